Background: an optimization exercise with open tools, aiming at small area and a short achievable clock period. Do not read the settings as production practice.
In this exercise RTL edits were held to simulation tests only and were not proved equivalent to the original.
The runs stand in the order in which they began. Some may have run side by side, so a run need not build on the results above it, and the first need not be the original design.
Not every run is shown, and edits may drop behaviour that the tests do not exercise.
No activity file was given, so power comes from the tool's default toggle rates.

===== config.mk =====
export PLATFORM = sky130hd
export DESIGN_NAME = cache
export DESIGN_NICKNAME = cache
export VERILOG_FILES = /design/flow/design.v
export SDC_FILE = /design/flow/constraint.sdc
export NUM_CORES = 4
export LEC_CHECK = 0
export CAP_MARGIN = 20
export CORE_MARGIN = 2
export CORE_UTILIZATION = 45
export SLEW_MARGIN = 20

===== constraint.sdc =====
create_clock -name core_clock -period 8.0 [get_ports {clk}]
set_input_delay 1.6000 -clock core_clock [delete_from_list [all_inputs] [get_ports {clk}]]
set_output_delay 1.6000 -clock core_clock [all_outputs]
set_load 0.01 [all_outputs]

===== run.sh =====
#!/bin/bash
# synth_recipe.tcl (not shown) runs the flow's synth.tcl, then flattens the netlist and writes it again
# the make line also repeats each setting of config.mk as NAME=value (left out here)
make -C /OpenROAD-flow-scripts/flow DESIGN_CONFIG=/design/flow/config.mk WORK_HOME=/design/flow/orfs CLKGATE_MAP_FILE= SYNTH_SCRIPT=/design/flow/synth_recipe.tcl finish

===== design.v =====
`timescale 1ns/1ps
module cache (
    input  logic        clk,
    input  logic        rst_n,
    input  logic        read_en,
    input  logic        write_en,
    input  logic [31:0] address,
    input  logic [31:0] write_data,
    output logic [31:0] read_data,
    output logic        hit
);
    localparam NSETS       = 16;
    localparam OFFSET_BITS = 2;
    localparam INDEX_BITS  = 4;
    localparam TAG_BITS    = 32 - OFFSET_BITS - INDEX_BITS;
    localparam NWAYS       = 2;
    logic [TAG_BITS-1:0]    tag;
    logic [INDEX_BITS-1:0]  index;
    logic [OFFSET_BITS-1:0] offset;
    always_comb begin
        tag    = address[31:OFFSET_BITS+INDEX_BITS];
        index  = address[OFFSET_BITS+INDEX_BITS-1:OFFSET_BITS];
        offset = address[OFFSET_BITS-1:0];
    end
    logic [TAG_BITS-1:0]  cache_tag   [0:NWAYS-1][0:NSETS-1];
    logic [31:0]         cache_data  [0:NWAYS-1][0:NSETS-1];
    logic                valid       [0:NWAYS-1][0:NSETS-1];
    logic                lru         [0:NSETS-1];
    logic chosen_way;
    logic w0_hit, w1_hit;
    logic [31:0] data_out;
    always_comb begin
        w0_hit = valid[0][index] && (cache_tag[0][index] == tag);
        w1_hit = valid[1][index] && (cache_tag[1][index] == tag);
        hit = w0_hit || w1_hit;
        data_out = w0_hit ? cache_data[0][index] : (w1_hit ? cache_data[1][index] : 32'b0);
    end
    always_comb begin
        if (!valid[0][index]) chosen_way = 0;
        else if (!valid[1][index]) chosen_way = 1;
        else chosen_way = lru[index];  
    end
    always_ff @(posedge clk or negedge rst_n) begin
        if (!rst_n) begin
            integer i, w;
            for (i = 0; i < NSETS; i++) begin
                lru[i] <= 0;
                for (w = 0; w < NWAYS; w++) begin
                    valid[w][i] <= 0;
                    cache_tag[w][i] <= 0;
                    cache_data[w][i] <= 0;
                end
            end
            read_data <= 0;
        end else if (read_en || write_en) begin
            if (hit) begin
                if (w0_hit) begin
                    lru[index] <= 1'b1;  
                    if (write_en) cache_data[0][index] <= write_data;
                end else begin
                    lru[index] <= 1'b0;  
                    if (write_en) cache_data[1][index] <= write_data;
                end
            end else begin
                valid[chosen_way][index] <= 1;
                cache_tag[chosen_way][index] <= tag;
                if (read_en) begin
                    cache_data[chosen_way][index] <= address;  
                end
                if (write_en) cache_data[chosen_way][index] <= write_data;
                lru[index] <= (chosen_way == 0) ? 1'b1 : 1'b0;
            end
            read_data <= data_out;
        end
    end
endmodule

==> results of run 1 <==
## layout make-up
| class | instances | area share |
|---|---|---|
| timing repair buffer | 603 | 0.05035 |
| clock buffer | 309 | 0.05512 |
| clock inverter | 76 | 0.008730 |
| inverter | 91 | 0.003083 |
| sequential | 1936 | 0.4373 |
| antenna | 12 | 0.0002710 |
| tap | 2854 | 0.03223 |
| multi-input combinational | 5358 | 0.4129 |
## worst register-to-register path: stages (launching register included)
cell and delay (ps):
dfrtp_1 380, mux2i_1 600, o22ai_1 410, a221oi_1 390, buf_4 210, o2111ai_1 120
xor2_1 250, nor4_1 90, nand3_1 390, buf_4 230, nor2_4 60, o21ai_1 850
nand3_1 1060, a22oi_1 460
## path summary, 6_finish.rpt
check / start / to / cells past startpoint
worst max register to register: cache_tag[26][11]$_DFFE_PN0P_ / cache_data[30][31]$_DFFE_PN0P_ / 13
max in group asynchronous: rst_n / cache_tag[0][18]$_DFFE_PN0P_ / 3
worst min register to register: valid[26]$_DFFE_PN0P_ / valid[26]$_DFFE_PN0P_ / 2
min in group asynchronous: rst_n / cache_data[5][9]$_DFFE_PN0P_ / 1
worst min-delay path: valid[26]$_DFFE_PN0P_ / valid[26]$_DFFE_PN0P_ / 2
worst max-delay path: address[3] / hit / 11
## state kept, by name (all words and copies together), names as in the netlist
register and count:
cache_data 1024, cache_tag 832, lru 16, read_data 32
valid 32
## metal layers
layer  share of wire  track usage  vias up
li1                -            -    32510
met1            0.35       0.5078    44001
met2            0.42       0.6025     7734
met3            0.13       0.1477     2487
met4           0.093       0.3160       40
met5         0.00077     0.002379        -
## report_power, final
part,switching [mW],internal (mW)
logic,3.65,3.82
clock network,4.41,5.78
registers,2.28,13.5
## cells in the final DEF, fill, tap and decap left out, types with 97 or more instances in the layout
master	count
dfrtp_1	1936
mux2_2	1057
a22o_1	525
a2bb2oi_1	483
buf_4	429
a22oi_1	335
o32ai_1	268
nand2_1	253
mux2i_1	231
clkbuf_16	210
nor3_1	202
o22a_1	191
a221oi_1	175
nand3_1	154
o2bb2ai_1	153
nor2_1	148
o32a_1	136
a21oi_1	111
o21ai_0	97
## metrics by stage
step	instance area, um^2	util	hold slack (ps)
detailed placement	103700	0.4779	432.8
finish	110800	0.5107	446.0
global route	110800	0.5106	481.3
global placement	103700	0.4778	425.0
CTS	110800	0.5105	447.9
floorplan	98210	-	414.3
## logic make-up (layout without fill, tap and decap cells)
| group | count (synthesis) | after routing | synth area share |
|---|---|---|---|
| AO/OA/AOI/OAI | 2820 | 2820 | 0.2391 |
| flip-flops | 1936 | 1936 | 0.4933 |
| multiplexers | 1311 | 1311 | 0.1480 |
| buffers and inverters | 1231 | 1079 | 0.05257 |
| AND/OR/NAND/NOR | 1201 | 1201 | 0.06470 |
| XOR/XNOR | 26 | 26 | 0.002319 |
| other | 0 | 12 | 0 |
==> impl_metrics.yaml, run 1 <==
detailed_routing:
  drcViolationCount: 0
  drtAntennaViolNets: 0
  vias: 86772
  vias_per_cell: 7.721
  avgRoutedWirePerCell_um: 42.28
  routed_wl_um: 475200
  first_pass_iters: 13
  drtIter0Drc: 13697
global_route:
  grt_antenna_before_repair: 31
  grt_max_degree: 182
  grtUsageTotal: 0.4164
  grt_pass1_wl_um: 665200
  grt-ovfl-total: 0
  grt_pass1_vias: 85019
floorplanning:
  start_util: 0.4527
  die_w_um: 471.2
  dieArea_um2: 222000
  ios: 101
  fp.dieH_um: 471.2
  core_um2: 217000
  rows: 171
pwr:
  p_leak_nw: 45.19
  power.density_nw_per_um2: 302.2
  vdd_drop_max_uv: 226.6
  p_total_mw: 33.48
clocking:
  cts_htree_levels: 4
  clk-insertion-delay-late_ps: 910
  post_cts_resized: 0
  clock_path_buffers: 3
  cts_tree: "built"
  cts_hold_buf: 0
  cts_made_buffers: 209
  path_clk_slew_ps: 60
  cts_setup_buffers: 0
  clock-sinks: 1936
  clockRootBuffer: "clkbuf_16"
critical_path:
  r2r_setup_slack_ps: 2400
  crit_arrival_ps: 6270
  slowest_stage: "nor2b_4"
  path_cells: "clkbuf_8 -> nor2b_4 -> buf_4 -> a221oi_1 -> or3_1 -> a21oi_1 -> xnor2_1 -> and4_1 -> nand3_1 -> nand2_4 -> clkdlybuf4s50_1"
  path_buf_inv: 3
  cp_max_fo: 48
  setup.worst_path.start_class: "input port"
  path_delay_family: "simple AND/OR/NAND/NOR gates"
  cp-end-kind: "output pin"
  crit_required_ps: 6400
  slowest_delay_ps: 900
  path_class: "in -> out"
logic_synthesis:
  ys.flop_type: "dfrtp_1"
  synth_edf_count: 0
  synthTopCellsByCount: "dfrtp_1, mux2_2, clkbuf_1, a22o_1, a2bb2oi_1"
  synth_top_area_frac: 0.4933
  synth-seq-area-share: 0.4933
  yosys_register_bits: 1936
  ys_top_cells_by_area: "dfrtp_1, mux2_2, a22o_1"
  yosysMostFrequentCell: "dfrtp_1"
  syn_area_um2: 98210
  postSynthCellCount: 8525
  ys_warn_count: 5
  synth_top_area_cell: "dfrtp_1"
  syn_nets: 8593
  synth_cell_types: 95
  syn_area_per_cell_um2: 11.52
  ys_async_sr_fraction: 1.000
finish:
  multi_input_comb_area_um2: 45750
  syn2layout_area_growth_pct: 12.82
  fin_cells: 11239
  seq_area_um2: 48450
  num-fill-cells: 18922
  drive_above_1_share: 0.2586
  final_nets: 8267
run:
  cap_viol_max_count: 0
sta:
  final-hold-violation-count: 0
  setup_tns_ps: 0
  drv_slew: 0
  fmax_mhz: 127.1
  period_share: 0.9834
  setup_violations: 0
  finalCriticalPeriod_ps: 7867
  setup_slack_ps: 132.6
  relSlewSlack: 0.1184
  tightestPinTransition_ps: 1309
  clock_skew_ps: 45.69
  rsz0062_at_grt: "false"
min_path:
  hp-class: "reg -> reg"
placed_design:
  place_ws_ps: 530.1
  portBuffers: 100
  hpwl_um: 285600
  dp.cells: 10841
  place_congestion: 0.9856
status:
  status: "no timing/DRC/antenna violations"
==> run 2, diff against run 1 <==
==> design.v (replaced) <==
`timescale 1ns/1ps
module cache (
    input  logic        clk,
    input  logic        rst_n,
    input  logic        read_en,
    input  logic        write_en,
    input  logic [31:0] address,
    input  logic [31:0] write_data,
    output logic [31:0] read_data,
    output logic        hit
);
    localparam NSETS = 16;
    logic [25:0] tag;
    logic [3:0]  index;
    logic        access;
    assign tag    = address[31:6];
    assign index  = address[5:2];
    assign access = read_en | write_en;
    logic [25:0] tag0  [0:NSETS-1];
    logic [25:0] tag1  [0:NSETS-1];
    logic [31:0] data0 [0:NSETS-1];
    logic [31:0] data1 [0:NSETS-1];
    logic [NSETS-1:0] v1;
    logic [NSETS-1:0] lru;
    logic [NSETS-1:0] sel;
    always_comb begin
        for (int s = 0; s < NSETS; s++) sel[s] = (index == s);
    end
    logic [NSETS-1:0] m0, m1, h0, h1;
    always_comb begin
        for (int s = 0; s < NSETS; s++) begin
            m0[s] = (v1[s] | lru[s]) & (tag0[s] == tag);
            m1[s] = v1[s] & (tag1[s] == tag);
            h0[s] = sel[s] & m0[s];
            h1[s] = sel[s] & m1[s];
        end
    end
    logic w0_hit, w1_hit;
    assign w0_hit = |h0;
    assign w1_hit = |h1;
    assign hit    = w0_hit | w1_hit;
    logic [31:0] data_out;
    always_comb begin
        data_out = '0;
        for (int s = 0; s < NSETS; s++) begin
            data_out = data_out | ({32{h0[s]}} & data0[s]) | ({32{h1[s]}} & data1[s]);
        end
    end
    logic [31:0] fill;
    assign fill = write_en ? write_data : address;
    always_ff @(posedge clk or negedge rst_n) begin
        if (!rst_n) begin
            v1        <= '0;
            lru       <= '0;
            read_data <= '0;
        end else if (access) begin
            read_data <= data_out;
            for (int s = 0; s < NSETS; s++) begin
                if (sel[s]) begin
                    if (hit) begin
                        lru[s] <= w0_hit;
                    end else begin
                        lru[s] <= ~lru[s];
                        if (lru[s]) v1[s] <= 1'b1;
                    end
                end
            end
        end
    end
    always_ff @(posedge clk) begin
        for (int s = 0; s < NSETS; s++) begin
            if (access && sel[s]) begin
                if (!hit && !lru[s]) tag0[s] <= tag;
                if (!hit &&  lru[s]) tag1[s] <= tag;
                if ((m0[s] && write_en) || (!hit && !lru[s])) data0[s] <= fill;
                if ((m1[s] && write_en) || (!hit &&  lru[s])) data1[s] <= fill;
            end
        end
    end
endmodule
==> impl_metrics.yaml, run 2 <==
floorplanning:
  fp.dieH_um: 426.4
  core_um2: 177800
  start_util: 0.4514
  die_w_um: 426.4
  dieArea_um2: 181800
  ios: 101
  rows: 155
clocking:
  cts_hold_buf: 0
  path_clk_slew_ps: 60
  clock_path_buffers: 3
  cts_setup_buffers: 0
  clockRootBuffer: "clkbuf_16"
  cts_tree: "built"
  clk-insertion-delay-late_ps: 880
  cts_htree_levels: 4
  post_cts_resized: 0
  cts_made_buffers: 194
  clock-sinks: 1920
critical_path:
  cp-end-kind: "output pin"
  path_class: "in -> out"
  reg2reg_from: "tag0[3][11]$_DFFE_PP_"
  critPathLaunch: "address[5]"
  crit_required_ps: 6400
  ff2ff_path_depth: 11
  cp-endpoint: "hit"
  setup.worst_path.start_class: "input port"
  rr_endpoint: "data1[2][12]$_DFFE_PP_"
  r2r_setup_slack_ps: 2930
  cp_max_fo: 7
  crit_arrival_ps: 5720
global_route:
  grtUsageTotal: 0.3291
  grt-ovfl-total: 0
  grt_max_degree: 57
  grt_pass1_wl_um: 412100
  grt_antenna_before_repair: 20
  grt_pass1_vias: 50199
logic_synthesis:
  syn_area_um2: 80280
  yosysMostFrequentCell: "edfxtp_1"
  synth_edf_count: 1856
  postSynthCellCount: 5205
  synthTopCellsByCount: "edfxtp_1, xnor2_1, nand4_1, nand2_1, a22oi_1"
  synth_top_area_frac: 0.6943
  synth_cell_types: 72
  ys_async_sr_fraction: 0.03333
  syn_nets: 5273
  yosys_register_bits: 1920
  synth_top_area_cell: "edfxtp_1"
  ys_warn_count: 5
  ys.flop_type: "edfxtp_1"
  synth-seq-area-share: 0.7142
  ys_top_cells_by_area: "edfxtp_1, xnor2_1, nand4_1"
  syn_area_per_cell_um2: 15.42
detailed_routing:
  drtAntennaViolNets: 0
  drtIter0Drc: 9014
  vias: 53259
  drcViolationCount: 0
  avgRoutedWirePerCell_um: 37.53
  routed_wl_um: 301900
  first_pass_iters: 8
  vias_per_cell: 6.621
sta:
  relSlewSlack: 0.1129
  finalCriticalPeriod_ps: 7324
  final-hold-violation-count: 0
  setup_tns_ps: 0
  setup_violations: 0
  tightestPinTransition_ps: 1318
  rsz0062_at_grt: "false"
  clock_skew_ps: 61.30
  fmax_mhz: 136.5
  period_share: 0.9155
  drv_slew: 0
finish:
  final_nets: 5578
  syn2layout_area_growth_pct: 14.83
  drive_above_1_share: 0.1439
  finalInstanceArea_um2: 92180
  mostFrequentLayoutCells: "edfxtp_1, xnor2_1, nand4_1"
  layout_commonest_cell: "edfxtp_1"
  largest_registers: "data0 (512), data1 (512)"
pwr:
  power.density_nw_per_um2: 239.0
  vdd_drop_max_uv: 206.2
  p_leak_nw: 28.26
placed_design:
  postPlaceCellArea_um2: 85730
  hpwl_um: 188400
  place_congestion: 0.9975
  portBuffers: 100
min_path:
  hp-class: "reg -> reg"
status:
  status: "no timing/DRC/antenna violations"
run:
  cap_viol_max_count: 0
==> run 2: cell count changes after synthesis, sizes merged, moves of 192 or more <==
cell / delta
a22o: -484
mux2: -1043
edfxtp: +1856
mux2i: -231
clkbuf: -642
nand4: +355
dfrtp: -1872
o32ai: -192
a2bb2oi: -491
xnor2: +645
==> run 2: worst max-delay path, cell delays in order <==
cell and delay [ps]:
clkdlybuf4s50_1 770, nor4bb_2 1060, nand4_1 190, nor4b_1 740, a2111oi_0 270, buf_4 210, nand2_1 50, or4_1 220
clkdlybuf4s50_1 580
==> run 2: logic make-up after synthesis <==
logic type                share of synthesized area
DFF                                          0.7142
muxes                                      0.004489
buffers and inverters                       0.02441
and+or+nand+nor                              0.1103
AOI/OAI and AO/OA                           0.05581
xor gates and xnor gates                    0.09077
==> run 2: per-stage QoR <==
step                      utilization  setup WS (ps)  instances  power, mW  hold WS (ps)
after floorplan                     -           1385       5205      12.29         487.4
after global placement         0.4820          641.2       7667      12.98         491.3
after detailed placement       0.4820          642.0       7667      13.00         496.4
after CTS                      0.5181          606.7       8032      22.05         509.8
after global routing           0.5182          594.8       8036      22.51         530.3
final                          0.5183          676.4       8044      22.03         506.7
==> run 2: how the worst min path moves through the flow <==
stage / startpoint / end / slack, ps / depth (start not counted)
2_1_floorplan: v1[7]$_DFFE_PN0P_ / v1[7]$_DFFE_PN0P_ / 490 / 1
3_3_place_gp: read_data[29]$_DFFE_PN0N_ / read_data[29]$_DFFE_PN0N_ / 490 / 1
3_5_place_dp: read_data[14]$_DFFE_PN0N_ / read_data[14]$_DFFE_PN0N_ / 500 / 1
4_1_cts: read_data[14]$_DFFE_PN0N_ / read_data[14]$_DFFE_PN0N_ / 510 / 1
5_1_grt: read_data[14]$_DFFE_PN0N_ / read_data[14]$_DFFE_PN0N_ / 530 / 1
6_report: read_data[14]$_DFFE_PN0N_ / read_data[14]$_DFFE_PN0N_ / 510 / 1
==> run 2: routing by layer <==
| layer | vias to the layer above | GRT usage | routed length (um) |
|---|---|---|---|
| li1 | 21217 | - | - |
| met3 | 864 | 0.08543 | 37950 |
| met1 | 27188 | 0.4458 | 113300 |
| met2 | 3976 | 0.5008 | 134000 |
| met5 | - | 0 | 101 |
| met4 | 14 | 0.1454 | 16600 |
==> run 2: power breakdown <==
part,switching [mW],internal [mW],total [mW]
Combinational,1.00,0.386,1.39
Sequential,0.128,11.3,11.4
Clock,3.99,5.22,9.21
Total,5.12,16.9,22.0
==> run 2: area by class of cell <==
| cell class | count | area [um^2] |
|---|---|---|
| Inverter | 15 | 56.30 |
| Antenna cell | 10 | 25.02 |
| Timing Repair Buffer | 428 | 3789 |
| Tap cell | 2355 | 2947 |
| Sequential cell | 1920 | 57340 |
| Clock buffer | 288 | 5530 |
| Clock inverter | 77 | 874.6 |
| Fill cell | 14600 | 85660 |
| Multi-Input combinational cell | 2951 | 21620 |
==> run 3, diff against run 2 <==
--- a/config.mk
+++ b/config.mk
@@ -7,5 +7,9 @@
 export LEC_CHECK = 0
 export CAP_MARGIN = 20
 export CORE_MARGIN = 2
-export CORE_UTILIZATION = 45
+export CORE_UTILIZATION = 55
+export CTS_BUF_LIST = sky130_fd_sc_hd__clkbuf_8
+export CTS_CLUSTER_SIZE = 30
+export SETUP_SLACK_MARGIN = 4.0
 export SLEW_MARGIN = 20
+export TNS_END_PERCENT = 5
==> impl_metrics.yaml, run 3 <==
sta:
  finalCriticalPeriod_ps: 5798
  final-hold-violation-count: 0
  whs_ps: 504.1
  tightestPinTransition_ps: 1354
  rsz0062_at_grt: "true"
  relSlewSlack: 0.08928
  fmax_mhz: 172.5
  setup_violations: 0
  setup_tns_ps: 0
  period_share: 0.7247
  clock_skew_ps: 83.26
  drv_slew: 0
detailed_routing:
  vias: 54330
  drcViolationCount: 0
  avgRoutedWirePerCell_um: 39.02
  drtAntennaViolNets: 0
  routed_wl_um: 304900
  first_pass_iters: 6
  vias_per_cell: 6.955
  drtIter0Drc: 8728
logic_synthesis:
  syn_nets: 5273
  ys.flop_type: "edfxtp_1"
  synth_top_area_frac: 0.6943
  yosysMostFrequentCell: "edfxtp_1"
  synth-seq-area-share: 0.7142
  synth_edf_count: 1856
  ys_async_sr_fraction: 0.03333
  yosys_register_bits: 1920
  ys_warn_count: 5
  synth_top_area_cell: "edfxtp_1"
  postSynthCellCount: 5205
  synthTopCellsByCount: "edfxtp_1, xnor2_1, nand4_1, nand2_1, a22oi_1"
  syn_area_per_cell_um2: 15.42
  syn_area_um2: 80280
  synth_cell_types: 72
  ys_top_cells_by_area: "edfxtp_1, xnor2_1, nand4_1"
clocking:
  cts_tree: "built"
  clockRootBuffer: "clkbuf_8"
  cts_made_buffers: 328
  clock_path_buffers: 4
  clock-sinks: 1920
  cts_htree_levels: 5
  clk-insertion-delay-late_ps: 1060
  cts_hold_buf: 0
  path_clk_slew_ps: 60
global_route:
  grt_pass1_vias: 51272
  grt_max_degree: 56
  grtUsageTotal: 0.4085
  grt_antenna_before_repair: 11
  grt-ovfl-total: 0
  grt_pass1_wl_um: 414100
finish:
  drive_above_1_share: 0.1677
  syn2layout_area_growth_pct: 15.05
  layout_commonest_cell: "edfxtp_1"
  final_nets: 5724
  mostFrequentLayoutCells: "edfxtp_1, xnor2_1, nand4_1"
  largest_registers: "data0 (512), data1 (512)"
min_path:
  holdPathStages: 1
  hp-class: "reg -> reg"
critical_path:
  cp_max_fo: 21
  path_cells: "buf_16 -> buf_6 -> buf_4 -> xnor2_1 -> nand4_1 -> nor4_1 -> nand3_1 -> nand4_1 -> or4_4 -> or4_4 -> buf_2"
  crit_arrival_ps: 4200
  setup.worst_path.start_class: "input port"
  ff2ff_path_depth: 10
  slowest_delay_ps: 620
  path_class: "in -> out"
  slowest_stage: "or4_4"
  cp-end-kind: "output pin"
  path_buf_inv: 4
  crit_required_ps: 6400
  path_delay_family: "simple AND/OR/NAND/NOR gates"
  worst-path-stages: 11
floorplanning:
  start_util: 0.5528
  ios: 101
  fp.dieH_um: 386.0
  rows: 140
  die_w_um: 386.0
  dieArea_um2: 149000
  core_um2: 145200
placed_design:
  portBuffers: 100
  hpwl_um: 183900
  place_congestion: 0.9845
pwr:
  power.density_nw_per_um2: 227.1
  vdd_drop_max_uv: 147.6
  p_total_mw: 20.98
  p_leak_nw: 29.20
run:
  cap_viol_max_count: 0
status:
  status: "no timing/DRC/antenna violations"
[run 3: cell type report]
cell class                      count  area, um^2
Antenna cell                        4       10.01
Clock buffer                      357        4913
Clock inverter                    208       893.4
Fill cell                       10815       52860
Inverter                           15       56.30
Multi-Input combinational cell   2951       22100
Sequential cell                  1920       57340
Tap cell                         1917        2399
Timing Repair Buffer              440        4649
[run 3: report_power, final]
part | internal, mW | total (mW) | switching, mW | leakage (nW)
sequential | 11.3 | 11.4 | 0.114 | 17.5
combinational | 0.430 | 1.44 | 1.01 | 8.20
clock | 4.16 | 8.11 | 3.95 | 3.48
total | 15.9 | 21.0 | 5.08 | 29.2
[run 3: logic make-up after synthesis]
logic type | share of synthesized area
flip-flops | 0.7142
AND/OR/NAND/NOR | 0.1103
XOR/XNOR | 0.09077
AO/OA/AOI/OAI | 0.05581
buffers and inverters | 0.02441
multiplexers | 0.004489
[run 3: per-layer routing]
layer,global-route usage,vias up,wire [um]
li1,-,21518,-
met1,0.5537,27367,112900
met2,0.6027,4430,132400
met3,0.1174,1007,39600
met4,0.2110,8,19930
met5,0,-,62
[run 3: worst paths after layout]
kind / start / to / slack (ps)
min in group asynchronous: rst_n / read_data[3]$_DFFE_PN0N_ / 520
max in group asynchronous: rst_n / v1[4]$_DFFE_PN0P_ / 6050
max reg2reg: tag0[5][13]$_DFFE_PP_ / data0[11][15]$_DFFE_PP_ / 3770
min reg2reg: read_data[8]$_DFFE_PN0N_ / read_data[8]$_DFFE_PN0N_ / 500
min: read_data[8]$_DFFE_PN0N_ / read_data[8]$_DFFE_PN0N_ / 500
max: address[6] / hit / 2200
[run 3: through the flow]
stage / setup slack, ps / cell area [um^2] / utilization / instances
6_report: 2202 / 92350 / 0.6360 / 7812
5_1_grt: 2203 / 92350 / 0.6359 / 7809
4_1_cts: 2195 / 92140 / 0.6345 / 7798
3_5_place_dp: 792.5 / 85000 / 0.5853 / 7201
3_3_place_gp: 929.1 / 84970 / 0.5851 / 7200
2_1_floorplan: 2864 / 81130 / - / 5205
[run 3: what timing repair did]
item	4_1_cts	5_1_grt
pin swaps	8	6
buffers inserted	26	10
resized for setup	207	16
setup endpoints to repair	1921	1892
gates cloned	6	0
==> run 4, diff against run 3 <==
--- a/design.v
+++ b/design.v
@@ -1,4 +1,62 @@
 `timescale 1ns/1ps
+module cache_xnor2 (input logic a, b, output logic y);
+    assign y = ~(a ^ b);
+endmodule
+module cache_nand4 (input logic a, b, c, d, output logic y);
+    assign y = ~(a & b & c & d);
+endmodule
+module cache_nor4 (input logic a, b, c, d, output logic y);
+    assign y = ~(a | b | c | d);
+endmodule
+module cache_nor3 (input logic a, b, c, output logic y);
+    assign y = ~(a | b | c);
+endmodule
+module cache_nand2 (input logic a, b, output logic y);
+    assign y = ~(a & b);
+endmodule
+module cache_line_match (
+    input  logic [25:0] stored,
+    input  logic [25:0] tag,
+    input  logic        valid,
+    input  logic        sel,
+    output logic        y,
+    output logic        y_n
+);
+    logic [27:0] eq;
+    genvar b;
+    generate
+        for (b = 0; b < 26; b++) begin : g_eq
+            cache_xnor2 u_x (.a(stored[b]), .b(tag[b]), .y(eq[b]));
+        end
+    endgenerate
+    assign eq[26] = valid;
+    assign eq[27] = sel;
+    logic [6:0] n;
+    genvar k;
+    generate
+        for (k = 0; k < 7; k++) begin : g_n
+            cache_nand4 u_n (.a(eq[4*k]), .b(eq[4*k+1]), .c(eq[4*k+2]), .d(eq[4*k+3]), .y(n[k]));
+        end
+    endgenerate
+    logic qa, qb;
+    cache_nor4  u_qa (.a(n[0]), .b(n[1]), .c(n[2]), .d(n[3]), .y(qa));
+    cache_nor3  u_qb (.a(n[4]), .b(n[5]), .c(n[6]), .y(qb));
+    cache_nand2 u_y  (.a(qa), .b(qb), .y(y_n));
+    assign y = qa & qb;
+endmodule
+module cache_or32n (input logic [31:0] in_n, output logic y);
+    logic [7:0] t;
+    genvar j;
+    generate
+        for (j = 0; j < 8; j++) begin : g_t
+            cache_nand4 u_t (.a(in_n[4*j]), .b(in_n[4*j+1]), .c(in_n[4*j+2]), .d(in_n[4*j+3]), .y(t[j]));
+        end
+    endgenerate
+    logic u0, u1;
+    cache_nor4  u_u0 (.a(t[0]), .b(t[1]), .c(t[2]), .d(t[3]), .y(u0));
+    cache_nor4  u_u1 (.a(t[4]), .b(t[5]), .c(t[6]), .d(t[7]), .y(u1));
+    cache_nand2 u_y  (.a(u0), .b(u1), .y(y));
+endmodule
 module cache (
     input  logic        clk,
     input  logic        rst_n,
@@ -26,19 +84,20 @@
     always_comb begin
         for (int s = 0; s < NSETS; s++) sel[s] = (index == s);
     end
-    logic [NSETS-1:0] m0, m1, h0, h1;
-    always_comb begin
-        for (int s = 0; s < NSETS; s++) begin
-            m0[s] = (v1[s] | lru[s]) & (tag0[s] == tag);
-            m1[s] = v1[s] & (tag1[s] == tag);
-            h0[s] = sel[s] & m0[s];
-            h1[s] = sel[s] & m1[s];
+    logic [NSETS-1:0] h0, h1, h0_n, h1_n;
+    genvar gs;
+    generate
+        for (gs = 0; gs < NSETS; gs++) begin : g_set
+            cache_line_match u_m0 (.stored(tag0[gs]), .tag(tag), .valid(v1[gs] | lru[gs]),
+                                   .sel(sel[gs]), .y(h0[gs]), .y_n(h0_n[gs]));
+            cache_line_match u_m1 (.stored(tag1[gs]), .tag(tag), .valid(v1[gs]),
+                                   .sel(sel[gs]), .y(h1[gs]), .y_n(h1_n[gs]));
         end
-    end
+    endgenerate
+    cache_or32n u_hit (.in_n({h1_n, h0_n}), .y(hit));
     logic w0_hit, w1_hit;
     assign w0_hit = |h0;
     assign w1_hit = |h1;
-    assign hit    = w0_hit | w1_hit;
     logic [31:0] data_out;
     always_comb begin
         data_out = '0;
@@ -72,8 +131,8 @@
             if (access && sel[s]) begin
                 if (!hit && !lru[s]) tag0[s] <= tag;
                 if (!hit &&  lru[s]) tag1[s] <= tag;
-                if ((m0[s] && write_en) || (!hit && !lru[s])) data0[s] <= fill;
-                if ((m1[s] && write_en) || (!hit &&  lru[s])) data1[s] <= fill;
+                if ((h0[s] && write_en) || (!hit && !lru[s])) data0[s] <= fill;
+                if ((h1[s] && write_en) || (!hit &&  lru[s])) data1[s] <= fill;
             end
         end
     end
--- a/config.mk
+++ b/config.mk
@@ -8,8 +8,8 @@
 export CAP_MARGIN = 20
 export CORE_MARGIN = 2
 export CORE_UTILIZATION = 55
-export CTS_BUF_LIST = sky130_fd_sc_hd__clkbuf_8
-export CTS_CLUSTER_SIZE = 30
 export SETUP_SLACK_MARGIN = 4.0
 export SLEW_MARGIN = 20
+export SYNTH_HIERARCHICAL = 1
+export SYNTH_MINIMUM_KEEP_SIZE = 0
 export TNS_END_PERCENT = 5
==> impl_metrics.yaml, run 4 <==
status:
  status: "no timing/DRC/antenna violations"
finish:
  num-fill-cells: 9312
  final_nets: 4776
  largest_registers: "data0 (512), data1 (512)"
  seq_area_um2: 57340
  drive_above_1_share: 0.1766
  layout_commonest_cell: "edfxtp_1"
  syn2layout_area_growth_pct: 19.01
  fin_cells: 6656
  mostFrequentLayoutCells: "edfxtp_1, xnor2_1, a22oi_1"
  multi_input_comb_area_um2: 17760
  post-route-util: 0.6580
logic_synthesis:
  synth_top_area_frac: 0.7460
  ys_warn_count: 15
  synth_edf_count: 1856
  yosysMostFrequentCell: "edfxtp_1"
  ys_top_cells_by_area: "edfxtp_1, xnor2_1, a22oi_1"
  syn_nets: 4322
  synth_top_area_cell: "edfxtp_1"
  ys.flop_type: "edfxtp_1"
  syn_area_per_cell_um2: 17.56
  synth-seq-area-share: 0.7675
  syn_area_um2: 74710
  ys_async_sr_fraction: 0.03333
  synth_cell_types: 44
  postSynthCellCount: 4254
  synthTopCellsByCount: "edfxtp_1, xnor2_1, a22oi_1, nand4_1, nand2_1"
  yosys_register_bits: 1920
detailed_routing:
  drcViolationCount: 0
  drtAntennaViolNets: 0
  routed_wl_um: 260000
  vias_per_cell: 6.743
  drtIter0Drc: 7206
  first_pass_iters: 6
  avgRoutedWirePerCell_um: 39.06
  vias: 44879
floorplanning:
  ios: 101
  core_um2: 135100
  rows: 135
  dieArea_um2: 138800
  die_w_um: 372.6
  fp.dieH_um: 372.6
  start_util: 0.5528
pwr:
  p_leak_nw: 28.32
  vdd_drop_max_uv: 237.3
  power.density_nw_per_um2: 243.3
placed_design:
  hpwl_um: 120200
  place_congestion: 0.9088
  portBuffers: 100
  dp.cells: 6132
sta:
  tightestPinTransition_ps: 1171
  finalCriticalPeriod_ps: 5109
  fmax_mhz: 195.7
  drv_slew: 0
  rsz0062_at_grt: "true"
  period_share: 0.6386
  setup_tns_ps: 0
  relSlewSlack: 0.2149
  setup_violations: 0
  clock_skew_ps: 44.64
  final-hold-violation-count: 0
critical_path:
  setup.worst_path.start_class: "input port"
  crit_top_cell: "nand4_1"
  crit_arrival_ps: 3510
  cp_max_fo: 38
  crit_required_ps: 6400
  path_class: "in -> out"
  slowest_stage: "nor3_2"
  cp-end-kind: "output pin"
  path_cells: "buf_12 -> buf_4 -> xnor2_1 -> nand4_1 -> nor3_2 -> nand2_4 -> nand4_1 -> nor4_4 -> nand2_2 -> buf_6"
  slowest_delay_ps: 350
clocking:
  path_clk_slew_ps: 50
  clock-sinks: 1920
  cts_made_buffers: 190
  cts_tree: "built"
  cts_htree_levels: 4
  clockRootBuffer: "clkbuf_16"
  clk-insertion-delay-late_ps: 840
  clock_path_buffers: 3
global_route:
  grt-ovfl-total: 0
  grt_antenna_before_repair: 10
  grt_max_degree: 66
  grt_pass1_wl_um: 348000
  grt_pass1_vias: 41260
  grtUsageTotal: 0.3734
min_path:
  hp-class: "reg -> reg"
run:
  cap_viol_max_count: 0
-- run 4: cell types whose count changed in the layout (fill, tap and decap cells not counted), moves of 88 or more --
| cell | change |
|---|---|
| nor3_1 | -198 |
| xor2_1 | -138 |
| a22oi_1 | +204 |
| buf_4 | -107 |
| clkbuf_8 | -342 |
| clkbuf_16 | +195 |
| nand2_1 | -337 |
| inv_1 | -146 |
| xnor2_1 | +153 |
| nor4_1 | -118 |
| nand4_1 | -88 |
-- run 4: power by group --
| part | switching (mW) | internal (mW) | total [mW] |
|---|---|---|---|
| logic | 0.859 | 0.511 | 1.37 |
| clock network | 3.78 | 5.03 | 8.81 |
| registers | 0.140 | 11.3 | 11.5 |
-- run 4: layer usage --
metal	global-route usage	part of all wire
met1	0.5312	0.38
met2	0.5478	0.44
met4	0.1348	0.043
met5	0	0.00080
met3	0.1138	0.14
-- run 4: path summary, 6_finish.rpt --
kind	from	to	slack [ps]	depth (start not counted)
setup / recovery	address[25]	hit	2890	10
hold / removal	v1[6]$_DFFE_PN0P_	v1[6]$_DFFE_PN0P_	480	1
hold reg to reg	v1[6]$_DFFE_PN0P_	v1[6]$_DFFE_PN0P_	480	1
setup reg to reg	lru[4]$_DFFE_PN0P_	data0[13][0]$_DFFE_PP_	3830	13
min in group asynchronous	rst_n	read_data[21]$_DFFE_PN0N_	650	1
max in group asynchronous	rst_n	v1[6]$_DFFE_PN0P_	5930	2
-- run 4: what timing repair did --
item / 4_1_cts / 5_1_grt
buffers inserted: 102 / 12
hold buffers: 0 / 0
gates resized for setup: 287 / 39
setup endpoints to repair: 1921 / 1858
pin swaps: 70 / 19
gates cloned: 44 / 6
endpoints found under the hold margin: 0 / 0
-- run 4: cells by family (layout without fill, tap and decap cells) --
kind of cell / after synthesis / count (layout) / share of synthesized area
AO/OA/AOI/OAI: 577 / 577 / 0.05939
XOR/XNOR: 832 / 832 / 0.09754
buffers and inverters: 147 / 751 / 0.009095
flip-flops: 1920 / 1920 / 0.7675
multiplexers: 32 / 32 / 0.004824
other: 0 / 11 / 0
AND/OR/NAND/NOR: 746 / 752 / 0.06167
-- run 4: modules after synthesis (local to each module, per instance), a selection --
module            flip-flops and latches  cells
cache_nor3                             0      1
cache_nand4                            0      1
cache                               1920   3059
cache_nor4                             0      1
cache_nand2                            0      1
cache_line_match                       0      1
cache_xnor2                            0      1
-- run 4: layout make-up --
cell class | count | share of cell area
well taps | 1781 | 0.02506
repair buffers | 394 | 0.06134
clock inverters | 75 | 0.009035
diodes | 11 | 0.0003096
clock buffers | 273 | 0.05927
inverters | 9 | 0.0004081
flip-flops and latches | 1920 | 0.6449
multi-input cells | 2193 | 0.1997
-- run 4: through the flow --
step	hold WS [ps]	total power, mW	worst slack, ps	instance area (um^2)
final	483.5	21.63	2891	88910
after global routing	505.4	22.13	2871	88880
after CTS	487.7	21.62	3021	88520
after detailed placement	474.9	12.72	1237	78880
after global placement	472.1	12.70	1274	78860
after floorplan	448.7	12.14	3453	75190
-- run 4: worst max-delay path, delay by kind of cell --
kind | cells | cell delay, ps
and+or+nand+nor | 6 | 1090
buffers and inverters | 3 | 640
xor gates and xnor gates | 1 | 140
==> run 5, diff against run 4 <==
--- a/design.v
+++ b/design.v
@@ -2,11 +2,8 @@
 module cache_xnor2 (input logic a, b, output logic y);
     assign y = ~(a ^ b);
 endmodule
-module cache_nand4 (input logic a, b, c, d, output logic y);
-    assign y = ~(a & b & c & d);
-endmodule
-module cache_nor4 (input logic a, b, c, d, output logic y);
-    assign y = ~(a | b | c | d);
+module cache_nand3 (input logic a, b, c, output logic y);
+    assign y = ~(a & b & c);
 endmodule
 module cache_nor3 (input logic a, b, c, output logic y);
     assign y = ~(a | b | c);
@@ -14,48 +11,59 @@
 module cache_nand2 (input logic a, b, output logic y);
     assign y = ~(a & b);
 endmodule
+module cache_nor2 (input logic a, b, output logic y);
+    assign y = ~(a | b);
+endmodule
 module cache_line_match (
     input  logic [25:0] stored,
     input  logic [25:0] tag,
-    input  logic        valid,
-    input  logic        sel,
-    output logic        y,
+    input  logic        en,
     output logic        y_n
 );
-    logic [27:0] eq;
+    logic [26:0] eq;
     genvar b;
     generate
         for (b = 0; b < 26; b++) begin : g_eq
             cache_xnor2 u_x (.a(stored[b]), .b(tag[b]), .y(eq[b]));
         end
     endgenerate
-    assign eq[26] = valid;
-    assign eq[27] = sel;
-    logic [6:0] n;
+    assign eq[26] = en;
+    logic [8:0] n;
     genvar k;
     generate
-        for (k = 0; k < 7; k++) begin : g_n
-            cache_nand4 u_n (.a(eq[4*k]), .b(eq[4*k+1]), .c(eq[4*k+2]), .d(eq[4*k+3]), .y(n[k]));
+        for (k = 0; k < 9; k++) begin : g_n
+            cache_nand3 u_n (.a(eq[3*k]), .b(eq[3*k+1]), .c(eq[3*k+2]), .y(n[k]));
         end
     endgenerate
-    logic qa, qb;
-    cache_nor4  u_qa (.a(n[0]), .b(n[1]), .c(n[2]), .d(n[3]), .y(qa));
-    cache_nor3  u_qb (.a(n[4]), .b(n[5]), .c(n[6]), .y(qb));
-    cache_nand2 u_y  (.a(qa), .b(qb), .y(y_n));
-    assign y = qa & qb;
+    logic [2:0] g;
+    generate
+        for (k = 0; k < 3; k++) begin : g_g
+            cache_nor3 u_g (.a(n[3*k]), .b(n[3*k+1]), .c(n[3*k+2]), .y(g[k]));
+        end
+    endgenerate
+    cache_nand3 u_y (.a(g[0]), .b(g[1]), .c(g[2]), .y(y_n));
 endmodule
 module cache_or32n (input logic [31:0] in_n, output logic y);
-    logic [7:0] t;
+    logic [15:0] l1;
+    logic [7:0]  l2;
+    logic [3:0]  l3;
+    logic [1:0]  l4;
     genvar j;
     generate
-        for (j = 0; j < 8; j++) begin : g_t
-            cache_nand4 u_t (.a(in_n[4*j]), .b(in_n[4*j+1]), .c(in_n[4*j+2]), .d(in_n[4*j+3]), .y(t[j]));
+        for (j = 0; j < 16; j++) begin : g_l1
+            cache_nand2 u (.a(in_n[2*j]), .b(in_n[2*j+1]), .y(l1[j]));
+        end
+        for (j = 0; j < 8; j++) begin : g_l2
+            cache_nor2 u (.a(l1[2*j]), .b(l1[2*j+1]), .y(l2[j]));
+        end
+        for (j = 0; j < 4; j++) begin : g_l3
+            cache_nand2 u (.a(l2[2*j]), .b(l2[2*j+1]), .y(l3[j]));
+        end
+        for (j = 0; j < 2; j++) begin : g_l4
+            cache_nor2 u (.a(l3[2*j]), .b(l3[2*j+1]), .y(l4[j]));
         end
     endgenerate
-    logic u0, u1;
-    cache_nor4  u_u0 (.a(t[0]), .b(t[1]), .c(t[2]), .d(t[3]), .y(u0));
-    cache_nor4  u_u1 (.a(t[4]), .b(t[5]), .c(t[6]), .d(t[7]), .y(u1));
-    cache_nand2 u_y  (.a(u0), .b(u1), .y(y));
+    cache_nand2 u_y (.a(l4[0]), .b(l4[1]), .y(y));
 endmodule
 module cache (
     input  logic        clk,
@@ -88,12 +96,14 @@
     genvar gs;
     generate
         for (gs = 0; gs < NSETS; gs++) begin : g_set
-            cache_line_match u_m0 (.stored(tag0[gs]), .tag(tag), .valid(v1[gs] | lru[gs]),
-                                   .sel(sel[gs]), .y(h0[gs]), .y_n(h0_n[gs]));
-            cache_line_match u_m1 (.stored(tag1[gs]), .tag(tag), .valid(v1[gs]),
-                                   .sel(sel[gs]), .y(h1[gs]), .y_n(h1_n[gs]));
+            cache_line_match u_m0 (.stored(tag0[gs]), .tag(tag), .en(sel[gs] & (v1[gs] | lru[gs])),
+                                   .y_n(h0_n[gs]));
+            cache_line_match u_m1 (.stored(tag1[gs]), .tag(tag), .en(sel[gs] & v1[gs]),
+                                   .y_n(h1_n[gs]));
         end
     endgenerate
+    assign h0 = ~h0_n;
+    assign h1 = ~h1_n;
     cache_or32n u_hit (.in_n({h1_n, h0_n}), .y(hit));
     logic w0_hit, w1_hit;
     assign w0_hit = |h0;
--- a/config.mk
+++ b/config.mk
@@ -7,7 +7,9 @@
 export LEC_CHECK = 0
 export CAP_MARGIN = 20
 export CORE_MARGIN = 2
-export CORE_UTILIZATION = 55
+export CORE_UTILIZATION = 65
+export CTS_CLUSTER_DIAMETER = 60
+export CTS_CLUSTER_SIZE = 30
 export SETUP_SLACK_MARGIN = 4.0
 export SLEW_MARGIN = 20
 export SYNTH_HIERARCHICAL = 1
==> impl_metrics.yaml, run 5 <==
status:
  status: "no timing/DRC/antenna violations"
sta:
  tightestPinTransition_ps: 1138
  setup_slack_ps: 2810
  finalCriticalPeriod_ps: 5190
  whs_ps: 495.2
  relSlewSlack: 0.2413
  final-hold-violation-count: 0
  period_share: 0.6487
  drv_slew: 0
  setup_tns_ps: 0
  setup_violations: 0
  rsz0062_at_grt: "true"
  fmax_mhz: 192.7
  clock_skew_ps: 43.01
logic_synthesis:
  ys.flop_type: "edfxtp_1"
  yosys_register_bits: 1920
  synth_cell_types: 34
  ys_warn_count: 15
  synth_top_area_cell: "edfxtp_1"
  yosysMostFrequentCell: "edfxtp_1"
  synth-seq-area-share: 0.7614
  synth_top_area_frac: 0.7401
  syn_area_um2: 75300
  syn_nets: 4494
  synthTopCellsByCount: "edfxtp_1, xnor2_1, a22oi_1, nand3_1, nor2_1"
  ys_top_cells_by_area: "edfxtp_1, xnor2_1, a22oi_1"
  postSynthCellCount: 4426
  syn_area_per_cell_um2: 17.01
  ys_async_sr_fraction: 0.03333
  synth_edf_count: 1856
floorplanning:
  start_util: 0.6568
  ios: 101
  rows: 124
  core_um2: 114700
  die_w_um: 344.4
  fp.dieH_um: 344.4
  dieArea_um2: 118600
clocking:
  cts_tree: "built"
  cts_htree_levels: 4
  clock_path_buffers: 3
  clockRootBuffer: "clkbuf_16"
  cts_made_buffers: 139
  clk-insertion-delay-late_ps: 790
  cts_hold_buf: 0
  clock-sinks: 1920
  path_clk_slew_ps: 50
pwr:
  p_leak_nw: 29.35
  vdd_drop_max_uv: 253.0
  power.density_nw_per_um2: 222.9
  p_total_mw: 20.36
finish:
  syn2layout_area_growth_pct: 21.31
  final_nets: 5100
  post-route-util: 0.7967
  multi_input_comb_area_um2: 19870
  finalInstanceArea_um2: 91350
  layout_commonest_cell: "edfxtp_1"
  num-fill-cells: 6082
  mostFrequentLayoutCells: "edfxtp_1, xnor2_1, a22oi_1"
  fin_cells: 6656
  largest_registers: "data0 (512), data1 (512)"
  seq_area_um2: 57340
  drive_above_1_share: 0.2353
detailed_routing:
  vias_per_cell: 7.087
  highest_layer: "met5"
  drtAntennaViolNets: 0
  drtIter0Drc: 8024
  wl_met3_um: 40070
  drcViolationCount: 0
  vias: 47173
  wl_met1_um: 87660
  first_pass_iters: 8
  wl_met2_um: 112500
  avgRoutedWirePerCell_um: 38.39
  routed_wl_um: 255500
min_path:
  holdPathStages: 1
  hp-class: "reg -> reg"
run:
  cap_viol_max_count: 0
critical_path:
  slowest_delay_ps: 330
  cp-end-kind: "output pin"
  slowest_stage: "nor3_4"
  path_cells: "buf_16 -> buf_4 -> buf_4 -> xnor2_2 -> nand3_2 -> nor3_4 -> nand3_4 -> nand2_1 -> nor2_1 -> nand2_1 -> nor2_2 -> nand2_2 -> buf_8 -> buf_6"
  ff2ff_path_depth: 16
  crit_arrival_ps: 3590
  crit_required_ps: 6400
  setup.worst_path.start_class: "input port"
  cp_max_fo: 6
  path_class: "in -> out"
global_route:
  grt_antenna_before_repair: 18
  grt_pass1_vias: 43428
  grt_max_degree: 55
  grt-ovfl-total: 0
  grtUsageTotal: 0.4150
  grt_pass1_wl_um: 335700
placed_design:
  place_ws_ps: 1068
  portBuffers: 100
  place_congestion: 0.8936
  hpwl_um: 124200
  dp.cells: 6129
  postPlaceCellArea_um2: 80000
[run 5: worst paths after layout]
| check | slack, ps | start | endpoint |
|---|---|---|---|
| min in group asynchronous | 840 | rst_n | read_data[13]$_DFFE_PN0N_ |
| hold / removal | 500 | v1[15]$_DFFE_PN0P_ | v1[15]$_DFFE_PN0P_ |
| setup / recovery | 2810 | address[19] | hit |
| max in group asynchronous | 6010 | rst_n | v1[8]$_DFFE_PN0P_ |
| setup reg to reg | 3720 | lru[9]$_DFFE_PN0P_ | tag0[8][13]$_DFFE_PP_ |
| hold reg to reg | 500 | v1[15]$_DFFE_PN0P_ | v1[15]$_DFFE_PN0P_ |
[run 5: modules after synthesis, one instance, submodules excluded, excerpt]
module | copies in the design | cells inside
cache_nand2 | 21 | 1
cache_nand3 | 320 | 1
cache | 1 | 3147
cache_nor2 | 10 | 1
cache_xnor2 | 832 | 1
cache_nor3 | 96 | 1
[run 5: cell families after synthesis]
| group | after synthesis | synth area share |
|---|---|---|
| xor+xnor | 832 | 0.09677 |
| flops | 1920 | 0.7614 |
| mux | 32 | 0.004785 |
| simple gates | 895 | 0.07040 |
| buf+inv | 155 | 0.007726 |
| compound gates | 592 | 0.05894 |
[run 5: repair_timing]
item / CTS / global route
pin swaps: 112 / 154
endpoints found under the setup margin: 1921 / 1920
gates cloned: 32 / 26
setup buffers: 116 / 100
resized for setup: 411 / 288
[run 5: critical path: cells and delay by family]
family                 cells  cell delay, ps
XOR/XNOR                   1             190
buffers and inverters      5             690
AND/OR/NAND/NOR            8            1060
[run 5: cell type report]
cell class,instances,share of cell area
sequential,1920,0.6277
multi-input combinational,2353,0.2175
timing repair buffer,586,0.08106
clock buffer,157,0.04008
tap,1512,0.02071
clock inverter,90,0.01138
inverter,32,0.001438
antenna,6,0.0001644
[run 5: power breakdown]
part | internal, mW | switching (mW) | leakage, nW
combinational | 0.568 | 0.930 | 9.55
sequential | 11.3 | 0.140 | 17.5
clock | 3.82 | 3.62 | 2.28
[run 5: routing by layer]
layer | global-route usage | vias up
li1 | - | 18464
met1 | 0.5803 | 23894
met2 | 0.6191 | 4005
met3 | 0.1165 | 800
met4 | 0.1820 | 10
met5 | 0 | -
==> run 6, diff against run 5 <==
==> design.v: back to that of run 4 <==
==> config.mk (replaced) <==
export PLATFORM = sky130hd
export DESIGN_NAME = cache
export DESIGN_NICKNAME = cache
export VERILOG_FILES = /design/flow/design.v
export SDC_FILE = /design/flow/constraint.sdc
export NUM_CORES = 4
export LEC_CHECK = 0
export CAP_MARGIN = 5
export CORE_MARGIN = 2
export CORE_UTILIZATION = 55
export CTS_CLUSTER_DIAMETER = 60
export CTS_CLUSTER_SIZE = 30
export SETUP_SLACK_MARGIN = 4.0
export SLEW_MARGIN = 5
export SYNTH_HIERARCHICAL = 1
export SYNTH_MINIMUM_KEEP_SIZE = 0
export TNS_END_PERCENT = 5
==> impl_metrics.yaml, run 6 <==
finish:
  layout_commonest_cell: "edfxtp_1"
  finalInstanceArea_um2: 87730
  largest_registers: "data0 (512), data1 (512)"
  mostFrequentLayoutCells: "edfxtp_1, xnor2_1, a22oi_1"
  num-fill-cells: 9441
  post-route-util: 0.6493
  final_nets: 4735
  syn2layout_area_growth_pct: 17.44
  drive_above_1_share: 0.1789
pwr:
  p_leak_nw: 27.79
  intPower_mw: 15.60
  p_sw_frac: 0.2313
  vdd_drop_max_uv: 245.7
  combPwrFrac: 0.068
  switchingPower_mw: 4.692
  pwr-share-seq: 0.564
  power.density_nw_per_um2: 231.3
  clockPowerShare: 0.368
clocking:
  cts_tree: "built"
  clockRootBuffer: "clkbuf_16"
  path_clk_slew_ps: 70
  clock_path_buffers: 3
  clock-sinks: 1920
  clk-insertion-delay-late_ps: 810
  cts_made_buffers: 137
  cts_htree_levels: 4
  cts_hold_buf: 0
global_route:
  grt_pass1_vias: 41043
  grt_max_degree: 66
  grt-ovfl-total: 0
  grtUsageTotal: 0.3724
  grt_pass1_wl_um: 346800
  grt_antenna_before_repair: 19
detailed_routing:
  vias_per_cell: 6.820
  routed_wl_um: 260300
  drtIter0Drc: 7266
  avgRoutedWirePerCell_um: 39.63
  vias: 44799
  first_pass_iters: 8
  drcViolationCount: 0
  drtAntennaViolNets: 0
critical_path:
  crit_required_ps: 6400
  r2r_setup_slack_ps: 3770
  crit_arrival_ps: 3460
  cp_max_fo: 6
  path_class: "in -> out"
  cp-end-kind: "output pin"
  setup.worst_path.start_class: "input port"
logic_synthesis:
  postSynthCellCount: 4254
  synth_top_area_cell: "edfxtp_1"
  ys_top_cells_by_area: "edfxtp_1, xnor2_1, a22oi_1"
  synth_edf_count: 1856
  syn_nets: 4322
  synthTopCellsByCount: "edfxtp_1, xnor2_1, a22oi_1, nand4_1, nand2_1"
  ys_warn_count: 15
  syn_area_per_cell_um2: 17.56
  yosysMostFrequentCell: "edfxtp_1"
  synth_top_area_frac: 0.7460
  yosys_register_bits: 1920
  ys_async_sr_fraction: 0.03333
  synth_cell_types: 44
  syn_area_um2: 74710
  ys.flop_type: "edfxtp_1"
  synth-seq-area-share: 0.7675
placed_design:
  place_ws_ps: 1241
  postPlaceCellArea_um2: 78860
  hpwl_um: 120200
  place_congestion: 0.9088
  portBuffers: 100
sta:
  rsz0062_at_grt: "true"
  final-hold-violation-count: 0
  setup_tns_ps: 0
  setup_slack_ps: 2935
  setup_violations: 0
  period_share: 0.6331
  finalCriticalPeriod_ps: 5065
  drv_slew: 0
  clock_skew_ps: 42.00
  tightestPinTransition_ps: 1240
  relSlewSlack: 0.1722
  fmax_mhz: 197.4
floorplanning:
  ios: 101
  fp.dieH_um: 372.6
  core_um2: 135100
  start_util: 0.5528
  rows: 135
  die_w_um: 372.6
  dieArea_um2: 138800
run:
  cap_viol_max_count: 0
status:
  status: "no timing/DRC/antenna violations"
min_path:
  hp-class: "reg -> reg"
run 6: cell count changes after synthesis, moves of 62 or more:
cell / change
nor3_2: -62
nor2_1: -66
and4_1: -92
nand3_1: -287
nand4_1: +294
nor2b_1: -66
run 6: layer usage:
layer | GRT usage | wire, um | vias to the layer above
met1 | 0.5417 | 99970 | 23440
met5 | 0 | 26 | -
met3 | 0.1012 | 34970 | 540
met2 | 0.5385 | 113800 | 3078
li1 | - | - | 17737
met4 | 0.1440 | 11560 | 4
run 6: cell type report:
type                            count  area, um^2  share of cell area
Clock inverter                     87        1007             0.01148
Clock buffer                      158        3707             0.04226
Inverter                            9       36.28           0.0004136
Multi-Input combinational cell   2194       17860              0.2036
Tap cell                         1781        2228             0.02540
Timing Repair Buffer              405        5524             0.06296
Sequential cell                  1920       57340              0.6535
Antenna cell                       15       37.54           0.0004278
run 6: Yosys stat by module, one instance, submodules excluded, a selection:
| module | flops+latches | area, um^2 |
|---|---|---|
| cache | 1920 | 64900 |
| cache_line_match | 0 | 6.256 |
| cache_nand2 | 0 | 3.754 |
| cache_nand4 | 0 | 6.256 |
| cache_nor3 | 0 | 10.01 |
| cache_nor4 | 0 | 12.51 |
| cache_xnor2 | 0 | 8.758 |
run 6: cells by family after synthesis:
logic type / after synthesis / share of synthesized area
buf+inv: 147 / 0.009095
compound gates: 577 / 0.05939
mux: 32 / 0.004824
simple gates: 746 / 0.06167
xor+xnor: 832 / 0.09754
flops: 1920 / 0.7675
run 6: path summary, 6_finish.rpt:
path,startpoint,end,cells after the start
worst max-delay path,address[20],hit,12
worst min-delay path,v1[14]$_DFFE_PN0P_,v1[14]$_DFFE_PN0P_,1
worst max register to register,lru[4]$_DFFE_PN0P_,data0[13][4]$_DFFE_PP_,14
worst min register to register,v1[14]$_DFFE_PN0P_,v1[14]$_DFFE_PN0P_,1
max in group asynchronous,rst_n,lru[10]$_DFFE_PN0P_,2
min in group asynchronous,rst_n,read_data[21]$_DFFE_PN0N_,1
run 6: metrics by stage:
| stage | power (mW) | cells | hold slack (ps) |
|---|---|---|---|
| 2_1_floorplan | 12.14 | 4254 | 448.7 |
| 3_5_place_dp | 12.72 | 6131 | 475.2 |
| 5_1_grt | 20.75 | 6556 | 511.4 |
| 6_report | 20.29 | 6569 | 493.2 |
| 3_3_place_gp | 12.70 | 6131 | 472.1 |
| 4_1_cts | 20.26 | 6521 | 492.2 |
run 6: what timing repair did:
| action | in CTS | in global routing |
|---|---|---|
| setup endpoints to repair | 1921 | 1891 |
| cloned | 45 | 11 |
| buffers inserted | 100 | 22 |
| gates resized for setup | 276 | 58 |
| pin swaps | 73 | 24 |
run 6: worst max-delay path: stages:
cell,delay [ps]
buf_16,150
buf_16,180
buf_4,200
xnor2_1,130
nand4_1,140
nor4_4,50
buf_4,160
nand2_1,70
nand4_1,190
nor4_2,260
nand2_2,120
buf_6,160
run 6: power groups by stage:
stage / Sequential (mW) / Combinational (mW) / Clock [mW]
global placement: 11.6 / 1.05 / 0
global route: 11.5 / 1.43 / 7.87
CTS: 11.4 / 1.33 / 7.51
floorplan: 11.6 / 0.526 / 0
finish: 11.4 / 1.38 / 7.47
detailed placement: 11.7 / 1.07 / 0
==> run 7, diff against run 6 <==
--- a/config.mk
+++ b/config.mk
@@ -10,7 +10,7 @@
 export CORE_UTILIZATION = 55
 export CTS_CLUSTER_DIAMETER = 60
 export CTS_CLUSTER_SIZE = 30
-export SETUP_SLACK_MARGIN = 4.0
+export SETUP_SLACK_MARGIN = 3.0
 export SLEW_MARGIN = 5
 export SYNTH_HIERARCHICAL = 1
 export SYNTH_MINIMUM_KEEP_SIZE = 0
==> impl_metrics.yaml, run 7 <==
floorplanning:
  ios: 101
  die_w_um: 372.6
  dieArea_um2: 138800
  fp.dieH_um: 372.6
  rows: 135
  start_util: 0.5528
  core_um2: 135100
detailed_routing:
  drtIter0Drc: 6794
  vias: 44085
  routed_wl_um: 249300
  drcViolationCount: 0
  first_pass_iters: 6
  drtAntennaViolNets: 0
  vias_per_cell: 6.784
  avgRoutedWirePerCell_um: 38.36
sta:
  final-hold-violation-count: 0
  setup_violations: 0
  period_share: 0.6619
  finalCriticalPeriod_ps: 5295
  clock_skew_ps: 51.25
  drv_slew: 0
  tightestPinTransition_ps: 1191
  relSlewSlack: 0.2060
  setup_tns_ps: 0
  rsz0062_at_grt: "true"
  fmax_mhz: 188.9
logic_synthesis:
  yosys_register_bits: 1920
  postSynthCellCount: 4254
  synth_top_area_cell: "edfxtp_1"
  ys_warn_count: 15
  ys.flop_type: "edfxtp_1"
  synth_edf_count: 1856
  synth_top_area_frac: 0.7460
  synth-seq-area-share: 0.7675
  syn_nets: 4322
  syn_area_per_cell_um2: 17.56
  syn_area_um2: 74710
  yosysMostFrequentCell: "edfxtp_1"
  ys_async_sr_fraction: 0.03333
  synthTopCellsByCount: "edfxtp_1, xnor2_1, a22oi_1, nand4_1, nand2_1"
  synth_cell_types: 44
  ys_top_cells_by_area: "edfxtp_1, xnor2_1, a22oi_1"
critical_path:
  crit_top_cell: "buf_4"
  slowest_delay_ps: 660
  slowest_stage: "buf_4"
  reg2reg_from: "tag1[3][7]$_DFFE_PP_"
  cp-end-kind: "flip-flop"
  setup.worst_path.start_class: "input port"
  path_cells: "buf_8 -> xnor2_1 -> nand4_1 -> nor3_2 -> nand2_1 -> nand4_1 -> nor4_2 -> nand2_2 -> buf_4 -> buf_4 -> nor3_1 -> and3_1 -> buf_4 -> a21o_2 -> buf_4"
  cp_max_fo: 65
  crit_arrival_ps: 5720
  critPathLaunch: "address[30]"
  path_class: "in -> reg"
  crit_required_ps: 8420
finish:
  drive_above_1_share: 0.1608
  largest_registers: "data0 (512), data1 (512)"
  final_nets: 4662
  layout_commonest_cell: "edfxtp_1"
  finalInstanceArea_um2: 87040
  syn2layout_area_growth_pct: 16.51
  mostFrequentLayoutCells: "edfxtp_1, xnor2_1, a22oi_1"
global_route:
  grt_pass1_wl_um: 339400
  grt_pass1_vias: 40816
  grtUsageTotal: 0.3622
  grt_antenna_before_repair: 15
  grt_max_degree: 66
  grt-ovfl-total: 0
clocking:
  clockRootBuffer: "clkbuf_16"
  cts_tree: "built"
  cts_htree_levels: 4
  clock_path_buffers: 3
  path_clk_slew_ps: 80
  clk-insertion-delay-late_ps: 820
  cts_made_buffers: 142
  clock-sinks: 1920
pwr:
  clockPowerShare: 0.382
  p_sw_frac: 0.2320
  vdd_drop_max_uv: 209.2
  p_leak_nw: 27.48
  combPwrFrac: 0.064
  pwr-share-seq: 0.554
  switchingPower_mw: 4.787
  intPower_mw: 15.85
  power.density_nw_per_um2: 237.1
status:
  status: "no timing/DRC/antenna violations"
placed_design:
  hpwl_um: 119800
  portBuffers: 100
  postPlaceCellArea_um2: 78760
  place_congestion: 0.8740
min_path:
  worstHoldStart: "v1[14]$_DFFE_PN0P_"
  hp-class: "reg -> reg"
run:
  cap_viol_max_count: 0
-- run 7: cell count changes in the layout (fill, tap and decap cells not counted), moves of 8 or more --
cell | previous run | this run
buf_4 | 186 | 145
buf_6 | 29 | 6
a21o_2 | 4 | 18
a21o_4 | 20 | 6
nand2_1 | 57 | 71
diode_2 | 15 | 2
xnor2_1 | 808 | 820
buf_12 | 34 | 23
xnor2_2 | 22 | 11
inv_8 | 9 | 18
and3_1 | 1 | 9
and3_4 | 8 | 0
nand2_2 | 15 | 7
-- run 7: modules after synthesis (local to each module, per instance), excerpt --
| module | flip-flops and latches | cells inside |
|---|---|---|
| cache | 1920 | 3059 |
| cache_nor4 | 0 | 1 |
| cache_nor3 | 0 | 1 |
| cache_xnor2 | 0 | 1 |
| cache_line_match | 0 | 1 |
| cache_nand4 | 0 | 1 |
| cache_nand2 | 0 | 1 |
-- run 7: layout make-up --
type | instances | area, um^2
multi-input combinational | 2187 | 17430
antenna | 2 | 5.005
fill | 9445 | 48090
timing repair buffer | 334 | 4876
clock buffer | 164 | 3921
clock inverter | 101 | 1211
sequential | 1920 | 57340
inverter | 9 | 33.78
tap | 1781 | 2228
-- run 7: logic make-up (layout without fill, tap and decap cells) --
group                     after synthesis  count (layout)  synth area share
AOI/OAI and AO/OA                     577             577           0.05939
xor gates and xnor gates              832             832           0.09754
buffers and inverters                 147             608          0.009095
DFF                                  1920            1920            0.7675
muxes                                  32              32          0.004824
other                                   0               2                 0
and+or+nand+nor                       746             746           0.06167
-- run 7: path summary, 6_finish.rpt --
path / slack (ps) / endpoint / cells after the start
worst max-delay path: 2710 / data1[0][9]$_DFFE_PP_ / 15
worst min-delay path: 500 / v1[14]$_DFFE_PN0P_ / 1
worst max register to register: 3520 / data1[0][9]$_DFFE_PP_ / 15
worst min register to register: 500 / v1[14]$_DFFE_PN0P_ / 1
max in group asynchronous: 5990 / lru[1]$_DFFE_PN0P_ / 2
min in group asynchronous: 800 / read_data[5]$_DFFE_PN0N_ / 1
-- run 7: power groups by stage --
stage	Sequential, mW	Combinational (mW)	Clock [mW]
2_1_floorplan	11.6	0.516	0
3_3_place_gp	11.6	1.05	0
3_5_place_dp	11.6	1.06	0
4_1_cts	11.4	1.31	7.93
5_1_grt	11.4	1.38	8.26
6_report	11.4	1.33	7.89
-- run 7: through the flow --
| stage | instances | worst slack, ps | power, mW | utilization | hold slack (ps) |
|---|---|---|---|---|---|
| after global placement | 6133 | 1406 | 12.69 | 0.5829 | 471.7 |
| after floorplan | 4254 | 2828 | 12.13 | - | 448.7 |
| final | 6498 | 2705 | 20.63 | 0.6441 | 495.6 |
| after global routing | 6496 | 2694 | 21.08 | 0.6441 | 510.3 |
| after CTS | 6496 | 2971 | 20.65 | 0.6439 | 493.1 |
| after detailed placement | 6133 | 1368 | 12.71 | 0.5829 | 477.3 |
-- run 7: repair_timing --
item                                    CTS  global route
resized for setup                       258             7
endpoints found under the setup margin  883           527
buffers inserted                         53             0
hold buffers                              0             0
pin swaps                                46             0
gates cloned                             45             0
-- run 7: critical path, delay by kind of cell --
| family | cells | cell delay [ps] |
|---|---|---|
| AO/OA/AOI/OAI | 1 | 150 |
| XOR/XNOR | 1 | 140 |
| buffers and inverters | 5 | 1790 |
| AND/OR/NAND/NOR | 8 | 1880 |
-- run 7: metal layers --
metal  GRT usage  wire (um)
met1      0.5327      98220
met2      0.5342     111000
met3     0.07983      29670
met4      0.1345      10270
met5           0         69
==> run 8, diff against run 7 <==
--- a/design.v
+++ b/design.v
@@ -95,9 +95,8 @@
         end
     endgenerate
     cache_or32n u_hit (.in_n({h1_n, h0_n}), .y(hit));
-    logic w0_hit, w1_hit;
-    assign w0_hit = |h0;
-    assign w1_hit = |h1;
+    logic [NSETS-1:0] hs;
+    assign hs = h0 | h1;
     logic [31:0] data_out;
     always_comb begin
         data_out = '0;
@@ -116,8 +115,8 @@
             read_data <= data_out;
             for (int s = 0; s < NSETS; s++) begin
                 if (sel[s]) begin
-                    if (hit) begin
-                        lru[s] <= w0_hit;
+                    if (hs[s]) begin
+                        lru[s] <= h0[s];
                     end else begin
                         lru[s] <= ~lru[s];
                         if (lru[s]) v1[s] <= 1'b1;
@@ -129,10 +128,10 @@
     always_ff @(posedge clk) begin
         for (int s = 0; s < NSETS; s++) begin
             if (access && sel[s]) begin
-                if (!hit && !lru[s]) tag0[s] <= tag;
-                if (!hit &&  lru[s]) tag1[s] <= tag;
-                if ((h0[s] && write_en) || (!hit && !lru[s])) data0[s] <= fill;
-                if ((h1[s] && write_en) || (!hit &&  lru[s])) data1[s] <= fill;
+                if (!hs[s] && !lru[s]) tag0[s] <= tag;
+                if (!hs[s] &&  lru[s]) tag1[s] <= tag;
+                if ((h0[s] && write_en) || (!hs[s] && !lru[s])) data0[s] <= fill;
+                if ((h1[s] && write_en) || (!hs[s] &&  lru[s])) data1[s] <= fill;
             end
         end
     end
--- a/config.mk
+++ b/config.mk
@@ -10,7 +10,7 @@
 export CORE_UTILIZATION = 55
 export CTS_CLUSTER_DIAMETER = 60
 export CTS_CLUSTER_SIZE = 30
-export SETUP_SLACK_MARGIN = 3.0
+export SETUP_SLACK_MARGIN = 4.0
 export SLEW_MARGIN = 5
 export SYNTH_HIERARCHICAL = 1
 export SYNTH_MINIMUM_KEEP_SIZE = 0
==> impl_metrics.yaml, run 8 <==
status:
  status: "no timing/DRC/antenna violations"
global_route:
  grt_pass1_wl_um: 330800
  grt_pass1_vias: 40781
  grt_antenna_before_repair: 13
  grt_max_degree: 66
  grtUsageTotal: 0.3448
  grt-ovfl-total: 0
placed_design:
  portBuffers: 100
  hpwl_um: 114900
  place_ws_ps: 1589
  place_congestion: 0.7974
  dp.cells: 6155
logic_synthesis:
  ys_warn_count: 15
  ys_top_cells_by_area: "edfxtp_1, xnor2_1, a22oi_1"
  syn_area_um2: 74810
  postSynthCellCount: 4288
  synth_edf_count: 1856
  synthTopCellsByCount: "edfxtp_1, xnor2_1, a22oi_1, nand4_1, nor2_1"
  synth_cell_types: 42
  synth_top_area_cell: "edfxtp_1"
  synth_top_area_frac: 0.7450
  synth-seq-area-share: 0.7664
  ys_async_sr_fraction: 0.03333
  yosysMostFrequentCell: "edfxtp_1"
  syn_area_per_cell_um2: 17.45
  syn_nets: 4356
  yosys_register_bits: 1920
  ys.flop_type: "edfxtp_1"
critical_path:
  reg2reg_from: "tag0[13][8]$_DFFE_PP_"
  path_delay_family: "simple AND/OR/NAND/NOR gates"
  slowest_stage: "nor4_4"
  cp-end-kind: "output pin"
  path_cells: "buf_16 -> buf_12 -> xnor2_2 -> nand4_1 -> nor4_4 -> nand2_2 -> nand4_1 -> nor4_2 -> nand2_1 -> buf_2"
  critPathLaunch: "address[17]"
  crit_top_cell: "nand4_1"
  cp_max_fo: 16
  rr_endpoint: "data0[13][23]$_DFFE_PP_"
  crit_required_ps: 6400
  path_class: "in -> out"
  ff2ff_path_depth: 8
  path_buf_inv: 3
  slowest_delay_ps: 410
  setup.worst_path.start_class: "input port"
  crit_arrival_ps: 3530
  r2r_setup_slack_ps: 4370
floorplanning:
  start_util: 0.5529
  core_um2: 135300
  rows: 135
  die_w_um: 372.8
  fp.dieH_um: 372.8
  ios: 101
  dieArea_um2: 139000
sta:
  tightestPinTransition_ps: 1238
  setup_tns_ps: 0
  period_share: 0.6407
  drv_slew: 0
  finalCriticalPeriod_ps: 5126
  relSlewSlack: 0.1727
  final-hold-violation-count: 0
  setup_slack_ps: 2874
  setup_violations: 0
  fmax_mhz: 195.1
  clock_skew_ps: 47.18
  rsz0062_at_grt: "true"
finish:
  mostFrequentLayoutCells: "edfxtp_1, xnor2_1, a22oi_1"
  drive_above_1_share: 0.1738
  layout_commonest_cell: "edfxtp_1"
  syn2layout_area_growth_pct: 17.20
  num-fill-cells: 9444
  antenna_cells: 0
  largest_registers: "data0 (512), data1 (512)"
  fin_cells: 6540
  final_nets: 4720
min_path:
  min_to: "v1[5]$_DFFE_PN0P_"
  holdPathStages: 1
  worstHoldStart: "v1[5]$_DFFE_PN0P_"
  hp-class: "reg -> reg"
detailed_routing:
  avgRoutedWirePerCell_um: 37.21
  routed_wl_um: 243400
  vias: 43670
  drtAntennaViolNets: 0
  drtIter0Drc: 6072
  drcViolationCount: 0
  vias_per_cell: 6.677
  first_pass_iters: 6
clocking:
  clk-insertion-delay-late_ps: 800
  clockRootBuffer: "clkbuf_16"
  path_clk_slew_ps: 60
  cts_htree_levels: 4
  cts_tree: "built"
  clock-sinks: 1920
  clock_path_buffers: 3
  cts_made_buffers: 140
pwr:
  clockPowerShare: 0.371
  intPower_mw: 15.72
  vdd_drop_max_uv: 177.8
  combPwrFrac: 0.067
  p_leak_nw: 27.56
  pwr-share-seq: 0.562
  power.density_nw_per_um2: 232.5
  switchingPower_mw: 4.665
  p_sw_frac: 0.2288
run:
  cap_viol_max_count: 0
[run 8: cell count changes after synthesis, sizes merged, moves of 8 or more]
cell / before / now
nor2: 58 / 87
a21oi: 22 / 40
clkbuf: 58 / 71
a22oi: 424 / 432
nand3b: 15 / 0
nand3: 62 / 52
nor4: 59 / 75
and3: 9 / 0
a21o: 24 / 0
nor4b: 0 / 12
a31o: 0 / 9
[run 8: area by class of cell]
class / count / area, um^2 / area share
inverters: 5 / 26.28 / 0.0002997
well taps: 1781 / 2228 / 0.02542
multi-input cells: 2214 / 18170 / 0.2072
flip-flops and latches: 1920 / 57340 / 0.6539
repair inverters: 2 / 15.01 / 0.0001712
clock inverters: 99 / 1166 / 0.01330
repair buffers: 369 / 5114 / 0.05832
clock buffers: 150 / 3625 / 0.04134
[run 8: cell families after synthesis]
kind of cell | share of synthesized area
buf+inv | 0.008663
flops | 0.7664
xor+xnor | 0.09741
compound gates | 0.05870
mux | 0.004817
simple gates | 0.06401
[run 8: what timing repair did]
item | CTS | global route
resized for setup | 293 | 41
pin swaps | 75 | 51
endpoints found under the setup margin | 1847 | 832
hold buffers | 0 | 0
gates cloned | 44 | 9
buffers inserted | 60 | 23
[run 8: worst register-to-register path, cell delays in order (launching register included)]
cell and delay (ps):
edfxtp_1 430, xnor2_1 160, nand4_1 230, nor4_4 390, and2_2 300, buf_4 690
a21oi_1 240, nor2_4 130, buf_4 670
[run 8: how the worst max path moves through the flow]
stage,depth (start not counted),to,slack (ps)
6_report,10,hit,2870
3_5_place_dp,10,hit,1590
3_3_place_gp,10,hit,1620
5_1_grt,10,hit,2880
2_1_floorplan,11,data1[15][0]$_DFFE_PP_,3660
4_1_cts,11,hit,2950
[run 8: power groups by stage]
stage	registers, mW	logic [mW]	clock network [mW]
2_1_floorplan	11.6	0.591	0
6_report	11.5	1.37	7.56
4_1_cts	11.4	1.33	7.63
3_3_place_gp	11.7	1.08	0
3_5_place_dp	11.7	1.10	0
5_1_grt	11.5	1.44	7.97
[run 8: modules after synthesis, one instance, submodules excluded, a selection]
module	cells inside	copies in the design	flip-flops and latches	area [um^2]
cache_nand4	1	232	0	6.256
cache_xnor2	1	832	0	8.758
cache_nand2	1	33	0	3.754
cache_nor3	1	32	0	10.01
cache	3093	1	1920	65000
cache_nor4	1	34	0	12.51
cache_line_match	1	32	0	6.256
[run 8: metrics by stage]
stage | utilization | instance area (um^2) | power [mW] | hold WS, ps
6_report | 0.6480 | 87680 | 20.39 | 491.7
5_1_grt | 0.6480 | 87680 | 20.89 | 506.7
4_1_cts | 0.6433 | 87030 | 20.40 | 487.5
3_5_place_dp | 0.5844 | 79070 | 12.77 | 467.8
3_3_place_gp | 0.5844 | 79070 | 12.75 | 466.7
2_1_floorplan | - | 75730 | 12.22 | 447.9
[run 8: metal layers]
layer | GRT usage | part of all wire
met5 | 0 | 0.00028
met4 | 0.1255 | 0.044
met2 | 0.5399 | 0.47
met3 | 0.05820 | 0.099
met1 | 0.4917 | 0.39
==> run 9, diff against run 8 <==
--- a/config.mk
+++ b/config.mk
@@ -10,7 +10,7 @@
 export CORE_UTILIZATION = 55
 export CTS_CLUSTER_DIAMETER = 60
 export CTS_CLUSTER_SIZE = 30
-export SETUP_SLACK_MARGIN = 4.0
+export SETUP_SLACK_MARGIN = 5.0
 export SLEW_MARGIN = 5
 export SYNTH_HIERARCHICAL = 1
 export SYNTH_MINIMUM_KEEP_SIZE = 0
==> impl_metrics.yaml, run 9 <==
clocking:
  clk-insertion-delay-late_ps: 820
  clock_path_buffers: 3
  cts_made_buffers: 142
  clockRootBuffer: "clkbuf_16"
  clock-sinks: 1920
  cts_tree: "built"
  cts_hold_buf: 0
  cts_htree_levels: 4
  path_clk_slew_ps: 60
logic_synthesis:
  synth_top_area_cell: "edfxtp_1"
  synth_cell_types: 42
  synth_top_area_frac: 0.7450
  ys_top_cells_by_area: "edfxtp_1, xnor2_1, a22oi_1"
  syn_area_per_cell_um2: 17.45
  ys.flop_type: "edfxtp_1"
  yosysMostFrequentCell: "edfxtp_1"
  synth_mux_area_frac: 0.004817
  synthTopCellsByCount: "edfxtp_1, xnor2_1, a22oi_1, nand4_1, nor2_1"
  ys_warn_count: 15
  syn_area_um2: 74810
  synth_xor_area_frac: 0.09741
  synth-seq-area-share: 0.7664
  synthAdderAreaFrac: 0
  yosys_register_bits: 1920
  postSynthCellCount: 4288
  synth_edf_count: 1856
  ys_async_sr_fraction: 0.03333
  synth_compound_area_frac: 0.05870
  synth_top_family_by_area: "XOR/XNOR gates"
  syn_nets: 4356
  synthSimpleGateAreaFrac: 0.06401
critical_path:
  crit_required_ps: 6400
  path_class: "in -> out"
  cp-end-kind: "output pin"
  crit_arrival_ps: 3640
  cp_max_fo: 7
  setup.worst_path.start_class: "input port"
  r2r_setup_slack_ps: 4490
floorplanning:
  dieArea_um2: 139000
  fp.dieH_um: 372.8
  die_w_um: 372.8
  core_um2: 135300
  ios: 101
  start_util: 0.5529
  rows: 135
sta:
  period_share: 0.6544
  relSlewSlack: 0.1759
  setup_tns_ps: 0
  setup_violations: 0
  drv_slew: 0
  tightestPinTransition_ps: 1233
  rsz0062_at_grt: "true"
  setup_slack_ps: 2765
  finalCriticalPeriod_ps: 5235
  clock_skew_ps: 52.66
  fmax_mhz: 191.0
  final-hold-violation-count: 0
global_route:
  grt-ovfl-total: 0
  grtUsageTotal: 0.3513
  grt_pass1_wl_um: 337000
  grt_max_degree: 66
  grt_pass1_vias: 41111
  grt_antenna_before_repair: 7
run:
  cap_viol_max_count: 0
finish:
  final_nets: 4827
  largest_registers: "data0 (512), data1 (512)"
  mostFrequentLayoutCells: "edfxtp_1, xnor2_1, a22oi_1"
  syn2layout_area_growth_pct: 19.35
  layout_commonest_cell: "edfxtp_1"
  drive_above_1_share: 0.1916
  post-route-util: 0.6599
detailed_routing:
  wl_met1_um: 98530
  drcViolationCount: 0
  vias_per_cell: 6.708
  wl_met3_um: 29660
  drtIter0Drc: 6546
  vias: 44714
  highest_layer: "met5"
  drtAntennaViolNets: 0
  routed_wl_um: 256100
  avgRoutedWirePerCell_um: 38.42
  wl_met2_um: 116700
  first_pass_iters: 8
status:
  status: "no timing/DRC/antenna violations"
placed_design:
  portBuffers: 100
  place_ws_ps: 1537
  place_congestion: 0.7929
  hpwl_um: 118800
min_path:
  hp-class: "reg -> reg"
pwr:
  vdd_drop_max_uv: 213.5
  power.density_nw_per_um2: 230.2
  p_leak_nw: 28.31
## run 9: changes by cell type in the layout (fill, tap and decap cells not counted), moves of 13 or more
cell	previous run	this run
clkbuf_16	150	174
and2_2	31	18
buf_12	26	40
and2_4	1	16
buf_4	168	219
buf_16	32	46
## run 9: area by class of cell
cell class,count,area [um^2]
sequential,1920,57340
tap,1781,2228
inverter,5,18.77
fill,9338,46020
antenna,5,12.51
timing repair buffer,471,6454
clock inverter,95,1071
multi-input combinational,2219,18240
clock buffer,170,3924
## run 9: kinds of logic after synthesis
| family | count (synthesis) |
|---|---|
| AND/OR/NAND/NOR | 766 |
| XOR/XNOR | 832 |
| flip-flops | 1920 |
| buffers and inverters | 156 |
| AO/OA/AOI/OAI | 582 |
| multiplexers | 32 |
## run 9: layer usage
layer,up-vias,track usage
li1,18026,-
met1,23241,0.5058
met2,2907,0.5458
met3,538,0.06286
met4,2,0.1199
met5,-,0
## run 9: worst max-delay path, cell delays in order
cell     delay (ps)
buf_16          150
buf_16          160
buf_8           120
buf_4           130
xnor2_2         150
nand4_1         200
nor4_4          310
buf_4           190
nand2_1          60
nand4_1         150
nor4_2           60
nand2_1         170
buf_2           170
## run 9: per-module statistics from Yosys, one instance, submodules excluded, a selection
module | cell area, um^2 | flops+latches | cells
cache | 65000 | 1920 | 3093
cache_nor4 | 12.51 | 0 | 1
cache_nor3 | 10.01 | 0 | 1
cache_xnor2 | 8.758 | 0 | 1
cache_line_match | 6.256 | 0 | 1
cache_nand4 | 6.256 | 0 | 1
cache_nand2 | 3.754 | 0 | 1
## run 9: worst paths after layout
kind	endpoint	cells past startpoint	from
worst max-delay path	hit	13	address[17]
worst min-delay path	v1[9]$_DFFE_PN0P_	1	v1[9]$_DFFE_PN0P_
worst max register to register	data0[13][27]$_DFFE_PP_	9	tag1[13][7]$_DFFE_PP_
worst min register to register	v1[9]$_DFFE_PN0P_	1	v1[9]$_DFFE_PN0P_
max in group asynchronous	v1[5]$_DFFE_PN0P_	2	rst_n
min in group asynchronous	read_data[15]$_DFFE_PN0N_	1	rst_n
## run 9: report_power, final
part	switching [mW]	leakage, nW	internal (mW)	total [mW]
Sequential	0.142	17.5	11.3	11.4
Combinational	0.852	8.36	0.539	1.39
Clock	3.80	2.41	3.91	7.71
Total	4.80	28.3	15.8	20.6
## run 9: what timing repair did
item / in CTS / in global routing
pin swaps: 58 / 40
setup endpoints to repair: 1985 / 1948
cloned: 37 / 24
setup buffers: 71 / 89
resized for setup: 292 / 130
## run 9: per-stage QoR
stage,hold slack [ps],cells,total power [mW],cell area (um^2)
final,490.9,6666,20.55,89280
after global routing,519.2,6661,21.06,89270
after CTS,488.5,6548,20.53,87350
after detailed placement,474.7,6175,12.80,79270
after global placement,464.8,6175,12.77,79270
after floorplan,447.9,4288,12.22,75780
==> run 10, diff against run 9 <==
--- a/config.mk
+++ b/config.mk
@@ -10,7 +10,8 @@
 export CORE_UTILIZATION = 55
 export CTS_CLUSTER_DIAMETER = 60
 export CTS_CLUSTER_SIZE = 30
-export SETUP_SLACK_MARGIN = 5.0
+export PLACE_DENSITY = 0.72
+export SETUP_SLACK_MARGIN = 4.0
 export SLEW_MARGIN = 5
 export SYNTH_HIERARCHICAL = 1
 export SYNTH_MINIMUM_KEEP_SIZE = 0
==> impl_metrics.yaml, run 10 <==
status:
  status: "no timing/DRC/antenna violations"
logic_synthesis:
  synthTopCellsByCount: "edfxtp_1, xnor2_1, a22oi_1, nand4_1, nor2_1"
  yosys_register_bits: 1920
  synth-seq-area-share: 0.7664
  syn_nets: 4356
  ys_async_sr_fraction: 0.03333
  ys.flop_type: "edfxtp_1"
  ys_warn_count: 15
  synth_cell_types: 42
  postSynthCellCount: 4288
  yosysMostFrequentCell: "edfxtp_1"
  synth_edf_count: 1856
  syn_area_per_cell_um2: 17.45
  synth_top_area_frac: 0.7450
  synth_top_area_cell: "edfxtp_1"
  ys_top_cells_by_area: "edfxtp_1, xnor2_1, a22oi_1"
  syn_area_um2: 74810
sta:
  fmax_mhz: 194.9
  clock_skew_ps: 70.80
  tightestPinTransition_ps: 1421
  relSlewSlack: 0.05050
  finalCriticalPeriod_ps: 5131
  rsz0062_at_grt: "true"
  final-hold-violation-count: 0
  whs_ps: 492.9
  drv_slew: 0
  setup_slack_ps: 2869
  period_share: 0.6413
  setup_violations: 0
  setup_tns_ps: 0
detailed_routing:
  drtAntennaViolNets: 0
  vias: 43285
  drtIter0Drc: 6949
  avgRoutedWirePerCell_um: 34.57
  vias_per_cell: 6.743
  drcViolationCount: 0
  first_pass_iters: 9
  routed_wl_um: 221900
run:
  cap_viol_max_count: 0
placed_design:
  place_ws_ps: 1685
  dp.cells: 6156
  postPlaceCellArea_um2: 79170
  portBuffers: 100
  hpwl_um: 113100
  place_congestion: 0.8435
critical_path:
  cp_max_fo: 20
  setup.worst_path.start_class: "input port"
  cp-end-kind: "output pin"
  crit_required_ps: 6400
  path_class: "in -> out"
  crit_arrival_ps: 3530
clocking:
  cts_htree_levels: 3
  path_clk_slew_ps: 80
  clock-sinks: 1920
  clock_path_buffers: 3
  cts_tree: "built"
  clk-insertion-delay-late_ps: 810
  clockRootBuffer: "clkbuf_16"
  cts_made_buffers: 115
  cts_hold_buf: 0
finish:
  layout_commonest_cell: "edfxtp_1"
  drive_above_1_share: 0.1449
  antenna_cells: 0
  post-route-util: 0.6278
  largest_registers: "data0 (512), data1 (512)"
  finalInstanceArea_um2: 84940
  final_nets: 4604
  syn2layout_area_growth_pct: 13.54
  mostFrequentLayoutCells: "edfxtp_1, xnor2_1, a22oi_1"
  fin_cells: 6419
floorplanning:
  fp.dieH_um: 372.8
  rows: 135
  core_um2: 135300
  ios: 101
  start_util: 0.5529
  die_w_um: 372.8
  dieArea_um2: 139000
global_route:
  grtUsageTotal: 0.3118
  grt_pass1_wl_um: 308100
  grt_pass1_vias: 40957
  grt_max_degree: 66
  grt_antenna_before_repair: 7
  grt-ovfl-total: 0
pwr:
  p_leak_nw: 25.95
  vdd_drop_max_uv: 237.3
  power.density_nw_per_um2: 228.5
  p_total_mw: 19.41
min_path:
  hp-class: "reg -> reg"
[run 10: critical path, stage by stage]
cell and delay (ps):
buf_16 160, buf_4 210, xnor2_1 180, nand4_1 220, nor4_4 380, nand2_1 140
nand4_1 230, nor4_4 80, nand2_2 160, buf_6 130
[run 10: kinds of logic after synthesis]
| logic type | Yosys count | share of synthesized area |
|---|---|---|
| and+or+nand+nor | 766 | 0.06401 |
| DFF | 1920 | 0.7664 |
| xor gates and xnor gates | 832 | 0.09741 |
| AOI/OAI and AO/OA | 582 | 0.05870 |
| muxes | 32 | 0.004817 |
| buffers and inverters | 156 | 0.008663 |
[run 10: layout make-up]
type                    instances  area, um^2
clock buffers                 129        2970
clock inverters                90        1154
fillers                      9217       50360
inverters                       5       18.77
multi-input cells            2217       17880
flip-flops and latches       1920       57340
well taps                    1781        2228
repair buffers                277        3353
[run 10: path summary, 6_finish.rpt]
path                       cells past startpoint                   endpoint               start  slack (ps)
max                                           10                        hit         address[11]        2870
min                                            1          v1[3]$_DFFE_PN0P_   v1[3]$_DFFE_PN0P_         490
max reg2reg                                    9     data0[2][25]$_DFFE_PP_  lru[2]$_DFFE_PN0P_        4320
min reg2reg                                    1          v1[3]$_DFFE_PN0P_   v1[3]$_DFFE_PN0P_         490
max in group asynchronous                      2        lru[10]$_DFFE_PN0P_               rst_n        5930
min in group asynchronous                      1  read_data[19]$_DFFE_PN0N_               rst_n         750
[run 10: power breakdown]
part / total, mW / switching [mW] / internal [mW]
sequential: 11.4 / 0.141 / 11.3
clock: 6.73 / 3.60 / 3.13
combinational: 1.24 / 0.793 / 0.444
[run 10: modules after synthesis (local to each module, per instance), excerpt]
| module | cell area (um^2) | cells inside | times used |
|---|---|---|---|
| cache | 65000 | 3093 | 1 |
| cache_nor4 | 12.51 | 1 | 34 |
| cache_nor3 | 10.01 | 1 | 32 |
| cache_xnor2 | 8.758 | 1 | 832 |
| cache_line_match | 6.256 | 1 | 32 |
| cache_nand4 | 6.256 | 1 | 232 |
| cache_nand2 | 3.754 | 1 | 33 |
[run 10: metal layers]
layer / global-route usage / vias to the layer above / part of all wire
met4: 0.1385 / 8 / 0.053
met3: 0.06507 / 612 / 0.13
met2: 0.4787 / 3235 / 0.45
li1: - / 17479 / -
met1: 0.4342 / 21951 / 0.36
met5: 0 / - / 0.00025
[run 10: what timing repair did]
action / 4_1_cts / 5_1_grt
pin swaps: 25 / 21
buffers inserted: 23 / 6
resized for setup: 183 / 40
endpoints found under the setup margin: 1763 / 1028
cloned: 10 / 5
==> run 11, diff against run 10 <==
--- a/config.mk
+++ b/config.mk
@@ -10,7 +10,7 @@
 export CORE_UTILIZATION = 55
 export CTS_CLUSTER_DIAMETER = 60
 export CTS_CLUSTER_SIZE = 30
-export PLACE_DENSITY = 0.72
+export PLACE_DENSITY = 0.85
 export SETUP_SLACK_MARGIN = 4.0
 export SLEW_MARGIN = 5
 export SYNTH_HIERARCHICAL = 1
==> impl_metrics.yaml, run 11 <==
status:
  status: "failed layout checks"
  so_faults: "capacitance limit, slew limit"
finish:
  num-fill-cells: 8261
  mostFrequentLayoutCells: "edfxtp_1, xnor2_1, a22oi_1"
  post-route-util: 0.6365
  syn2layout_area_growth_pct: 15.12
  multi_input_comb_area_um2: 17980
  layout_commonest_cell: "edfxtp_1"
  seq_area_um2: 57340
  final_nets: 4642
  drive_above_1_share: 0.1535
  largest_registers: "data0 (512), data1 (512)"
clocking:
  cts_made_buffers: 109
  path_clk_slew_ps: 80
  clock_path_buffers: 3
  clock-sinks: 1920
  cts_htree_levels: 3
  clk-insertion-delay-late_ps: 810
  cts_tree: "built"
  clockRootBuffer: "clkbuf_16"
sta:
  fmax_mhz: 191.4
  finalCriticalPeriod_ps: 5225
  relSlewSlack: -0.1495
  rsz0062_at_grt: "true"
  final-hold-violation-count: 0
  period_share: 0.6531
  clock_skew_ps: 71.64
  tightestPinTransition_ps: 1711
  setup_slack_ps: 2775
  setup_tns_ps: 0
  drv_slew: 6
  setup_violations: 0
detailed_routing:
  routed_wl_um: 245100
  drtIter0Drc: 9387
  vias_per_cell: 7.215
  vias: 46604
  avgRoutedWirePerCell_um: 37.94
  drcViolationCount: 0
  first_pass_iters: 8
  drtAntennaViolNets: 0
critical_path:
  r2r_setup_slack_ps: 3860
  ff2ff_path_depth: 7
  crit_arrival_ps: 3620
  setup.worst_path.start_class: "input port"
  cp-end-kind: "output pin"
  critPathLaunch: "address[10]"
  path_class: "in -> out"
  reg2reg_from: "tag0[12][8]$_DFFE_PP_"
  rr_endpoint: "data0[12][21]$_DFFE_PP_"
  cp_max_fo: 6
  crit_required_ps: 6400
  cp-endpoint: "hit"
global_route:
  grt-ovfl-total: 0
  grtUsageTotal: 0.3387
  grt_antenna_before_repair: 8
  grt_pass1_vias: 44456
  grt_max_degree: 66
  grt_pass1_wl_um: 331400
logic_synthesis:
  synth_top_area_cell: "edfxtp_1"
  ys_top_cells_by_area: "edfxtp_1, xnor2_1, a22oi_1"
  ys.flop_type: "edfxtp_1"
  synth-seq-area-share: 0.7664
  synthTopCellsByCount: "edfxtp_1, xnor2_1, a22oi_1, nand4_1, nor2_1"
  syn_area_um2: 74810
  synth_edf_count: 1856
  ys_async_sr_fraction: 0.03333
  syn_area_per_cell_um2: 17.45
  ys_warn_count: 15
  postSynthCellCount: 4288
  synth_top_area_frac: 0.7450
  yosysMostFrequentCell: "edfxtp_1"
  syn_nets: 4356
  synth_cell_types: 42
  yosys_register_bits: 1920
floorplanning:
  die_w_um: 372.8
  fp.dieH_um: 372.8
  start_util: 0.5529
  rows: 135
  ios: 101
  core_um2: 135300
  dieArea_um2: 139000
placed_design:
  place_congestion: 0.8808
  portBuffers: 100
  place_ws_ps: 1517
  hpwl_um: 109100
pwr:
  combPwrFrac: 0.073
  intPower_mw: 14.73
  vdd_drop_max_uv: 207.7
  power.density_nw_per_um2: 224.6
  pwr-share-seq: 0.592
  p_total_mw: 19.35
  switchingPower_mw: 4.619
  clockPowerShare: 0.335
  p_leak_nw: 26.60
  p_sw_frac: 0.2387
min_path:
  worstHoldStart: "v1[12]$_DFFE_PN0P_"
  hp-class: "reg -> reg"
run:
  cap_viol_max_count: 1
[run 11: worst max-delay path, cell delays in order]
cell and delay [ps]:
buf_16 140, clkbuf_4 210, buf_4 160, xnor2_1 200, nand4_1 220, nor4_4 370
nand2_1 200, nand4_1 160, nor4_2 60, nand2_2 170, buf_6 130
[run 11: how the worst min path moves through the flow]
stage / to / cells after the start
2_1_floorplan: v1[1]$_DFFE_PN0P_ / 1
3_3_place_gp: v1[3]$_DFFE_PN0P_ / 1
6_report: v1[12]$_DFFE_PN0P_ / 1
3_5_place_dp: v1[5]$_DFFE_PN0P_ / 1
5_1_grt: v1[12]$_DFFE_PN0P_ / 1
4_1_cts: v1[12]$_DFFE_PN0P_ / 1
[run 11: power groups by stage]
| stage | clock network (mW) | registers [mW] | logic (mW) |
|---|---|---|---|
| floorplan | 0 | 11.6 | 0.591 |
| global placement | 0 | 11.7 | 1.05 |
| detailed placement | 0 | 11.7 | 1.09 |
| CTS | 6.41 | 11.4 | 1.30 |
| global route | 6.79 | 11.5 | 1.44 |
| finish | 6.48 | 11.5 | 1.41 |
[run 11: layout make-up]
type / count / area share
clock buffers: 121 / 0.03281
multi-input cells: 2214 / 0.2088
inverters: 5 / 0.0002179
repair buffers: 324 / 0.05403
well taps: 1781 / 0.02588
diodes: 8 / 0.0002325
flip-flops and latches: 1920 / 0.6658
clock inverters: 86 / 0.01225
[run 11: through the flow]
| stage | cell area [um^2] | instances | hold slack, ps |
|---|---|---|---|
| 6_report | 86120 | 6459 | 502.1 |
| 5_1_grt | 86100 | 6452 | 520.7 |
| 4_1_cts | 85350 | 6405 | 504.3 |
| 3_5_place_dp | 78910 | 6123 | 471.7 |
| 3_3_place_gp | 78910 | 6123 | 462.5 |
| 2_1_floorplan | 75730 | 4288 | 447.9 |
[run 11: per-module statistics from Yosys (local to each module, per instance), excerpt]
module,cells inside,flip-flops and latches
cache,3093,1920
cache_line_match,1,0
cache_nand2,1,0
cache_nand4,1,0
cache_nor3,1,0
cache_nor4,1,0
cache_xnor2,1,0
[run 11: logic make-up after synthesis]
kind of cell	Yosys count	share of synthesized area
xor+xnor	832	0.09741
flops	1920	0.7664
simple gates	766	0.06401
mux	32	0.004817
compound gates	582	0.05870
buf+inv	156	0.008663
[run 11: repair_timing]
item / in CTS / in global routing
setup endpoints to repair: 1885 / 1227
pin swaps: 36 / 42
resized for setup: 204 / 50
cloned: 39 / 8
hold buffers: 0 / 0
buffers inserted: 36 / 38
[run 11: per-layer routing]
layer	track usage	wire length (um)	up-vias
met3	0.1150	44510	1207
met2	0.5075	107700	5098
li1	-	-	17551
met4	0.2000	18550	8
met1	0.4310	74290	22740
met5	0.001398	78	-
==> run 12, diff against run 11 <==
--- a/design.v
+++ b/design.v
@@ -1,6 +1,12 @@
 `timescale 1ns/1ps
-module cache_xnor2 (input logic a, b, output logic y);
-    assign y = ~(a ^ b);
+module cache_xor2 (input logic a, b, output logic y);
+    assign y = a ^ b;
+endmodule
+module cache_nor2 (input logic a, b, output logic y);
+    assign y = ~(a | b);
+endmodule
+module cache_nand3 (input logic a, b, c, output logic y);
+    assign y = ~(a & b & c);
 endmodule
 module cache_nand4 (input logic a, b, c, d, output logic y);
     assign y = ~(a & b & c & d);
@@ -17,32 +23,30 @@
 module cache_line_match (
     input  logic [25:0] stored,
     input  logic [25:0] tag,
-    input  logic        valid,
-    input  logic        sel,
-    output logic        y,
+    input  logic        en,
     output logic        y_n
 );
-    logic [27:0] eq;
-    genvar b;
+    logic [25:0] x;
+    logic [13:0] a;
+    logic [6:0]  b;
+    logic [2:0]  c;
+    genvar k;
     generate
-        for (b = 0; b < 26; b++) begin : g_eq
-            cache_xnor2 u_x (.a(stored[b]), .b(tag[b]), .y(eq[b]));
+        for (k = 0; k < 26; k++) begin : g_x
+            cache_xor2 u_x (.a(stored[k]), .b(tag[k]), .y(x[k]));
+        end
+        for (k = 0; k < 13; k++) begin : g_a
+            cache_nor2 u_a (.a(x[2*k]), .b(x[2*k+1]), .y(a[k]));
+        end
+        for (k = 0; k < 7; k++) begin : g_b
+            cache_nand2 u_b (.a(a[2*k]), .b(a[2*k+1]), .y(b[k]));
         end
     endgenerate
-    assign eq[26] = valid;
-    assign eq[27] = sel;
-    logic [6:0] n;
-    genvar k;
-    generate
-        for (k = 0; k < 7; k++) begin : g_n
-            cache_nand4 u_n (.a(eq[4*k]), .b(eq[4*k+1]), .c(eq[4*k+2]), .d(eq[4*k+3]), .y(n[k]));
-        end
-    endgenerate
-    logic qa, qb;
-    cache_nor4  u_qa (.a(n[0]), .b(n[1]), .c(n[2]), .d(n[3]), .y(qa));
-    cache_nor3  u_qb (.a(n[4]), .b(n[5]), .c(n[6]), .y(qb));
-    cache_nand2 u_y  (.a(qa), .b(qb), .y(y_n));
-    assign y = qa & qb;
+    assign a[13] = en;
+    cache_nor2  u_c0 (.a(b[0]), .b(b[1]), .y(c[0]));
+    cache_nor2  u_c1 (.a(b[2]), .b(b[3]), .y(c[1]));
+    cache_nor3  u_c2 (.a(b[4]), .b(b[5]), .c(b[6]), .y(c[2]));
+    cache_nand3 u_y  (.a(c[0]), .b(c[1]), .c(c[2]), .y(y_n));
 endmodule
 module cache_or32n (input logic [31:0] in_n, output logic y);
     logic [7:0] t;
@@ -88,12 +92,14 @@
     genvar gs;
     generate
         for (gs = 0; gs < NSETS; gs++) begin : g_set
-            cache_line_match u_m0 (.stored(tag0[gs]), .tag(tag), .valid(v1[gs] | lru[gs]),
-                                   .sel(sel[gs]), .y(h0[gs]), .y_n(h0_n[gs]));
-            cache_line_match u_m1 (.stored(tag1[gs]), .tag(tag), .valid(v1[gs]),
-                                   .sel(sel[gs]), .y(h1[gs]), .y_n(h1_n[gs]));
+            cache_line_match u_m0 (.stored(tag0[gs]), .tag(tag), .en(sel[gs] & (v1[gs] | lru[gs])),
+                                   .y_n(h0_n[gs]));
+            cache_line_match u_m1 (.stored(tag1[gs]), .tag(tag), .en(sel[gs] & v1[gs]),
+                                   .y_n(h1_n[gs]));
         end
     endgenerate
+    assign h0 = ~h0_n;
+    assign h1 = ~h1_n;
     cache_or32n u_hit (.in_n({h1_n, h0_n}), .y(hit));
     logic [NSETS-1:0] hs;
     assign hs = h0 | h1;
--- a/config.mk
+++ b/config.mk
@@ -10,7 +10,7 @@
 export CORE_UTILIZATION = 55
 export CTS_CLUSTER_DIAMETER = 60
 export CTS_CLUSTER_SIZE = 30
-export PLACE_DENSITY = 0.85
+export PLACE_DENSITY = 0.72
 export SETUP_SLACK_MARGIN = 4.0
 export SLEW_MARGIN = 5
 export SYNTH_HIERARCHICAL = 1
==> impl_metrics.yaml, run 12 <==
critical_path:
  r2r_setup_slack_ps: 4440
  reg2reg_from: "tag1[10][19]$_DFFE_PP_"
  cp-end-kind: "output pin"
  path_buf_inv: 4
  worst-path-stages: 12
  path_cells: "buf_16 -> buf_16 -> xor2_2 -> nor2_1 -> nand2_1 -> nor2_1 -> nand3_1 -> buf_6 -> nand4_1 -> nor4_2 -> nand2_2 -> buf_6"
  slowest_stage: "nor4_2"
  ff2ff_path_depth: 9
  cp-endpoint: "hit"
  cp_max_fo: 7
  path_delay_family: "simple AND/OR/NAND/NOR gates"
  path_class: "in -> out"
  crit_required_ps: 6400
  slowest_delay_ps: 380
  crit_arrival_ps: 3610
  setup.worst_path.start_class: "input port"
  rr_endpoint: "data1[10][7]$_DFFE_PP_"
  critPathLaunch: "address[7]"
floorplanning:
  ios: 101
  rows: 136
  start_util: 0.5530
  dieArea_um2: 141100
  fp.dieH_um: 375.6
  die_w_um: 375.6
  core_um2: 137300
sta:
  drv_slew: 0
  setup_violations: 0
  relSlewSlack: 0.1453
  setup_slack_ps: 2788
  tightestPinTransition_ps: 1282
  clock_skew_ps: 44.85
  rsz0062_at_grt: "true"
  fmax_mhz: 191.9
  period_share: 0.6515
  final-hold-violation-count: 0
  finalCriticalPeriod_ps: 5212
  setup_tns_ps: 0
detailed_routing:
  avgRoutedWirePerCell_um: 34.83
  vias: 46885
  vias_per_cell: 6.619
  first_pass_iters: 8
  drcViolationCount: 0
  routed_wl_um: 246700
  drtAntennaViolNets: 0
  drtIter0Drc: 8256
pwr:
  p_leak_nw: 30.16
  power.density_nw_per_um2: 226.0
  vdd_drop_max_uv: 194.4
global_route:
  grt-ovfl-total: 0
  use_met2: 0.5203
  grt_pass1_wl_um: 339300
  grtUsageMet1: 0.4837
  grt_max_degree: 43
  grt_pass1_vias: 44609
  grt_antenna_before_repair: 9
  grtUsageTotal: 0.3462
  grt_busiest_layer: "met2"
  gr-usage-met3: 0.08267
clocking:
  cts_tree: "built"
  cts_hold_buf: 0
  cts_htree_levels: 3
  clk-insertion-delay-late_ps: 810
  clock_path_buffers: 3
  clockRootBuffer: "clkbuf_16"
  clock-sinks: 1920
  path_clk_slew_ps: 90
  cts_made_buffers: 121
logic_synthesis:
  synth_cell_types: 45
  synthSimpleGateAreaFrac: 0.07462
  syn_nets: 4791
  postSynthCellCount: 4723
  ys.flop_type: "edfxtp_1"
  syn_area_per_cell_um2: 16.08
  synthTopCellsByCount: "edfxtp_1, xor2_1, nor2_1, a22oi_1, nand2_1"
  synth_xor_area_frac: 0.09595
  syn_area_um2: 75950
  synth_compound_area_frac: 0.05819
  yosysMostFrequentCell: "edfxtp_1"
  synth_mux_area_frac: 0.006228
  synth_top_family_by_area: "XOR/XNOR gates"
  ys_async_sr_fraction: 0.03333
  synth_top_area_cell: "edfxtp_1"
  synth-seq-area-share: 0.7550
  synth_top_area_frac: 0.7339
  ys_warn_count: 15
  synth_edf_count: 1856
  ys_top_cells_by_area: "edfxtp_1, xor2_1, a22oi_1"
  yosys_register_bits: 1920
  synthAdderAreaFrac: 0
placed_design:
  place_congestion: 0.8434
  hpwl_um: 114900
  place_ws_ps: 1397
  portBuffers: 100
finish:
  layout_commonest_cell: "edfxtp_1"
  drive_above_1_share: 0.1614
  final_nets: 5243
  largest_registers: "data0 (512), data1 (512)"
  syn2layout_area_growth_pct: 17.91
  num-fill-cells: 8972
  mostFrequentLayoutCells: "edfxtp_1, xor2_1, nor2_1"
min_path:
  hp-class: "reg -> reg"
run:
  cap_viol_max_count: 0
status:
  status: "no timing/DRC/antenna violations"
[run 12: area by class of cell]
class	instances	area, um^2	share of cell area
inverters	52	202.7	0.002263
diodes	5	12.51	0.0001397
multi-input cells	2635	18770	0.2096
well taps	1794	2245	0.02507
flip-flops and latches	1920	57340	0.6403
clock buffers	131	3149	0.03517
clock inverters	101	1430	0.01597
repair buffers	445	6410	0.07158
[run 12: how the worst min path moves through the flow]
stage                             from  slack (ps)  cells after the start            endpoint
finish              v1[14]$_DFFE_PN0P_         480                      2  v1[14]$_DFFE_PN0P_
global route         v1[9]$_DFFE_PN0P_         510                      1   v1[9]$_DFFE_PN0P_
CTS                  v1[7]$_DFFE_PN0P_         480                      2   v1[7]$_DFFE_PN0P_
detailed placement   v1[7]$_DFFE_PN0P_         460                      2   v1[7]$_DFFE_PN0P_
global placement    v1[15]$_DFFE_PN0P_         460                      2  v1[15]$_DFFE_PN0P_
floorplan           v1[15]$_DFFE_PN0P_         440                      2  v1[15]$_DFFE_PN0P_
[run 12: report_power, final]
| group | internal [mW] | leakage (nW) | switching [mW] |
|---|---|---|---|
| Sequential | 11.4 | 17.5 | 0.172 |
| Combinational | 0.536 | 10.4 | 0.915 |
| Clock | 3.37 | 2.20 | 3.88 |
[run 12: tightest hold or removal path, cell delays in order (launching register included)]
cell and delay [ps]:
dfrtp_1 350, inv_1 50, nand2_1 50
[run 12: per-layer routing]
layer  vias to the layer above  part of all wire
li1                      18690                 -
met1                     23504              0.35
met2                      3998              0.44
met3                       689              0.15
met4                         4             0.052
met5                         -          0.000093
[run 12: logic make-up (layout without fill, tap and decap cells)]
family | after synthesis | in the layout
buffers and inverters | 168 | 729
xor gates and xnor gates | 832 | 832
AOI/OAI and AO/OA | 586 | 586
muxes | 42 | 42
other | 0 | 5
DFF | 1920 | 1920
and+or+nand+nor | 1175 | 1175
[run 12: metrics by stage]
stage                     std cells  hold slack, ps    util  total power, mW  area, um^2
after detailed placement       6625           459.8  0.5827            12.82       80020
after global routing           7080           512.9  0.6521            20.64       89540
final                          7083           479.8  0.6521            20.23       89550
after floorplan                4723           440.2       -            12.21       76080
after CTS                      7011           483.0  0.6468            20.12       88810
after global placement         6625           455.9  0.5827            12.77       80020
[run 12: per-module statistics from Yosys (local to each module, per instance), excerpt]
module       copies in the design  cells
cache_nor2                    480      1
cache_xor2                    832      1
cache_nor4                      2      1
cache                           1   3112
cache_nand4                     8      1
cache_nor3                     32      1
cache_nand3                    32      1
cache_nand2                   225      1
[run 12: repair_timing]
item | 4_1_cts | 5_1_grt
pin swaps | 24 | 34
setup buffers | 89 | 67
resized for setup | 316 | 34
setup endpoints to repair | 1382 | 364
gates cloned | 65 | 0

[separate check: timing with driven ports]
How much do the figures lean on ideal ports? The routed layouts below were timed once more, with nothing changed but the port constraints. Step 1 sets driving cells, clkbuf_16 on the clock port and buf_2 on the other inputs (assumed; they add their load-dependent delay and slew). Step 2, shift: input delay + t, output delay - t, t = (earliest + latest rising clock arrival at the registers) / 2. This alone moves slack from input paths to output paths. a / b / c = ideal ports / drivers / drivers and shift; a / b = the first two.
| run | t (ns) | slack for setup (ns) | latest minus earliest clock arrival (ns) | worst register clock-pin slew, ns | worst slew at a driven data input, ns |
|---|---|---|---|---|---|
| run 1 | 0.994 | 0.133 / 0.101 / 0.101 | 0.046 / 0.046 | 0.07 / 0.07 | 0.30 |
| run 2 | 0.947 | 0.676 / 0.649 / 0.649 | 0.062 / 0.061 | 0.07 / 0.07 | 0.05 |
| run 3 | 1.098 | 2.202 / 1.931 / 1.843 | 0.084 / 0.083 | 0.07 / 0.07 | 0.35 |
| run 4 | 0.903 | 2.891 / 2.546 / 1.935 | 0.045 / 0.045 | 0.07 / 0.07 | 0.44 |
| run 5 | 0.855 | 2.810 / 2.485 / 1.956 | 0.043 / 0.043 | 0.10 / 0.10 | 0.50 |
| run 6 | 0.870 | 2.935 / 2.629 / 1.942 | 0.042 / 0.042 | 0.10 / 0.10 | 0.42 |
| run 7 | 0.885 | 2.705 / 2.512 / 1.626 | 0.051 / 0.051 | 0.10 / 0.10 | 0.41 |
| run 8 | 0.862 | 2.874 / 2.596 / 2.486 | 0.048 / 0.048 | 0.10 / 0.10 | 0.37 |
| run 9 | 0.885 | 2.765 / 2.442 / 2.442 | 0.053 / 0.053 | 0.10 / 0.10 | 0.53 |
| run 10 | 0.859 | 2.869 / 2.622 / 2.439 | 0.071 / 0.071 | 0.11 / 0.11 | 0.27 |
| run 11 | 0.858 | 2.775 / 2.585 / 2.091 | 0.072 / 0.072 | 0.11 / 0.11 | 0.30 |
| run 12 | 0.857 | 2.788 / 2.512 / 2.512 | 0.045 / 0.045 | 0.11 / 0.11 | 0.35 |
For run 7, which loses most, drivers alone change the setup slack by -0.193 ns; drivers and shift together by -1.079 ns.
